This design comes from an exercise in tuning for small area, a short achievable clock period and few clock cycles on the open sky130 flow, not from production work.
Only simulation tests tie the RTL to the original design; equivalence was not proved.
The runs stand in the order in which they began. Some may have run side by side, so a run need not build on the results above it, and the first need not be the original design.
Not every run is shown, and edits may drop behaviour that the tests do not exercise.

[flow/design.v]
`timescale 1ns/100ps
module pipeline ( 
                 clock,
                 reset,
                 mem2proc_response,
                 mem2proc_data,
                 mem2proc_tag,
                 proc2mem_command,
                 proc2mem_addr,
                 proc2mem_data,
                 pipeline_completed_insts,
                 pipeline_error_status,
                 pipeline_commit_wr_data,
                 pipeline_commit_wr_idx,
                 pipeline_commit_wr_en,
                 pipeline_commit_NPC
                );
  input         clock;              
  input         reset;              
  input  [3:0]  mem2proc_response;  
  input  [63:0] mem2proc_data;      
  input  [3:0]  mem2proc_tag;       
  output [1:0]  proc2mem_command;   
  output [63:0] proc2mem_addr;      
  output [63:0] proc2mem_data;      
  output [3:0]  pipeline_completed_insts;
  output [3:0]  pipeline_error_status;
  output [4:0]  pipeline_commit_wr_idx;
  output [63:0] pipeline_commit_wr_data;
  output        pipeline_commit_wr_en;
  output [63:0] pipeline_commit_NPC;
  wire   if_id_enable, id_ex_enable, ex_mem_enable, mem_wb_enable;
  wire [63:0] if_NPC_out;
  wire [31:0] if_IR_out;
  wire        if_valid_inst_out;
  wire [63:0] proc2Imem_addr;
  reg  [63:0] if_id_NPC;
  reg  [31:0] if_id_IR;
  reg         if_id_valid_inst;
  wire [63:0] id_rega_out;
  wire [63:0] id_regb_out;
  wire  [1:0] id_opa_select_out;
  wire  [1:0] id_opb_select_out;
  wire  [4:0] id_dest_reg_idx_out;
  wire  [4:0] id_alu_func_out;
  wire        id_rd_mem_out;
  wire        id_wr_mem_out;
  wire        id_cond_branch_out;
  wire        id_uncond_branch_out;
  wire        id_halt_out;
  wire        id_illegal_out;
  wire        id_valid_inst_out;
	wire	[2:0]	id_raw_rega_out;
	wire	[2:0]	id_raw_regb_out;
	wire				id_raw_stall;
  reg  [63:0] id_ex_NPC;
  reg  [31:0] id_ex_IR;
  reg  [63:0] id_ex_rega;
  reg  [63:0] id_ex_regb;
  reg   [1:0] id_ex_opa_select;
  reg   [1:0] id_ex_opb_select;
  reg   [4:0] id_ex_dest_reg_idx;
  reg   [4:0] id_ex_alu_func;
  reg         id_ex_rd_mem;
  reg         id_ex_wr_mem;
  reg         id_ex_cond_branch;
  reg         id_ex_uncond_branch;
  reg         id_ex_halt;
  reg         id_ex_illegal;
  reg         id_ex_valid_inst;
 	reg		[2:0]	id_ex_raw_rega;
	reg		[2:0]	id_ex_raw_regb;
	reg	 [63:0]	id_ex_real_rega;
	reg	 [63:0] id_ex_real_regb;
  wire [63:0] ex_alu_result_out;
  wire        ex_take_branch_out;
  reg  [63:0] ex_mem_NPC;
  reg  [31:0] ex_mem_IR;
  reg   [4:0] ex_mem_dest_reg_idx;
  reg         ex_mem_rd_mem;
  reg         ex_mem_wr_mem;
  reg         ex_mem_halt;
  reg         ex_mem_illegal;
  reg         ex_mem_valid_inst;
  reg  [63:0] ex_mem_rega;
  reg  [63:0] ex_mem_alu_result;
  reg         ex_mem_take_branch;
  wire [63:0] mem_result_out;
  wire [63:0] proc2Dmem_addr;
  wire [1:0]  proc2Dmem_command;
  reg  [63:0] mem_wb_NPC;
  reg  [31:0] mem_wb_IR;
  reg         mem_wb_halt;
  reg         mem_wb_illegal;
  reg         mem_wb_valid_inst;
  reg   [4:0] mem_wb_dest_reg_idx;
  reg  [63:0] mem_wb_result;
  reg         mem_wb_take_branch;
  wire [63:0] wb_reg_wr_data_out;
  wire  [4:0] wb_reg_wr_idx_out;
  wire        wb_reg_wr_en_out;
  assign pipeline_completed_insts = {3'b0, mem_wb_valid_inst};
  assign pipeline_error_status = 
    mem_wb_illegal ? 4'h3
                   : mem_wb_halt ? 4'h2
                                 : (mem2proc_response==4'h0) 
                                   ? 4'h1 
                                   : 4'h0;
  assign pipeline_commit_wr_idx = wb_reg_wr_idx_out;
  assign pipeline_commit_wr_data = wb_reg_wr_data_out;
  assign pipeline_commit_wr_en = wb_reg_wr_en_out;
  assign pipeline_commit_NPC = mem_wb_NPC;
  assign proc2mem_command =
           (proc2Dmem_command==2'h0 || ~ex_mem_valid_inst)?2'h1:proc2Dmem_command;
  assign proc2mem_addr =
           (proc2Dmem_command==2'h0 || ~ex_mem_valid_inst)?proc2Imem_addr:proc2Dmem_addr;
  if_stage if_stage_0 ( 
                       .clock (clock),
                       .reset (reset),
                       .mem_wb_valid_inst(mem_wb_valid_inst),
                       .ex_mem_take_branch(ex_mem_take_branch),
                       .ex_mem_target_pc(ex_mem_alu_result),
                       .Imem2proc_data(mem2proc_data),
											 .id_raw_stall(id_raw_stall),
											 .ex_mem_rd_mem(ex_mem_rd_mem),
											 .ex_mem_wr_mem(ex_mem_wr_mem),
											 .ex_mem_valid_inst(ex_mem_valid_inst),
                       .if_NPC_out(if_NPC_out), 
                       .if_IR_out(if_IR_out),
                       .proc2Imem_addr(proc2Imem_addr),
                       .if_valid_inst_out(if_valid_inst_out)
                      );
  assign if_id_enable = 1'b1;  
  always @(posedge clock)
  begin
    if(reset || ex_mem_take_branch)
    begin
      if_id_NPC        <=  0;
      if_id_IR         <=  32'h47ff041f;
      if_id_valid_inst <=  1'h0;
    end  
    else if (if_id_enable && ~id_raw_stall)
      begin
        if_id_NPC        <=  if_NPC_out;
        if_id_IR         <=  if_IR_out;
        if_id_valid_inst <=  if_valid_inst_out;
      end  
  end  
  id_stage id_stage_0 ( 
                       .clock     (clock),
                       .reset   (reset),
                       .if_id_IR   (if_id_IR),
                       .if_id_valid_inst(if_id_valid_inst),
                       .wb_reg_wr_en_out   (wb_reg_wr_en_out),
                       .wb_reg_wr_idx_out  (wb_reg_wr_idx_out),
                       .wb_reg_wr_data_out (wb_reg_wr_data_out),
											 .id_ex_IR(id_ex_IR),
											 .id_ex_dest_reg_idx(id_ex_dest_reg_idx),
											 .ex_mem_dest_reg_idx(ex_mem_dest_reg_idx),
											 .id_ex_wr_mem(id_ex_wr_mem),
											 .ex_mem_wr_mem(ex_mem_wr_mem),
                       .id_ra_value_out(id_rega_out),
                       .id_rb_value_out(id_regb_out),
                       .id_opa_select_out(id_opa_select_out),
                       .id_opb_select_out(id_opb_select_out),
                       .id_dest_reg_idx_out(id_dest_reg_idx_out),
                       .id_alu_func_out(id_alu_func_out),
                       .id_rd_mem_out(id_rd_mem_out),
                       .id_wr_mem_out(id_wr_mem_out),
                       .id_cond_branch_out(id_cond_branch_out),
                       .id_uncond_branch_out(id_uncond_branch_out),
                       .id_halt_out(id_halt_out),
                       .id_illegal_out(id_illegal_out),
                       .id_valid_inst_out(id_valid_inst_out),
											 .id_raw_rega_out(id_raw_rega_out),
											 .id_raw_regb_out(id_raw_regb_out),
											 .id_raw_stall(id_raw_stall)
                      );
  assign id_ex_enable = 1'b1;  
  always @(posedge clock)
  begin
    if (reset || id_raw_stall || ex_mem_take_branch)
    begin
      id_ex_NPC           <=  0;
      id_ex_IR            <=  32'h47ff041f;
      id_ex_rega          <=  0;
      id_ex_regb          <=  0;
      id_ex_opa_select    <=  0;
      id_ex_opb_select    <=  0;
      id_ex_dest_reg_idx  <=  5'd31;
      id_ex_alu_func      <=  0;
      id_ex_rd_mem        <=  0;
      id_ex_wr_mem        <=  0;
      id_ex_cond_branch   <=  0;
      id_ex_uncond_branch <=  0;
      id_ex_halt          <=  0;
      id_ex_illegal       <=  0;
      id_ex_valid_inst    <=  0;
    end  
    else
    begin
      if (id_ex_enable)
      begin
        id_ex_NPC           <=  if_id_NPC;
        id_ex_IR            <=  if_id_IR;
        id_ex_rega          <=  id_rega_out;
        id_ex_regb          <=  id_regb_out;
        id_ex_opa_select    <=  id_opa_select_out;
        id_ex_opb_select    <=  id_opb_select_out;
        id_ex_dest_reg_idx  <=  id_dest_reg_idx_out;
        id_ex_alu_func      <=  id_alu_func_out;
        id_ex_rd_mem        <=  id_rd_mem_out;
        id_ex_wr_mem        <=  id_wr_mem_out;
        id_ex_cond_branch   <=  id_cond_branch_out;
        id_ex_uncond_branch <=  id_uncond_branch_out;
        id_ex_halt          <=  id_halt_out;
        id_ex_illegal       <=  id_illegal_out;
				id_ex_valid_inst		<=  id_valid_inst_out;
				id_ex_raw_rega			<=  id_raw_rega_out;
				id_ex_raw_regb			<=  id_raw_regb_out;
      end  
    end  
  end  
	always @*
	begin
		case (id_ex_raw_rega)
			3'h0: id_ex_real_rega = id_ex_rega;
			3'h1: id_ex_real_rega = ex_mem_alu_result;
			3'h3: id_ex_real_rega = mem_wb_result;
			default: id_ex_real_rega = id_ex_rega;
		endcase
		case (id_ex_raw_regb)
			3'h0: id_ex_real_regb = id_ex_regb;
			3'h1: id_ex_real_regb = ex_mem_alu_result;
			3'h3: id_ex_real_regb = mem_wb_result;
			default: id_ex_real_regb = id_ex_regb;
		endcase
	end
  ex_stage ex_stage_0 ( 
                       .clock(clock),
                       .reset(reset),
                       .id_ex_NPC(id_ex_NPC), 
                       .id_ex_IR(id_ex_IR),
                       .id_ex_rega(id_ex_real_rega),
                       .id_ex_regb(id_ex_real_regb),
                       .id_ex_opa_select(id_ex_opa_select),
                       .id_ex_opb_select(id_ex_opb_select),
                       .id_ex_alu_func(id_ex_alu_func),
                       .id_ex_cond_branch(id_ex_cond_branch),
                       .id_ex_uncond_branch(id_ex_uncond_branch),
                       .ex_alu_result_out(ex_alu_result_out),
                       .ex_take_branch_out(ex_take_branch_out)
                      );
  assign ex_mem_enable = 1'b1;  
  always @(posedge clock)
  begin
    if (reset || ex_mem_take_branch)  
    begin
      ex_mem_NPC          <=  0;
      ex_mem_IR           <=  32'h47ff041f;
      ex_mem_dest_reg_idx <=  5'd31;
      ex_mem_rd_mem       <=  0;
      ex_mem_wr_mem       <=  0;
      ex_mem_halt         <=  0;
      ex_mem_illegal      <=  0;
      ex_mem_valid_inst   <=  0;
      ex_mem_rega         <=  0;
      ex_mem_alu_result   <=  0; 
      ex_mem_take_branch  <=  0;
    end
    else
    begin
      if (ex_mem_enable)
      begin
        ex_mem_NPC          <=  id_ex_NPC;
        ex_mem_IR           <=  id_ex_IR;
        ex_mem_dest_reg_idx <=  id_ex_dest_reg_idx;
        ex_mem_rd_mem       <=  id_ex_rd_mem;
        ex_mem_wr_mem       <=  id_ex_wr_mem;
        ex_mem_halt         <=  id_ex_halt;
        ex_mem_illegal      <=  id_ex_illegal;
        ex_mem_valid_inst   <=  id_ex_valid_inst;
        ex_mem_rega         <=  id_ex_real_rega;
        ex_mem_alu_result   <=  ex_alu_result_out;
        ex_mem_take_branch  <=  ex_take_branch_out;
      end  
    end  
  end  
  mem_stage mem_stage_0 ( 
                         .clock(clock),
                         .reset(reset),
                         .ex_mem_rega(ex_mem_rega),
                         .ex_mem_alu_result(ex_mem_alu_result), 
                         .ex_mem_rd_mem(ex_mem_rd_mem),
                         .ex_mem_wr_mem(ex_mem_wr_mem),
                         .Dmem2proc_data(mem2proc_data),
                         .mem_result_out(mem_result_out),
                         .proc2Dmem_command(proc2Dmem_command),
                         .proc2Dmem_addr(proc2Dmem_addr),
                         .proc2Dmem_data(proc2mem_data)
                        );
  assign mem_wb_enable = 1'b1;  
  always @(posedge clock)
  begin
    if (reset || ~ex_mem_valid_inst)
    begin
      mem_wb_NPC          <=  0;
      mem_wb_IR           <=  32'h47ff041f;
      mem_wb_halt         <=  0;
      mem_wb_illegal      <=  0;
      mem_wb_valid_inst   <=  0;
      mem_wb_dest_reg_idx <=  5'd31;
      mem_wb_take_branch  <=  0;
      mem_wb_result       <=  0;
    end
    else
    begin
      if (mem_wb_enable)
      begin
        mem_wb_NPC          <=  ex_mem_NPC;
        mem_wb_IR           <=  ex_mem_IR;
        mem_wb_halt         <=  ex_mem_halt;
        mem_wb_illegal      <=  ex_mem_illegal;
        mem_wb_valid_inst   <=  ex_mem_valid_inst;
				mem_wb_dest_reg_idx <=  5'd31;
				mem_wb_dest_reg_idx <=  ex_mem_dest_reg_idx;
        mem_wb_take_branch  <=  ex_mem_take_branch;
        mem_wb_result       <=  mem_result_out;
      end  
    end  
  end  
  wb_stage wb_stage_0 ( 
                       .clock(clock),
                       .reset(reset),
                       .mem_wb_NPC(mem_wb_NPC),
                       .mem_wb_result(mem_wb_result),
                       .mem_wb_dest_reg_idx(mem_wb_dest_reg_idx),
                       .mem_wb_take_branch(mem_wb_take_branch),
                       .mem_wb_valid_inst(mem_wb_valid_inst),
                       .reg_wr_data_out(wb_reg_wr_data_out),
                       .reg_wr_idx_out(wb_reg_wr_idx_out),
                       .reg_wr_en_out(wb_reg_wr_en_out)
                      );
endmodule   
`timescale 1ns/100ps
module regfile(rda_idx, rda_out,                 
               rdb_idx, rdb_out,                 
               wr_idx, wr_data, wr_en, wr_clk);  
  input   [4:0] rda_idx, rdb_idx, wr_idx;
  input  [63:0] wr_data;
  input         wr_en, wr_clk;
  output [63:0] rda_out, rdb_out;
  reg    [63:0] rda_out, rdb_out;
  reg    [63:0] registers[31:0];    
  wire   [63:0] rda_reg = registers[rda_idx];
  wire   [63:0] rdb_reg = registers[rdb_idx];
  always @*
    if (rda_idx == 5'd31)
      rda_out = 0;
    else if (wr_en && (wr_idx == rda_idx))
      rda_out = wr_data;   
    else
      rda_out = rda_reg;
  always @*
    if (rdb_idx == 5'd31)
      rdb_out = 0;
    else if (wr_en && (wr_idx == rdb_idx))
      rdb_out = wr_data;   
    else
      rdb_out = rdb_reg;
  always @(posedge wr_clk)
    if (wr_en)
    begin
      registers[wr_idx] <=  wr_data;
    end
endmodule  
`timescale 1ns/100ps
module if_stage( 
                clock,
                reset,
                mem_wb_valid_inst,
                ex_mem_take_branch,
                ex_mem_target_pc,
                Imem2proc_data,
								id_raw_stall,
								ex_mem_rd_mem,
								ex_mem_wr_mem,
								ex_mem_valid_inst,
                if_NPC_out,         
                if_IR_out,          
                proc2Imem_addr,
                if_valid_inst_out   
               );
  input         clock;               
  input         reset;               
  input         mem_wb_valid_inst;   
  input         ex_mem_take_branch;  
  input  [63:0] ex_mem_target_pc;    
  input  [63:0] Imem2proc_data;      
  input			id_raw_stall;	 
	input			ex_mem_rd_mem;
	input			ex_mem_wr_mem;
	input			ex_mem_valid_inst;
  output [63:0] proc2Imem_addr;      
  output [63:0] if_NPC_out;          
  output [31:0] if_IR_out;           
  output        if_valid_inst_out;
  reg    [63:0] PC_reg;                
  wire   [63:0] PC_plus_4;
  wire   [63:0] next_PC;
  wire          PC_enable;
	wire					mem_struct_hazard;
  assign proc2Imem_addr = {PC_reg[63:3], 3'b0};
	assign if_IR_out = PC_reg[2] ? Imem2proc_data[63:32] : Imem2proc_data[31:0];
  assign PC_plus_4 = PC_reg + 4;
	assign mem_struct_hazard = (ex_mem_rd_mem || ex_mem_wr_mem);
	assign next_PC = ex_mem_take_branch ? ex_mem_target_pc : PC_plus_4;
  assign PC_enable= (if_valid_inst_out & ~id_raw_stall) 
										| ex_mem_take_branch;
  assign if_NPC_out = (if_valid_inst_out)? PC_plus_4 : 0;
  always @(posedge clock)
  begin
    if(reset)
      PC_reg <=  0;        
    else if(PC_enable)
      PC_reg <=  next_PC;  
  end   
	assign if_valid_inst_out = (~mem_struct_hazard || ~ex_mem_valid_inst) ? 1 : 0;
endmodule   
`timescale 1ns/100ps
module decoder( 
               inst,
               valid_inst_in,   
               opa_select,
               opb_select,
               alu_func,
               dest_reg,
               rd_mem,
               wr_mem,
               cond_branch,
               uncond_branch,
               halt,            
               illegal,         
               valid_inst       
              );
  input [31:0] inst;
  input valid_inst_in;
  output [1:0] opa_select, opb_select, dest_reg;  
  output [4:0] alu_func;
  output rd_mem, wr_mem, cond_branch, uncond_branch, halt, illegal, valid_inst;
  reg [1:0] opa_select, opb_select, dest_reg;  
  reg [4:0] alu_func;
  reg rd_mem, wr_mem, cond_branch, uncond_branch, halt, illegal;
  assign valid_inst = valid_inst_in & ~illegal;
  always @*
  begin
    opa_select = 0;
    opb_select = 0;
    alu_func = 0;
    dest_reg = 2'h2;
    rd_mem = 1'h0;
    wr_mem = 1'h0;
    cond_branch = 1'h0;
    uncond_branch = 1'h0;
    halt = 1'h0;
    illegal = 1'h0;
    if(valid_inst_in)
    begin
      case ({inst[31:29], 3'b0})
        6'h0:
          case (inst[31:26])
            6'h00:
               if (inst[25:0] == 26'h0555)
                 halt = 1'h1;
               else
                 illegal = 1'h1;
            default: illegal = 1'h1;
          endcase  
        6'h10:
          begin
            opa_select = 2'h0;
            opb_select = inst[12] ? 2'h1 : 2'h0;
            dest_reg = 2'h0;
            case (inst[31:26])
              6'h10:
                 case (inst[11:5])
                   7'h1d:  alu_func = 5'h0f;
                   7'h20:    alu_func = 5'h00;
                   7'h29:    alu_func = 5'h01;
                   7'h2d:   alu_func = 5'h0c;
                   7'h3d:  alu_func = 5'h10;
                   7'h4d:   alu_func = 5'h0d;
                   7'h6d:   alu_func = 5'h0e;
                    default:      illegal = 1'h1;
                  endcase  
              6'h11:
                case (inst[11:5])
                  7'h00:    alu_func = 5'h02;
                  7'h08:    alu_func = 5'h03;
                  7'h20:    alu_func = 5'h04;
                  7'h28:  alu_func = 5'h05;
                  7'h40:    alu_func = 5'h06;
                  7'h48:    alu_func = 5'h07;
                  default:      illegal = 1'h1;
                endcase  
              6'h12:
                case (inst[11:5])
                  7'h34:  alu_func = 5'h08;
                  7'h39:  alu_func = 5'h09;
                  7'h3c:  alu_func = 5'h0a;
                  default:    illegal = 1'h1;
                endcase  
              6'h13:
                case (inst[11:5])
                  7'h20:       alu_func = 5'h0b;
                  default:          illegal = 1'h1;
                endcase  
              6'h14:       illegal = 1'h1;        
              6'h15:       illegal = 1'h1;        
              6'h16:       illegal = 1'h1;        
              6'h17:       illegal = 1'h1;        
            endcase  
          end
        6'h18:
          case (inst[31:26])
            6'h18:       illegal = 1'h1;  
            6'h1a:
               begin
                 opa_select = 2'h3;
                 opb_select = 2'h0;
                 alu_func = 5'h02;  
                 dest_reg = 2'h1;
                 uncond_branch = 1'h1;
               end
            6'h1c:       illegal = 1'h1;        
           endcase  
        6'h08, 6'h20, 6'h28:
          begin
            opa_select = 2'h1;
            opb_select = 2'h0;
            alu_func = 5'h00;
            dest_reg = 2'h1;
            case (inst[31:26])
              6'h08:   ;
              6'h29:
                begin
                  rd_mem = 1'h1;
                  dest_reg = 2'h1;
                end  
              6'h2d:
                begin
                  wr_mem = 1'h1;
                  dest_reg = 2'h2;
                end  
              default:       illegal = 1'h1;
            endcase  
          end
        6'h30, 6'h38:
          begin
            opa_select = 2'h2;
            opb_select = 2'h2;
            alu_func = 5'h00;
            case (inst[31:26])
              6'h31, 6'h32, 6'h33,
              6'h35, 6'h36, 6'h37:
                begin
                  illegal = 1'h1;
                end
              6'h30, 6'h34:
                begin
                  dest_reg = 2'h1;
                  uncond_branch = 1'h1;
                end
              default:
                cond_branch = 1'h1;  
            endcase  
          end
      endcase  
    end  
  end  
endmodule  
module id_stage(
              clock,
              reset,
              if_id_IR,
              if_id_valid_inst,
              wb_reg_wr_en_out,
              wb_reg_wr_idx_out,
              wb_reg_wr_data_out,
							id_ex_IR,
			  			id_ex_dest_reg_idx,
			 				ex_mem_dest_reg_idx,
							id_ex_wr_mem,
							ex_mem_wr_mem,
              id_ra_value_out,
              id_rb_value_out,
              id_opa_select_out,
              id_opb_select_out,
              id_dest_reg_idx_out,
              id_alu_func_out,
              id_rd_mem_out,
              id_wr_mem_out,
              id_cond_branch_out,
              id_uncond_branch_out,
              id_halt_out,
              id_illegal_out,
              id_valid_inst_out,
							id_raw_rega_out,
							id_raw_regb_out,
							id_raw_stall
              );
  input         clock;                 
  input         reset;                 
  input  [31:0] if_id_IR;              
  input         wb_reg_wr_en_out;      
  input   [4:0] wb_reg_wr_idx_out;     
  input  [63:0] wb_reg_wr_data_out;    
  input         if_id_valid_inst;
	input	 [31:0]	id_ex_IR;
  input		[4:0]	id_ex_dest_reg_idx;		 
	input		[4:0]	ex_mem_dest_reg_idx;	 
	input					id_ex_wr_mem;
	input					ex_mem_wr_mem;
  output [63:0] id_ra_value_out;       
  output [63:0] id_rb_value_out;       
  output  [1:0] id_opa_select_out;     
  output  [1:0] id_opb_select_out;     
  output  [4:0] id_dest_reg_idx_out;   
  output  [4:0] id_alu_func_out;       
  output        id_rd_mem_out;         
  output        id_wr_mem_out;         
  output        id_cond_branch_out;    
  output        id_uncond_branch_out;  
  output        id_halt_out;
  output        id_illegal_out;
  output        id_valid_inst_out;     
	output				id_raw_stall;			 
	output	[2:0]	id_raw_rega_out;			 
	output	[2:0]	id_raw_regb_out;
  wire    [1:0] dest_reg_select;
  reg     [4:0] id_dest_reg_idx_out;      
  wire    [4:0] ra_idx = if_id_IR[25:21];    
  wire    [4:0] rb_idx = if_id_IR[20:16];    
  wire    [4:0] rc_idx = if_id_IR[4:0];      
	wire					id_ex_IR_is_lw;
	reg						id_raw_stall;
	reg			[2:0]	id_raw_rega_out;
	reg			[2:0]	id_raw_regb_out;
  regfile regf_0 (.rda_idx(ra_idx),
                  .rda_out(id_ra_value_out), 
                  .rdb_idx(rb_idx),
                  .rdb_out(id_rb_value_out),
                  .wr_clk(clock),
                  .wr_en(wb_reg_wr_en_out),
                  .wr_idx(wb_reg_wr_idx_out),
                  .wr_data(wb_reg_wr_data_out)
                 );
  decoder decoder_0 ( 
                     .inst(if_id_IR),
                     .valid_inst_in(if_id_valid_inst),
                     .opa_select(id_opa_select_out),
                     .opb_select(id_opb_select_out),
                     .alu_func(id_alu_func_out),
                     .dest_reg(dest_reg_select),
                     .rd_mem(id_rd_mem_out),
                     .wr_mem(id_wr_mem_out),
                     .cond_branch(id_cond_branch_out),
                     .uncond_branch(id_uncond_branch_out),
                     .halt(id_halt_out),
                     .illegal(id_illegal_out),
                     .valid_inst(id_valid_inst_out)
                    );
	assign id_ex_IR_is_lw = (id_ex_IR[31:26] == 6'h29) ? 1 : 0;
	always @*
	begin
		id_raw_stall = 1'b0;
		id_raw_rega_out = 3'h0;
		id_raw_regb_out = 3'h0;
		if (id_valid_inst_out) begin
		if ((id_cond_branch_out || id_opa_select_out == 2'h0 || 
								dest_reg_select == 2'h1 || if_id_IR[31:26] == 6'h2d) &&
								ra_idx != 5'd31) begin
			case (ra_idx)
				id_ex_dest_reg_idx: begin
						if (id_ex_IR_is_lw)
							id_raw_stall = 1'b1;
						else
							id_raw_rega_out = 3'h1;
				end
				ex_mem_dest_reg_idx: begin
						id_raw_rega_out = 3'h3;
					end
			endcase
		end
		if (id_opb_select_out == 2'h0 && rb_idx != 5'd31) begin
			case (rb_idx)
				id_ex_dest_reg_idx: begin
						if (id_ex_IR_is_lw)
							id_raw_stall = 1'b1;
						else
							id_raw_regb_out = 3'h1;
				end
				ex_mem_dest_reg_idx: begin
						id_raw_regb_out = 3'h3;
				end
			endcase
		end
		end
	end
  always @*
    begin
      case (dest_reg_select)
        2'h0: id_dest_reg_idx_out = rc_idx;
        2'h1: id_dest_reg_idx_out = ra_idx;
        2'h2:    id_dest_reg_idx_out = 5'd31;
        default:       id_dest_reg_idx_out = 5'd31; 
      endcase
    end
endmodule  
`timescale 1ns/100ps
module alu( 
           opa,
           opb,
           func,
           result
          );
  input  [63:0] opa;
  input  [63:0] opb;
  input   [4:0] func;
  output [63:0] result;
  reg    [63:0] result;
  function signed_lt;
    input [63:0] a, b;
    if (a[63] == b[63]) 
      signed_lt = (a < b);  
    else
      signed_lt = a[63];    
  endfunction
  always @*
  begin
    case (func)
      5'h00:   result = opa + opb;
      5'h01:   result = opa - opb;
      5'h02:    result = opa & opb;
      5'h03:    result = opa & ~opb;
      5'h04:    result = opa | opb;
      5'h05:  result = opa | ~opb;
      5'h06:    result = opa ^ opb;
      5'h07:    result = opa ^ ~opb;
      5'h08:    result = opa >> opb[5:0];
      5'h09:    result = opa << opb[5:0];
      5'h0a:    result = (opa >> opb[5:0]) | ({64{opa[63]}} << (64 -
                             opb[5:0]));  
      5'h0b:   result = opa * opb;
      5'h0f: result = { 63'd0, (opa < opb) };
      5'h0c:  result = { 63'd0, (opa == opb) };
      5'h10: result = { 63'd0, (opa <= opb) };
      5'h0d:  result = { 63'd0, signed_lt(opa, opb) };
      5'h0e:  result = { 63'd0, (signed_lt(opa, opb) || (opa == opb)) };
      default:     result = 64'hdeadbeefbaadbeef;  
    endcase
  end
endmodule  
module brcond( 
              opa,         
              func,        
              cond         
             );
  input   [2:0] func;
  input  [63:0] opa;
  output        cond;
  reg           cond;
  always @*
  begin
    case (func[1:0])  
      2'b00: cond = (opa[0] == 0);   
      2'b01: cond = (opa == 0);      
      2'b10: cond = (opa[63] == 1);  
      2'b11: cond = (opa[63] == 1) || (opa == 0);  
    endcase
    if (func[2])
      cond = ~cond;
  end
endmodule  
module ex_stage( 
                clock,
                reset,
                id_ex_NPC,
                id_ex_IR,
                id_ex_rega,
                id_ex_regb,
                id_ex_opa_select,
                id_ex_opb_select,
                id_ex_alu_func,
                id_ex_cond_branch,
                id_ex_uncond_branch,
                ex_alu_result_out,
                ex_take_branch_out
               );
  input         clock;                
  input         reset;                
  input  [63:0] id_ex_NPC;            
  input  [31:0] id_ex_IR;             
  input  [63:0] id_ex_rega;           
  input  [63:0] id_ex_regb;           
  input   [1:0] id_ex_opa_select;     
  input   [1:0] id_ex_opb_select;     
  input   [4:0] id_ex_alu_func;       
  input         id_ex_cond_branch;    
  input         id_ex_uncond_branch;  
  output [63:0] ex_alu_result_out;    
  output        ex_take_branch_out;   
  reg    [63:0] opa_mux_out, opb_mux_out;
  wire          brcond_result;
  wire [63:0] mem_disp = { {48{id_ex_IR[15]}}, id_ex_IR[15:0] };
  wire [63:0] br_disp  = { {41{id_ex_IR[20]}}, id_ex_IR[20:0], 2'b00 };
  wire [63:0] alu_imm  = { 56'b0, id_ex_IR[20:13] };
  always @*
  begin
    case (id_ex_opa_select)
      2'h0:     opa_mux_out = id_ex_rega;
      2'h1: opa_mux_out = mem_disp;
      2'h2:      opa_mux_out = id_ex_NPC;
      2'h3:     opa_mux_out = ~64'h3;
    endcase
  end
  always @*
  begin
    opb_mux_out = 64'hbaadbeefdeadbeef;
    case (id_ex_opb_select)
      2'h0:    opb_mux_out = id_ex_regb;
      2'h1: opb_mux_out = alu_imm;
      2'h2: opb_mux_out = br_disp;
    endcase 
  end
  alu alu_0 ( 
             .opa(opa_mux_out),
             .opb(opb_mux_out),
             .func(id_ex_alu_func),
             .result(ex_alu_result_out)
            );
  brcond brcond ( 
                .opa(id_ex_rega),        
                .func(id_ex_IR[28:26]),  
                .cond(brcond_result)
               );
  assign ex_take_branch_out = id_ex_uncond_branch
                          | (id_ex_cond_branch & brcond_result);
endmodule  
`timescale 1ns/100ps
module mem_stage( 
                 clock,
                 reset,
                 ex_mem_rega,
                 ex_mem_alu_result,
                 ex_mem_rd_mem,
                 ex_mem_wr_mem,
                 Dmem2proc_data,
                 mem_result_out,
                 proc2Dmem_command,
                 proc2Dmem_addr,
                 proc2Dmem_data
                );
  input         clock;              
  input         reset;              
  input  [63:0] ex_mem_rega;        
  input  [63:0] ex_mem_alu_result;  
  input         ex_mem_rd_mem;      
  input         ex_mem_wr_mem;      
  input  [63:0] Dmem2proc_data;
  output [63:0] mem_result_out;     
  output [1:0]  proc2Dmem_command;
  output [63:0] proc2Dmem_addr;      
  output [63:0] proc2Dmem_data;      
  assign proc2Dmem_command =
    ex_mem_wr_mem ? 2'h2 
                  : ex_mem_rd_mem ? 2'h1
                                  : 2'h0;
  assign proc2Dmem_data = ex_mem_rega;
  assign proc2Dmem_addr = ex_mem_alu_result;
  assign mem_result_out = (ex_mem_rd_mem) ? Dmem2proc_data : ex_mem_alu_result;
endmodule  
`timescale 1ns/100ps
module wb_stage( 
                clock,
                reset,
                mem_wb_NPC,
                mem_wb_result,
                mem_wb_take_branch,
                mem_wb_dest_reg_idx,
                mem_wb_valid_inst,
                reg_wr_data_out,
                reg_wr_idx_out,
                reg_wr_en_out
               );
  input         clock;                
  input         reset;                
  input  [63:0] mem_wb_NPC;           
  input  [63:0] mem_wb_result;        
  input         mem_wb_take_branch; 
  input   [4:0] mem_wb_dest_reg_idx;  
  input         mem_wb_valid_inst;
  output [63:0] reg_wr_data_out;      
  output  [4:0] reg_wr_idx_out;       
  output        reg_wr_en_out;        
  wire   [63:0] result_mux;
  assign result_mux = (mem_wb_take_branch) ? mem_wb_NPC : mem_wb_result;
  assign reg_wr_en_out  = mem_wb_dest_reg_idx!=5'd31;
  assign reg_wr_idx_out = mem_wb_dest_reg_idx;
  assign reg_wr_data_out = result_mux;
endmodule  
[flow/run.sh]
#!/bin/bash
# synth_recipe.tcl (not shown) runs the flow's synth.tcl, then flattens the netlist and writes it again
# the make line also repeats each setting of config.mk as NAME=value (left out here)
make -C /OpenROAD-flow-scripts/flow DESIGN_CONFIG=/design/flow/config.mk WORK_HOME=/design/flow/orfs CLKGATE_MAP_FILE= SYNTH_SCRIPT=/design/flow/synth_recipe.tcl finish
[flow/config.mk]
export PLATFORM = sky130hd
export DESIGN_NAME = pipeline
export DESIGN_NICKNAME = pipeline
export VERILOG_FILES = /design/flow/design.v
export SDC_FILE = /design/flow/constraint.sdc
export NUM_CORES = 4
export LEC_CHECK = 0
export CAP_MARGIN = 30
export CORE_MARGIN = 2
export CORE_UTILIZATION = 40
export SLEW_MARGIN = 30
[flow/constraint.sdc]
create_clock -name core_clock -period 17.0 [get_ports {clock}]
set_input_delay 3.4000 -clock core_clock [delete_from_list [all_inputs] [get_ports {clock}]]
set_output_delay 3.4000 -clock core_clock [all_outputs]
set_load 0.01 [all_outputs]
==> results.toml, run 1 <==
[outcome]
status = "no timing/DRC/antenna violations"

[synth]
yosysTopAreaCell = "edfxtp_1"
syn-cell-area_sq_mm = 0.206
synthCells = 17809
ys.flop_type = "edfxtp_1"
muxShareOfSynthArea = 0.169
synth-xor-area-share = 0.0199
ys_top_cells_by_count = "inv_1, edfxtp_1, nand2_1"
synth_fa_ha_area_frac = 0.205
ys.warnings.count = 8
yosysSeqAreaShare = 0.371
ys_types = 112
synth_area_leaders = "edfxtp_1, fa_1, mux4_2"
syn_avg_cell_area_sq_um = 11.6
yosys.area_share.simple = 0.0974
yosysMostFrequentCell = "inv_1"
synth-edff-count = 2052
synth_seq_cells = 2793
synth_top_area_share = 0.299
synth_compound_area_frac = 0.0704
synth_top_family_by_area = "adder cells"
synthArstFlopShare = 0

[final_layout]
fillers = 47368
largest_reg_flops = 2048
multi_input_comb_area_sq_mm = 0.117
drive_above_1_share = 0.150
register_area_sq_mm = 0.0765
area_growth_pct = 10.9
num-nets-final = 20180
top_register = "id_stage_0.regf_0.registers"

[worst_setup_path]
start_kind = "flop"
cp.arrival_ns = 14.55
required_ns = 17.78
r2r-start = "id_ex_raw_rega[1]$_SDFFCE_PP0N_"
crit_type = "flop to flop"
cpMostUsedCell = "fa_1"
worstPathMaxFanout = 42
worstRegToRegCells = 36
slowest_delay_ns = 0.80
critPathLaunch = "id_ex_raw_rega[1]$_SDFFCE_PP0N_"
worst_path_max_delay_cell = "mux2i_1"
cp-end-kind = "flop"

[grt]
grt_pass1_wl_mm = 1260
grt_usage = 0.349
grt_pass1_vias = 156066
antenna_found_initial = 92
overflow = 0
grt_max_degree = 142

[clock_network]
cts_sinks = 2793
worstSkewPairLatency_ns = 0.91
cts.path.max_buffers = 4
cts_tree = "built"
numCtsBuffers = 283
cts_resized = 0
holdBufCountCts = 0
post_cts_buffers = 0
clk_pin_slew_ns = 0.07
h-tree-depth = 5
clk_root_buffer_cell = "clkbuf_16"

[detailed_routing]
top_layer_used = "met5"
met1_length_mm = 319
met2WireLength_mm = 395
drt-total-wl_mm = 918
viasPerCell = 6.29
vias = 156363
dr_wl_met3_mm = 113
first_pass_iters = 9
first_iter_violations = 21592
antenna_left = 0
drc = 0
routedWlPerCell_um = 36.9

[placement]
gp_congestion = 1.08
hpwl_mm = 664
port_buffers = 336

[sta]
tightest_slew_ns = 1.26
min_period_ns = 13.77
slew_headroom = 0.152
fmax_mhz = 72.6
period_share = 0.810
rsz0062_at_grt = "no"
skew_ns = 0.0860
hold_viol_final = 0
drv_slew = 0
setup_viol = 0
tns_ns = 0

[floorplan]
dieArea_sq_mm = 0.521
io_pins = 346
start_util = 0.401
core_area_sq_mm = 0.513
die_y_um = 722
rows = 263
die_w_um = 722

[min_path]
hp-start = "id_ex_rd_mem$_SDFF_PP0_"
whs_path_depth = 1
hold_class = "flop to flop"

[job]
drv_cap = 0
-- cells by family (layout without fill, tap and decap cells) --
logic type | Yosys count | in the layout
xor+xnor | 460 | 460
simple gates | 4687 | 4687
other cells | 1 | 118
mux | 1877 | 1877
compound gates | 2186 | 2186
flops | 2793 | 2793
fa+ha+maj | 2274 | 2274
buf+inv | 3531 | 3704
-- area by class of cell --
type                            count  share of cell area
Antenna cell                       49            0.000537
Timing Repair Buffer              974              0.0373
Inverter                         2227              0.0367
Sequential cell                  2793               0.335
Tap cell                         6757              0.0370
Clock buffer                      380              0.0352
Clock inverter                    123             0.00519
Multi-Input combinational cell  11553               0.513
-- cells in the final DEF, fill, tap and decap left out, drive strengths merged, types with 42 or more instances in the layout --
master	Yosys	layout
o21ai	434	434
ha	441	441
a31oi	70	70
o22ai	47	47
nand3	176	176
conb	1	69
buf	402	639
mux2	69	69
clkbuf	902	380
nor2b	173	173
xnor2	352	352
nand4	68	68
o221ai	66	66
and2	187	187
inv	2206	2205
xor2	104	104
or3	48	48
dfxtp	741	741
and3	126	126
nor2	1608	1608
o21bai	64	64
a211oi	416	416
o211ai	61	61
clkdlybuf4s50	0	335
clkinv	21	116
mux2i	528	528
edfxtp	2052	2052
nand2	1988	1988
a21o	77	77
a21oi	595	595
fa	1833	1833
a32oi	51	51
o21a	43	43
nor3	160	160
mux4	1280	1280
diode	0	49
nor4	42	42
-- through the flow --
stage                     std cells  setup slack, ns  area [sq um]  hold slack [ns]  utilization
final                         24856             3.23        228000            0.377        0.445
after global routing          24822             3.15        228000            0.409        0.445
after CTS                     24797             3.71        228000            0.381        0.445
after detailed placement      24294             3.72        219000            0.410        0.427
after global placement        24288             3.49        219000            0.407        0.426
after floorplan               17877             6.49        206000            0.406            -
-- critical path: cells and delay by family (launching register included) --
family	cells	cell delay, ns
flip-flops	1	0.33
multiplexers	2	1.01
buffers and inverters	9	2.28
adder cells (fa/ha/maj)	11	5.24
AND/OR/NAND/NOR	4	1.14
AO/OA/AOI/OAI	10	3.55
-- final timing paths --
check / endpoint / slack, ns
hold reg to reg: ex_mem_rd_mem$_SDFF_PP0_ / 0.38
hold / removal: ex_mem_rd_mem$_SDFF_PP0_ / 0.38
setup / recovery: ex_mem_alu_result[57]$_SDFF_PP0_ / 3.23
setup reg to reg: ex_mem_alu_result[57]$_SDFF_PP0_ / 3.23
-- per-layer routing --
layer,global-route usage,up-vias
met5,0.00296,-
met4,0.274,66
met3,0.110,3033
met2,0.516,11131
met1,0.421,80514
li1,-,61619
Testbench counts, summed over its fixed seeds: cycles 195,660.
Power of run 1 is left out: the tool's default activity adds up to more than one toggle a clock period on the data nets, which glitch-free logic cannot reach.
==> run 2, diff against run 1 <==
==> flow/design.v (replaced) <==
`timescale 1ns/100ps
module pipeline ( 
                 clock,
                 reset,
                 mem2proc_response,
                 mem2proc_data,
                 mem2proc_tag,
                 proc2mem_command,
                 proc2mem_addr,
                 proc2mem_data,
                 pipeline_completed_insts,
                 pipeline_error_status,
                 pipeline_commit_wr_data,
                 pipeline_commit_wr_idx,
                 pipeline_commit_wr_en,
                 pipeline_commit_NPC
                );
  input         clock;
  input         reset;
  input  [3:0]  mem2proc_response;
  input  [63:0] mem2proc_data;
  input  [3:0]  mem2proc_tag;
  output [1:0]  proc2mem_command;
  output [63:0] proc2mem_addr;
  output [63:0] proc2mem_data;
  output [3:0]  pipeline_completed_insts;
  output [3:0]  pipeline_error_status;
  output [4:0]  pipeline_commit_wr_idx;
  output [63:0] pipeline_commit_wr_data;
  output        pipeline_commit_wr_en;
  output [63:0] pipeline_commit_NPC;
  reg  [16:2] f_pc;
  reg  [63:0] f_s;
  reg         f_vc;         
  reg         f_halted;
  reg  [16:2] ras0, ras1;
  reg         rv0, rv1;
  reg         d_v;
  reg  [31:0] d_ir;
  reg  [16:2] d_npc;
  reg  [16:2] d_tgt;        
  reg         x_v;
  reg  [63:0] x_a, x_b;
  reg  [15:0] x_imm;
  reg  [16:2] x_npc;
  reg  [16:2] x_tgt;
  reg   [4:0] x_dst;
  reg         x_we;
  reg         x_ld, x_st, x_lda, x_bc, x_pt, x_jmp, x_link, x_halt, x_mul;
  reg         x_sub, x_cmp, x_logic, x_shift;
  reg   [2:0] x_cf;      
  reg   [1:0] x_lf;      
  reg         x_linv;    
  reg         x_sll, x_sra;
  reg         m_prev;
  reg         m_first;
  reg         w_v;
  reg         w_we;
  reg         w_halt;
  reg   [4:0] w_idx;
  reg  [63:0] w_data;
  reg  [16:2] w_npc;
  wire  [5:0] d_op   = d_ir[31:26];
  wire  [4:0] d_ra   = d_ir[25:21];
  wire  [4:0] d_rb   = d_ir[20:16];
  wire  [4:0] d_rc   = d_ir[4:0];
  wire  [6:0] d_fn   = d_ir[11:5];
  wire        d_lit  = d_ir[12];
  wire d_opr   = (d_op[5:2] == 4'b0100);          
  wire d_inta  = d_opr & (d_op[1:0] == 2'b00);
  wire d_intl  = d_opr & (d_op[1:0] == 2'b01);
  wire d_ints  = d_opr & (d_op[1:0] == 2'b10);
  wire d_intm  = d_opr & (d_op[1:0] == 2'b11);
  wire d_lda   = (d_op == 6'h08);
  wire d_ldq   = (d_op == 6'h29);
  wire d_stq   = (d_op == 6'h2d);
  wire d_jsr   = (d_op == 6'h1a);
  wire d_brs   = (d_op == 6'h30) | (d_op == 6'h34);
  wire d_bcnd  = (d_op[5:3] == 3'b111);
  wire d_halt  = (d_ir == 32'h0000_0555);
  wire d_isub  = d_inta & (d_fn[3:0] != 4'h0);    
  wire d_icmp  = d_inta & (d_fn[3:0] == 4'hd);
  wire  [4:0] d_dst  = d_opr ? d_rc :
                       (d_lda | d_ldq | d_jsr | d_brs) ? d_ra : 5'd31;
  wire        d_pt   = d_bcnd & d_ir[20] & ~d_tgt[16];    
  wire        d_call = (d_op == 6'h34) | (d_jsr & d_ir[14]);
  wire        d_ret  = d_jsr & (d_ir[15:14] == 2'b10);
  wire        d_rp   = d_ret & rv0 & ~ras0[16];           
  wire [63:0] rf_a, rf_b;
  wire [63:0] x_result;
  wire        rf_we;
  regfile regf_0 (.clock(clock),
                  .rda_idx(d_ra), .rda_out(rf_a),
                  .rdb_idx(d_rb), .rdb_out(rf_b),
                  .wr_en(rf_we), .wr_idx(x_dst), .wr_data(x_result));
  wire [63:0] d_a = (x_v & x_we & (x_dst == d_ra)) ? x_result : rf_a;
  wire [63:0] d_b = d_lit & d_opr ? {56'd0, d_ir[20:13]} :
                    (x_v & x_we & (x_dst == d_rb)) ? x_result : rf_b;
  wire [2:0] bd0 = {x_b[1], x_b[0], m_prev};
  wire [2:0] bd1 = {x_b[3], x_b[2], x_b[1]};
  wire b0_one = bd0[1] ^ bd0[0];
  wire b0_two = (bd0 == 3'b011) | (bd0 == 3'b100);
  wire b0_neg = bd0[2] & ~(bd0[1] & bd0[0]);
  wire b1_one = bd1[1] ^ bd1[0];
  wire b1_two = (bd1 == 3'b011) | (bd1 == 3'b100);
  wire b1_neg = bd1[2] & ~(bd1[1] & bd1[0]);
  wire [63:0] pp0 = (({64{b0_one}} & x_a) | ({64{b0_two}} & {x_a[62:0], 1'b0})) ^ {64{b0_neg}};
  wire [63:0] pp1 = ({({62{b1_one}} & x_a[61:0]) | ({62{b1_two}} & {x_a[60:0], 1'b0}), 2'b00})
                    ^ {64{b1_neg}};
  wire [63:0] acc   = w_data & {64{~m_first}};
  wire [63:0] csa_s = acc ^ pp0 ^ pp1;
  wire [63:0] csa_c = {(acc[62:0] & pp0[62:0]) | (acc[62:0] & pp1[62:0]) |
                       (pp0[62:0] & pp1[62:0]), b0_neg};
  wire m_last = (x_b[63:3] == 61'd0) | (x_b[63:3] == {61{1'b1}});
  wire x_busy = x_v & x_mul & ~m_last;
  wire [63:0] ad_a  = x_mul ? csa_s : x_a;
  wire [63:0] ad_b  = x_mul ? csa_c : (x_b ^ {64{x_sub}});
  wire        ad_ci = x_mul ? b1_neg : x_sub;
  wire [64:0] ad_s  = {1'b0, ad_a} + {1'b0, ad_b} + {64'd0, ad_ci};
  wire [63:0] sum   = ad_s[63:0];
  wire        eq  = (sum == 64'd0);
  wire        ult = ~ad_s[64];
  wire        slt = (x_a[63] ^ x_b[63]) ? x_a[63] : ult;
  wire        cmp = (x_cf[0] & eq) | (x_cf[1] & (x_cf[2] ? slt : ult));
  wire [63:0] lb   = x_b ^ {64{x_linv}};
  wire [63:0] lres = (x_lf == 2'd0) ? (x_a & lb) :
                     (x_lf == 2'd1) ? (x_a | lb) : (x_a ^ lb);
  wire        sh_fill = x_sra & x_a[63];
  reg  [63:0] sh_v, sres;
  integer k;
  always @* begin
    for (k = 0; k < 64; k = k + 1) sh_v[k] = x_sll ? x_a[63-k] : x_a[k];
    if (x_b[0]) sh_v = {{ 1{sh_fill}}, sh_v[63: 1]};
    if (x_b[1]) sh_v = {{ 2{sh_fill}}, sh_v[63: 2]};
    if (x_b[2]) sh_v = {{ 4{sh_fill}}, sh_v[63: 4]};
    if (x_b[3]) sh_v = {{ 8{sh_fill}}, sh_v[63: 8]};
    if (x_b[4]) sh_v = {{16{sh_fill}}, sh_v[63:16]};
    if (x_b[5]) sh_v = {{32{sh_fill}}, sh_v[63:32]};
    for (k = 0; k < 64; k = k + 1) sres[k] = x_sll ? sh_v[63-k] : sh_v[k];
  end
  wire [63:0] maddr = x_b + {{48{x_imm[15]}}, x_imm};
  wire [63:0] alu_out = x_logic ? lres :
                        x_shift ? sres :
                        x_cmp   ? {63'd0, cmp} : sum;
  assign x_result = x_ld   ? mem2proc_data :
                    x_lda  ? maddr :
                    x_link ? {47'd0, x_npc, 2'b00} : alu_out;
  assign rf_we = x_v & x_we & ~x_busy;
  wire a_zero = (x_a == 64'd0);
  reg  bcond;
  always @* begin
    case (x_cf[1:0])
      2'b00: bcond = ~x_a[0];
      2'b01: bcond = a_zero;
      2'b10: bcond = x_a[63];
      2'b11: bcond = x_a[63] | a_zero;
    endcase
    if (x_cf[2]) bcond = ~bcond;
  end
  wire        x_mem   = x_v & (x_ld | x_st);
  wire        j_hit   = x_pt & (x_b[15:2] == x_tgt[15:2]) & (x_b[63:16] == 48'd0);
  wire        x_redir = x_v & ((x_bc & (bcond != x_pt)) | (x_jmp & ~j_hit));
  wire [16:2] x_rtgt  = x_jmp ? {(x_b[63:16] != 48'd0), x_b[15:2]} :
                        bcond ? x_tgt : x_npc;
  wire        d_adv    = ~x_busy;
  wire        d_redir  = d_v & (d_brs | d_pt | d_rp) & ~x_redir & d_adv;
  wire        redir    = x_redir | d_redir;
  wire [16:2] d_ptgt   = d_ret ? ras0 : d_tgt;
  wire [16:2] fa       = x_redir ? x_rtgt : d_redir ? d_ptgt : f_pc;
  wire        hit      = ~redir & f_vc;
  wire        f_allow  = x_redir | ~((d_v & d_halt) | f_halted);
  wire        want     = d_adv & f_allow;
  wire        dem      = want & ~hit & ~x_mem;
  wire        deliver  = want & (hit | ~x_mem);
  wire        pref     = (~want & f_allow & ~f_vc | want & hit & fa[2]) & ~x_mem;
  wire [16:3] pcw      = f_pc[16:3];
  wire [16:3] fword    = redir ? fa[16:3] : f_vc ? pcw + 14'd1 : pcw;
  wire        f_bus    = dem | pref;
  wire [63:0] f_slot   = f_s;
  wire [31:0] f_inst   = hit ? (fa[2] ? f_slot[63:32] : f_slot[31:0]) :
                               (fa[2] ? mem2proc_data[63:32] : mem2proc_data[31:0]);
  wire [16:2] fa_inc   = fa + 15'd1;
  wire [21:0] f_t22    = {7'b0, fa_inc} + {f_inst[20], f_inst[20:0]};
  wire [16:2] f_tgt    = {(f_t22[21:14] != 8'd0), f_t22[13:0]};
  wire [16:3] st_w     = {(maddr[63:16] != 48'd0), maddr[15:3]};
  wire [16:3] faw      = fa[16:3];
  wire        st_c     = x_v & x_st & (st_w == faw);
  wire        st_n     = x_v & x_st & (st_w == faw + 14'd1);
  wire        cvalid   = ((~redir & f_vc & ~pref) | dem | (pref & ~f_vc)) & ~st_c;
  wire        nvalid   = (pref & f_vc) & ~st_n;
  wire        f_next_w = deliver & fa[2];
  assign proc2mem_command = x_mem ? (x_st ? 2'h2 : 2'h1) : 2'h1;
  assign proc2mem_addr    = x_mem ? maddr : {47'd0, fword, 3'b000};
  assign proc2mem_data    = x_a;
  assign pipeline_completed_insts = {3'b0, w_v};
  assign pipeline_error_status = (w_v & w_halt) ? 4'h2 :
                                 (mem2proc_response == 4'h0) ? 4'h1 :
                                 4'h0;
  assign pipeline_commit_wr_idx  = w_idx;
  assign pipeline_commit_wr_data = w_data;
  assign pipeline_commit_wr_en   = w_we;
  assign pipeline_commit_NPC     = {47'd0, w_npc, 2'b00};
  always @(posedge clock) begin
    if (reset) begin
      f_pc     <= 15'd0;
      f_vc     <= 1'b0;
      f_halted <= 1'b0;
      rv0      <= 1'b0;
      rv1      <= 1'b0;
      d_v      <= 1'b0;
      x_v      <= 1'b0;
      w_v      <= 1'b0;
    end else begin
      f_pc <= deliver ? fa_inc : fa;
      f_vc <= f_next_w ? nvalid : cvalid;
      if (d_adv & d_v & ~x_redir) begin
        if (d_call) begin
          rv0 <= 1'b1; rv1 <= rv0;
        end else if (d_ret) begin
          rv0 <= rv1; rv1 <= 1'b0;
        end
      end
      if (d_adv) begin
        d_v <= deliver;
        x_v <= d_v & ~x_redir;
        if (d_v & d_halt & ~x_redir)
          f_halted <= 1'b1;
      end
      w_v <= x_v & ~x_busy;
    end
  end
  always @(posedge clock) begin
    if (f_bus) f_s <= mem2proc_data;
    if (deliver) begin
      d_ir  <= f_inst;
      d_npc <= fa_inc;
      d_tgt <= f_tgt;
    end
    if (d_adv & d_v & ~x_redir) begin
      if (d_call) begin
        ras0 <= d_npc; ras1 <= ras0;
      end else if (d_ret) begin
        ras0 <= ras1;
      end
    end
    m_first <= d_adv;
    if (d_adv) begin
      x_a     <= d_a;
      x_b     <= d_b;
      x_imm   <= d_ir[15:0];
      x_npc   <= d_npc;
      x_tgt   <= d_ptgt;
      x_dst   <= d_dst;
      x_we    <= (d_dst != 5'd31);
      x_ld    <= d_ldq;
      x_st    <= d_stq;
      x_lda   <= d_lda;
      x_bc    <= d_bcnd;
      x_pt    <= d_pt | d_rp;
      x_jmp   <= d_jsr;
      x_link  <= d_jsr | d_brs;
      x_halt  <= d_halt;
      x_mul   <= d_intm;
      x_sub   <= d_isub;
      x_cmp   <= d_icmp;
      x_logic <= d_intl;
      x_shift <= d_ints;
      x_cf    <= d_bcnd ? d_ir[28:26] : {d_fn[6], d_fn[6] | d_fn[4], d_fn[5]};
      x_lf    <= d_fn[6] ? 2'd2 : d_fn[5] ? 2'd1 : 2'd0;
      x_linv  <= d_fn[3];
      x_sll   <= (d_fn[3:0] == 4'h9);
      x_sra   <= (d_fn[3:0] == 4'hc);
      m_prev  <= 1'b0;
    end else begin
      x_a    <= {x_a[59:0], 4'b0};
      x_b    <= {{4{x_b[63]}}, x_b[63:4]};
      m_prev <= x_b[3];
    end
    w_we   <= x_we;
    w_idx  <= x_dst;
    w_data <= x_result;
    w_npc  <= x_npc;
    w_halt <= x_halt;
  end
endmodule
`timescale 1ns/100ps
module regfile(clock, rda_idx, rda_out, rdb_idx, rdb_out, wr_en, wr_idx, wr_data);
  input         clock;
  input   [4:0] rda_idx, rdb_idx, wr_idx;
  input         wr_en;
  input  [63:0] wr_data;
  output [63:0] rda_out, rdb_out;
  reg    [63:0] registers [0:30];
  reg    [63:0] rda_out, rdb_out;
  integer i;
  always @* begin
    rda_out = 64'd0;
    rdb_out = 64'd0;
    for (i = 0; i < 31; i = i + 1) begin
      rda_out = rda_out | ({64{rda_idx == i}} & registers[i]);
      rdb_out = rdb_out | ({64{rdb_idx == i}} & registers[i]);
    end
  end
  always @(posedge clock)
    if (wr_en && wr_idx != 5'd31)
      registers[wr_idx] <= wr_data;
endmodule
==> flow/flow/run.sh (new file) <==
#!/bin/bash
# The standard layout (standard.sh: standard synthesis, floorplan, placement, CTS,
# routing) with two changes to how ORFS optimises it:
#  - repair_timing is asked for a setup slack margin of 9.6 ns, so that it sizes and
#    buffers the logic for a shorter achieved period;
#  - the port buffers that global placement inserts on every input and output are
#    sky130_fd_sc_hd__buf_4 instead of the default delay buffer.
# The SDC, the clock period and every other setting are the standard flow's. The full make output goes
# to standard.log here; ORFS keeps each step's own log under orfs/logs.
set -euo pipefail
bash standard.sh SETUP_SLACK_MARGIN=9.6 "BUFFER_PORTS_ARGS=-buffer_cell sky130_fd_sc_hd__buf_4" finish > standard.log 2>&1
==> flow/standard.sh (new file) <==
#!/bin/bash
# synth_recipe.tcl (not shown) runs the flow's synth.tcl, then flattens the netlist and writes it again
# the make line also repeats each setting of config.mk as NAME=value (left out here)
make -C /OpenROAD-flow-scripts/flow DESIGN_CONFIG=/design/flow/config.mk WORK_HOME=/design/flow/orfs CLKGATE_MAP_FILE= SYNTH_SCRIPT=/design/flow/synth_recipe.tcl "${@:-finish}"
--- a/flow/config.mk
+++ b/flow/config.mk
@@ -6,6 +6,8 @@
 export NUM_CORES = 4
 export LEC_CHECK = 0
-export CAP_MARGIN = 30
+export CAP_MARGIN = 20
 export CORE_MARGIN = 2
-export CORE_UTILIZATION = 40
-export SLEW_MARGIN = 30
+export CORE_UTILIZATION = 45
+export CTS_CLUSTER_DIAMETER = 180
+export CTS_CLUSTER_SIZE = 18
+export SLEW_MARGIN = 20
removed: flow/run.sh
==> results.toml, run 2 <==
[grt]
antenna_found_initial = 83
grt_usage = 0.488
grt_pass1_vias = 110238
overflow = 0
grt_pass1_wl_mm = 970
grt_max_degree = 185

[final_layout]
drive_above_1_share = 0.183
top_register = "regf_0.registers"
mostFrequentLayoutCell = "edfxtp_1"
mostFrequentLayoutCells = "edfxtp_1, buf_4, a22oi_1, a221oi_1, nand2_1"
largest_reg_flops = 1984
post-route-cell-area_sq_mm = 0.148
num-nets-final = 11504
area_growth_pct = 14.8
fin_util = 0.518

[placement]
dp_slack_ns = 7.50
place_area_sq_mm = 0.137
hpwl_mm = 426
gp_congestion = 1.08
port_buffers = 287

[worst_setup_path]
required_ns = 13.60
slowest_delay_ns = 0.42
crit_path_cell_trace = "buf_6, buf_12, buf_4, ha_4, nand2_4, or3_4, a311oi_4, a2111oi_4, buf_4, o311a_1, nor2_1, xnor2_2, nor2_2, buf_4"
start_kind = "flop"
cp.arrival_ns = 4.53
crit_type = "flop to output pin"
worstPathMaxFanout = 7
cp-end-kind = "output pin"
cpMostUsedCell = "buf_4"
worst_path_max_delay_cell = "or3_4"

[floorplan]
dieArea_sq_mm = 0.290
io_pins = 346
rows = 196
die_w_um = 538
core_area_sq_mm = 0.285
start_util = 0.451
die_y_um = 538

[synth]
syn-cell-area_sq_mm = 0.129
ys.flop_type = "edfxtp_1"
synth_seq_cells = 2450
syn_avg_cell_area_sq_um = 11.9
yosysMostFrequentCell = "edfxtp_1"
synthArstFlopShare = 0
synth_area_leaders = "edfxtp_1, a22oi_1, a221oi_1"
ys_top_cells_by_count = "edfxtp_1, a22oi_1, clkbuf_1"
synthCells = 10791
ys_types = 113
synth-edff-count = 2213
yosysSeqAreaShare = 0.554
yosysTopAreaCell = "edfxtp_1"
ys.warnings.count = 2
synth_top_area_share = 0.517

[clock_network]
cts.path.max_buffers = 4
numCtsBuffers = 162
holdBufCountCts = 0
clk_root_buffer_cell = "clkbuf_16"
cts_tree = "built"
h-tree-depth = 4
worstSkewPairLatency_ns = 0.92
clk_pin_slew_ns = 0.09
cts_sinks = 2450

[sta]
rsz0062_at_grt = "yes"
min_period_ns = 7.93
skew_ns = 0.0842
period_share = 0.467
fin_ws_ns = 9.07
fmax_mhz = 126
hold_viol_final = 0
setup_viol = 0
slew_headroom = 0.0856
tns_ns = 0
drv_slew = 0
tightest_slew_ns = 1.36

[detailed_routing]
drc = 0
first_iter_violations = 28404
viasPerCell = 8.15
first_pass_iters = 13
drt-total-wl_mm = 739
routedWlPerCell_um = 49.4
vias = 122031
antenna_left = 0

[outcome]
status = "no timing/DRC/antenna violations"

[job]
drv_cap = 0

[min_path]
hold_class = "flop to flop"
==> run 2: changes by cell type in the layout (fill, tap and decap cells not counted), moves of 567 or more <==
cell / delta
a22o_1: +567
fa_1: -1767
nor2_1: -1056
inv_1: -1932
mux4_2: -1183
a22oi_1: +791
nand2_1: -1386
==> run 2: timing repair <==
action	in CTS	in global routing
pin swaps	96	87
resized for setup	603	219
setup buffers	169	82
gates cloned	19	4
endpoints found under the setup margin	1442	540
==> run 2: final timing paths <==
check,cells past startpoint,slack (ns),endpoint,start
setup / recovery,14,9.07,proc2mem_addr[35],x_imm[15]$_DFFE_PN_
setup reg to reg,23,9.30,x_a[37]$_DFF_P_,x_b[1]$_DFF_P_
hold / removal,0,0.35,w_halt$_DFF_P_,x_halt$_DFFE_PN_
hold reg to reg,0,0.35,w_halt$_DFF_P_,x_halt$_DFFE_PN_
==> run 2: area by class of cell <==
| type | instances | area, sq um |
|---|---|---|
| timing repair inverter | 9 | 72.6 |
| tap | 3762 | 4710 |
| inverter | 241 | 981 |
| fill | 24447 | 137000 |
| sequential | 2450 | 71300 |
| timing repair buffer | 998 | 9080 |
| clock buffer | 222 | 4390 |
| antenna | 66 | 165 |
| clock inverter | 5 | 61.3 |
| multi-input combinational | 7224 | 56800 |
==> run 2: logic make-up after synthesis <==
kind of cell / Yosys count / share of synthesized area
AND/OR/NAND/NOR: 2385 / 0.0894
adder cells (fa/ha/maj): 344 / 0.0374
buffers and inverters: 1174 / 0.0372
flip-flops: 2450 / 0.554
multiplexers: 380 / 0.0404
AO/OA/AOI/OAI: 3604 / 0.211
other: 1 / 0.0000292
XOR/XNOR: 453 / 0.0309
==> run 2: worst max-delay path, delay by kind of cell (launching register included) <==
| family | cells | cell delay [ns] |
|---|---|---|
| simple gates | 4 | 1.09 |
| buf+inv | 5 | 0.82 |
| compound gates | 3 | 0.78 |
| flops | 1 | 0.39 |
| fa+ha+maj | 1 | 0.30 |
| xor+xnor | 1 | 0.27 |
==> run 2: layer usage <==
layer | global-route usage | up-vias | part of all wire
met5 | 0.0135 | - | 0.0023
li1 | - | 43846 | -
met1 | 0.570 | 59080 | 0.32
met2 | 0.663 | 14576 | 0.39
met4 | 0.395 | 62 | 0.11
met3 | 0.255 | 4467 | 0.19
==> run 2: per-stage QoR <==
| step | hold WS (ns) | instances |
|---|---|---|
| after detailed placement | 0.335 | 14397 |
| after global placement | 0.332 | 14396 |
| after floorplan | 0.323 | 10844 |
| after CTS | 0.354 | 14812 |
| final | 0.352 | 14977 |
| after global routing | 0.365 | 14924 |
Testbench counts for the RTL of run 2, summed over its fixed seeds: cycles 130,316.
Power of run 2 is not shown: the default activity estimate is doubtful for this run.
==> run 3, diff against run 2 <==
--- a/flow/design.v
+++ b/flow/design.v
@@ -139,5 +139,9 @@
     for (k = 0; k < 64; k = k + 1) sres[k] = x_sll ? sh_v[63-k] : sh_v[k];
   end
-  wire [63:0] maddr = x_b + {{48{x_imm[15]}}, x_imm};
+  wire [16:0] ma_lo = {1'b0, x_b[15:0]} + {1'b0, x_imm};
+  wire [47:0] ma_up = x_b[63:16] + 48'd1;
+  wire [47:0] ma_dn = x_b[63:16] - 48'd1;
+  wire [63:0] maddr = {(ma_lo[16] & ~x_imm[15]) ? ma_up :
+                       (~ma_lo[16] & x_imm[15]) ? ma_dn : x_b[63:16], ma_lo[15:0]};
   wire [63:0] alu_out = x_logic ? lres :
                         x_shift ? sres :
--- a/flow/config.mk
+++ b/flow/config.mk
@@ -8,5 +8,5 @@
 export CAP_MARGIN = 20
 export CORE_MARGIN = 2
-export CORE_UTILIZATION = 45
+export CORE_UTILIZATION = 50
 export CTS_CLUSTER_DIAMETER = 180
 export CTS_CLUSTER_SIZE = 18
==> results.toml, run 3 <==
[outcome]
status = "complete, but fails checks"
check.faults = "capacitance limit, slew limit"

[worst_setup_path]
cpLargestDelayFamily = "simple AND/OR/NAND/NOR gates"
cp.arrival_ns = 4.45
path_depth = 13
cp-end-kind = "output pin"
worstSetupEndpoint = "proc2mem_addr[11]"
cp_num_buf_inv = 3
r2r-start = "x_b[2]$_DFF_P_"
slowest_delay_ns = 0.46
cpMostUsedCell = "buf_4"
required_ns = 13.60
worst_path_max_delay_cell = "buf_4"
critPathLaunch = "x_b[19]$_DFF_P_"
r2r-end = "x_a[53]$_DFF_P_"
crit_type = "flop to output pin"
crit_path_cell_trace = "buf_4, and4_1, nand4_1, nor2_2, a31oi_4, and2_4, buf_4, nor3_1, nor3_1, a22oi_2, mux2_2, a21oi_2, buf_4"
worstRegToRegCells = 24
rrSetupSlack_ns = 9.19
start_kind = "flop"
worstPathMaxFanout = 11

[grt]
grt_pass1_wl_mm = 973
grt_usage = 0.564
grt_pass1_vias = 106651
grt_max_degree = 150
antenna_found_initial = 110
overflow = 0

[clock_network]
holdBufCountCts = 0
cts.path.max_buffers = 3
clk_root_buffer_cell = "clkbuf_16"
h-tree-depth = 4
clk_pin_slew_ns = 0.08
worstSkewPairLatency_ns = 0.92
numCtsBuffers = 155
cts_sinks = 2450
cts_tree = "built"

[detailed_routing]
routedWlPerCell_um = 52.8
top_layer_used = "met5"
first_pass_iters = 14
viasPerCell = 8.43
dr_wl_met3_mm = 141
met2WireLength_mm = 289
first_iter_violations = 30435
drt-total-wl_mm = 753
drc = 0
antenna_left = 0
vias = 120280
met1_length_mm = 237

[final_layout]
largest_reg_flops = 1984
mostFrequentLayoutCell = "edfxtp_1"
mostFrequentLayoutCells = "edfxtp_1, buf_4, a22oi_1, a221oi_1, a22o_1"
num-nets-final = 11155
drive_above_1_share = 0.178
post-route-cell-area_sq_mm = 0.144
area_growth_pct = 14.5
top_register = "regf_0.registers"
fin_util = 0.575

[synth]
ys_types = 106
synthArstFlopShare = 0
ys.warnings.count = 2
ys.flop_type = "edfxtp_1"
synth_area_leaders = "edfxtp_1, a22oi_1, a221oi_1"
synth_top_area_share = 0.527
synth_seq_cells = 2450
yosysSeqAreaShare = 0.565
syn-cell-area_sq_mm = 0.126
ys_top_cells_by_count = "edfxtp_1, a22oi_1, clkbuf_1"
synth-edff-count = 2213
yosysMostFrequentCell = "edfxtp_1"
yosysTopAreaCell = "edfxtp_1"
synthCells = 10479
syn_avg_cell_area_sq_um = 12.0

[sta]
setup_viol = 0
fin_ws_ns = 9.15
period_share = 0.462
tightest_slew_ns = 1.57
rsz0062_at_grt = "yes"
min_period_ns = 7.85
slew_headroom = -0.0587
skew_ns = 0.123
drv_slew = 3
fmax_mhz = 127
tns_ns = 0
hold_viol_final = 0

[floorplan]
die_y_um = 506
die_w_um = 506
rows = 184
start_util = 0.502
dieArea_sq_mm = 0.256
core_area_sq_mm = 0.251
io_pins = 346

[placement]
dp_slack_ns = 7.67
place_area_sq_mm = 0.134
hpwl_mm = 447
gp_congestion = 1.08
port_buffers = 287

[min_path]
hold_class = "flop to flop"

[job]
drv_cap = 1
## run 3: changes by cell type after synthesis, moves of 22 or more
cell	previous run	this run
a22oi_1	804	837
o21ai_1	28	6
nand3_1	284	308
nand2_1	604	548
a21oi_1	476	451
nand4_1	305	267
mux2_2	121	76
a21o_1	72	40
a221oi_1	609	571
nor4_1	78	56
ha_1	277	232
buf_1	118	156
## run 3: kinds of logic after synthesis
kind of cell	after synthesis	synth area share
simple gates	2337	0.0904
other cells	1	0.0000298
compound gates	3429	0.204
flops	2450	0.565
mux	343	0.0384
fa+ha+maj	299	0.0337
xor+xnor	439	0.0305
buf+inv	1181	0.0375
## run 3: routing by layer
metal,vias up,track usage
met2,14750,0.755
li1,42498,-
met1,58250,0.668
met3,4698,0.292
met5,-,0.0217
met4,84,0.462
## run 3: repair_timing
action,4_1_cts,5_1_grt
pin swaps,89,93
endpoints found under the setup margin,1690,631
resized for setup,371,237
cloned,14,9
hold endpoints to repair,0,0
setup buffers,155,89
## run 3: cell type report
type,instances,area (sq um)
diodes,83,208
clock buffers,195,4070
clock inverters,19,405
fillers,20585,107000
inverters,232,925
multi-input cells,6907,53900
flip-flops and latches,2450,71300
well taps,3348,4190
repair buffers,1030,9250
repair inverters,6,47.5
## run 3: through the flow
stage               hold slack, ns  instances
global placement             0.330      13695
detailed placement           0.343      13698
floorplan                    0.323      10532
global route                 0.368      14203
CTS                          0.358      14081
finish                       0.357      14270
## run 3: worst min-delay path by stage
| stage | startpoint | slack (ns) | depth (start not counted) | to |
|---|---|---|---|---|
| global placement | x_halt$_DFFE_PN_ | 0.33 | 0 | w_halt$_DFF_P_ |
| detailed placement | x_halt$_DFFE_PN_ | 0.34 | 0 | w_halt$_DFF_P_ |
| global route | x_halt$_DFFE_PN_ | 0.37 | 0 | w_halt$_DFF_P_ |
| floorplan | x_halt$_DFFE_PN_ | 0.32 | 0 | w_halt$_DFF_P_ |
| CTS | x_halt$_DFFE_PN_ | 0.36 | 0 | w_halt$_DFF_P_ |
| finish | x_halt$_DFFE_PN_ | 0.36 | 0 | w_halt$_DFF_P_ |
Testbench counts for the RTL of run 3, summed over its fixed seeds: cycles 130,316.
Power of run 3 is not shown: the default activity estimate is doubtful for this run.
==> run 4, diff against run 3 <==
==> flow/config.mk (replaced) <==
export PLATFORM = sky130hd
export DESIGN_NAME = pipeline
export DESIGN_NICKNAME = pipeline
export VERILOG_FILES = /design/flow/design.v
export SDC_FILE = /design/flow/constraint.sdc
export NUM_CORES = 4
export LEC_CHECK = 0
export CAP_MARGIN = 30
export CORE_MARGIN = 2
export CORE_UTILIZATION = 40
export SLEW_MARGIN = 30
==> results.toml, run 4 <==
[detailed_routing]
first_iter_violations = 29394
routedWlPerCell_um = 49.9
antenna_left = 0
drt-total-wl_mm = 766
drc = 0
viasPerCell = 7.89
first_pass_iters = 13
vias = 121047

[synth]
synth_compound_area_frac = 0.204
ys_types = 106
ys.flop_type = "edfxtp_1"
synthArstFlopShare = 0
synth_seq_cells = 2450
synthCells = 10479
synth_area_leaders = "edfxtp_1, a22oi_1, a221oi_1"
synth-xor-area-share = 0.0305
ys.warnings.count = 2
muxShareOfSynthArea = 0.0384
yosysSeqAreaShare = 0.565
syn_avg_cell_area_sq_um = 12.0
synth_fa_ha_area_frac = 0.0337
ys_top_cells_by_count = "edfxtp_1, a22oi_1, clkbuf_1"
synth_top_area_share = 0.527
synth-edff-count = 2213
synth_top_family_by_area = "compound AO/OA/AOI/OAI gates"
yosysTopAreaCell = "edfxtp_1"
syn-cell-area_sq_mm = 0.126
yosysMostFrequentCell = "edfxtp_1"
yosys.area_share.simple = 0.0904

[worst_setup_path]
required_ns = 13.60
rrSetupSlack_ns = 9.48
worstRegToRegCells = 24
start_kind = "flop"
crit_type = "flop to output pin"
cp-end-kind = "output pin"
r2r-start = "x_b[1]$_DFF_P_"
cp.arrival_ns = 4.46
r2r-end = "x_a[41]$_DFF_P_"
worstPathMaxFanout = 7

[final_layout]
post-route-cell-area_sq_mm = 0.150
mostFrequentLayoutCells = "edfxtp_1, a22oi_1, buf_4, a221oi_1, a22o_1"
fillers = 27781
finalNonFillerCells = 15334
top_register = "regf_0.registers"
num-nets-final = 11265
fin_util = 0.476
mostFrequentLayoutCell = "edfxtp_1"
largest_reg_flops = 1984
area_growth_pct = 18.8
drive_above_1_share = 0.196

[sta]
slew_headroom = 0.126
fmax_mhz = 127
hold_viol_final = 0
skew_ns = 0.0706
tns_ns = 0
min_period_ns = 7.86
setup_viol = 0
tightest_slew_ns = 1.31
period_share = 0.462
rsz0062_at_grt = "yes"
drv_slew = 0

[placement]
hpwl_mm = 450
placedCellCount = 14537
gp_congestion = 1.06
place_area_sq_mm = 0.135
port_buffers = 287

[grt]
grt_usage = 0.460
antenna_found_initial = 109
grt_pass1_wl_mm = 990
grt_pass1_vias = 108724
grt_max_degree = 140
overflow = 0

[floorplan]
die_w_um = 565
core_area_sq_mm = 0.314
io_pins = 346
dieArea_sq_mm = 0.320
start_util = 0.401
rows = 206
die_y_um = 565

[min_path]
whs_path_depth = 0
whs_endpoint = "w_halt$_DFF_P_"
hp-start = "x_halt$_DFFE_PN_"
hold_class = "flop to flop"

[clock_network]
cts_tree = "built"
holdBufCountCts = 0
numCtsBuffers = 267
cts.path.max_buffers = 4
clk_pin_slew_ns = 0.06
h-tree-depth = 5
worstSkewPairLatency_ns = 0.90
cts_sinks = 2450
clk_root_buffer_cell = "clkbuf_16"

[job]
drv_cap = 0

[outcome]
status = "no timing/DRC/antenna violations"
[run 4: kinds of logic (layout without fill, tap and decap cells)]
kind of cell | after synthesis | after routing
xor gates and xnor gates | 439 | 439
muxes | 343 | 345
DFF | 2450 | 2450
adders and majority gates | 299 | 299
other | 1 | 133
buffers and inverters | 1181 | 1736
AOI/OAI and AO/OA | 3429 | 3433
and+or+nand+nor | 2337 | 2339
[run 4: layer usage]
metal | vias up | routed length, um | global-route usage
met5 | - | 907 | 0.0109
met4 | 51 | 87200 | 0.388
met3 | 4636 | 140000 | 0.236
met2 | 14831 | 295000 | 0.624
met1 | 58638 | 243000 | 0.533
li1 | 42891 | - | -
[run 4: repair_timing]
item,in CTS,in global routing
resized for setup,413,247
setup endpoints to repair,1841,573
buffers inserted,145,72
endpoints found under the hold margin,0,0
pin swaps,91,87
cloned,17,6
[run 4: worst max-delay path, stage by stage (launching register included)]
cell and delay [ns]:
dfxtp_1 0.50, or3_1 0.49, nor4_4 0.41, nand4b_4 0.20, or4_4 0.61, a21oi_4 0.26
buf_6 0.17, a211oi_2 0.06, a21o_2 0.21, o211ai_1 0.30, o21ai_2 0.16, buf_4 0.19
[run 4: per-stage QoR]
| stage | hold slack, ns | worst slack [ns] |
|---|---|---|
| 6_report | 0.351 | 9.14 |
| 2_1_floorplan | 0.323 | 9.54 |
| 5_1_grt | 0.364 | 9.15 |
| 3_5_place_dp | 0.344 | 6.57 |
| 3_3_place_gp | 0.342 | 6.73 |
| 4_1_cts | 0.358 | 9.28 |
[run 4: worst max-delay path by stage]
| stage | to | start | slack [ns] |
|---|---|---|---|
| 2_1_floorplan | pipeline_error_status[0] | mem2proc_response[1] | 9.54 |
| 3_3_place_gp | regf_0.registers[0][0]$_DFFE_PP_ | x_b[2]$_DFF_P_ | 6.73 |
| 3_5_place_dp | regf_0.registers[19][0]$_DFFE_PP_ | x_b[2]$_DFF_P_ | 6.57 |
| 4_1_cts | proc2mem_addr[9] | x_b[40]$_DFF_P_ | 9.28 |
| 5_1_grt | proc2mem_addr[11] | x_b[56]$_DFF_P_ | 9.15 |
| 6_report | proc2mem_addr[9] | x_b[45]$_DFF_P_ | 9.14 |
[run 4: layout make-up]
class                   count  area, sq um  area share
diodes                     79          198     0.00132
clock buffers             330         7090      0.0473
clock inverters           142         1490     0.00994
inverters                 232          930     0.00621
multi-input cells        6909        54000       0.361
flip-flops and latches   2450        71200       0.476
well taps                4160         5200      0.0348
repair buffers           1027         9500      0.0635
repair inverters            5         40.0    0.000268
Power of run 4 is not shown: the default activity estimate is doubtful for this run.

## afterwards: timing with drivers on the ports
No port has a modelled driver above. Below, the same layouts with a new extraction and two added sets of constraints. Step 1 assumes that a clkbuf_16 drives the clock port and a buf_2 every other input. Step 2 times the ports against the registers' clock, not the clock port: input delays grow and output delays shrink by t, the midpoint of the rising clock arrivals with the driver on. a / b / c = ideal / step 1 / step 2; a / b = the first two.
run | shift t [ns] | slack for setup (ns) | hold slack, ns | worst setup path after step 2
run 1 | 0.973 | 3.230 / 3.230 / 3.230 | 0.377 / 0.377 / 0.377 | register to register
run 2 | 0.987 | 9.069 / 8.957 / 9.260 | 0.352 / 0.352 / 0.352 | input to register
run 3 | 0.964 | 9.152 / 9.051 / 9.190 | 0.357 / 0.357 / 0.357 | register to register
run 4 | 0.967 | 9.143 / 9.043 / 9.349 | 0.351 / 0.351 / 0.351 | input to output
